From an optimization exercise on the open Yosys and OpenROAD flow, aimed at a short achievable clock period and few clock cycles; shortcuts taken in it are not production practice.
At most, simulation tests tie the RTL to the original design; equivalence was not proved.
Order is by start time. A run may have started before the one above it ended, and the first run may already hold edits.
The series may have gaps, and a smaller design here may also do less where the tests do not look.
For runs 2 and 3, only the layout was checked, not whether the RTL still works.
Power figures rest on the tool's default switching activity, not on a simulated workload.

`design/flow/design.v`:
```
module mips32 #(parameter WIDTH = 32, REGBITS = 3) (
	input			clk, reset,
	input [WIDTH-1:0] 	memdata,
	output			memread, memwrite,
	output [WIDTH-1:0] 	adr, writedata
);
wire [31:0]	instr;
wire		zero, alusrca, memtoreg, iord, pcen, regwrite, regdst;
wire [1:0]	aluop, pcsource, alusrcb;
wire [3:0]	irwrite;
wire [2:0]	alucont;
controller cont(clk, reset, instr[31:26], zero, memread, memwrite,
			alusrca, memtoreg, iord, pcen, regwrite, regdst,
			pcsource, alusrcb, aluop, irwrite);
alucontrol ac(aluop, instr[5:0], alucont);
datapath #(WIDTH, REGBITS) dp(clk, reset, memdata, alusrca, memtoreg,
			iord, pcen, regwrite, regdst, pcsource, alusrcb,
			irwrite, alucont, zero, instr, adr, writedata);
endmodule
module controller (
	input			clk, reset,
	input [5:0]		op,
	input			zero,
	output reg		memread, memwrite, alusrca, memtoreg, iord,
	output			pcen,
	output reg		regwrite, regdst,
	output reg [1:0]	pcsource, alusrcb, aluop,
	output reg [3:0]	irwrite
);
parameter FETCH1  = 4'b0001;
parameter FETCH2  = 4'b0010;
parameter FETCH3  = 4'b0011;
parameter FETCH4  = 4'b0100;
parameter DECODE  = 4'b0101;
parameter MEMADR  = 4'b0110;
parameter LBRD    = 4'b0111;
parameter LBWR    = 4'b1000;
parameter SBWR    = 4'b1001;
parameter RTYPEEX = 4'b1010;
parameter RTYPEWR = 4'b1011;
parameter BEQEX   = 4'b1100;
parameter JEX     = 4'b1101;
parameter ADDIEX  = 4'b1110;
parameter ADDIWR  = 4'b1111;
parameter LB      = 6'b100000;
parameter SB      = 6'b101000;
parameter LW      = 6'b100011;
parameter SW      = 6'b101011;
parameter RTYPE   = 6'b0;
parameter BEQ     = 6'b000100;
parameter ADDI    = 6'b001000;
parameter J       = 6'b000010;
reg [3:0]	state, nextstate;
reg		pcwrite, pcwritecond;
always @(posedge clk)
	if (reset) state <= FETCH1;
	else state <= nextstate;
always @(*) begin
	case (state)
		FETCH1:	nextstate <= DECODE;
		DECODE:	case (op)
			LB:	nextstate <= MEMADR;
			SB:	nextstate <= MEMADR;
			LW:	nextstate <= MEMADR;
			SW:	nextstate <= MEMADR;
			RTYPE:	nextstate <= RTYPEEX;
			BEQ:	nextstate <= BEQEX;
			ADDI:	nextstate <= ADDIEX;
			J:	nextstate <= JEX;
			default:nextstate <= FETCH1;  
		endcase
		MEMADR: case (op)
			LB:	nextstate <= LBRD;
			SB:	nextstate <= SBWR;
			LW:	nextstate <= LBRD;
			SW:	nextstate <= SBWR;
			default:nextstate <= FETCH1;  
		endcase
		LBRD:	nextstate <= LBWR;
		LBWR:	nextstate <= FETCH1;
		SBWR:	nextstate <= FETCH1;
		RTYPEEX:nextstate <= RTYPEWR;
		RTYPEWR:nextstate <= FETCH1;
		BEQEX:	nextstate <= FETCH1;
		JEX:	nextstate <= FETCH1;
		ADDIEX: nextstate <= ADDIWR;
		ADDIWR:	nextstate <= FETCH1;
		default:nextstate <= FETCH1;  
	endcase
end
always @(*) begin
	irwrite <= 4'b0000;
	pcwrite <= 0; pcwritecond <= 0;
	regwrite <= 0; regdst <= 0;
	memread <= 0; memwrite <= 0;
	alusrca <= 0; alusrcb <= 2'b00; aluop <= 2'b00;
	pcsource <= 2'b00;
	iord <= 0; memtoreg <= 0;
	case (state)
		FETCH1: begin
			memread <= 1;
			irwrite <= 4'b1000;
			alusrcb <= 2'b01;
			pcwrite <= 1;
		end
		FETCH2: begin
			memread <= 1;
			irwrite <= 4'b0100;
			alusrcb <= 2'b01;
			pcwrite <= 1;
		end
		FETCH3: begin
			memread <= 1;
			irwrite <= 4'b0010;
			alusrcb <= 2'b01;
			pcwrite <= 1;
		end
		FETCH4: begin
			memread <= 1;
			irwrite <= 4'b0001;
			alusrcb <= 2'b01;
			pcwrite <= 1;
		end
		DECODE: alusrcb <= 2'b11;
		MEMADR: begin
			alusrca <= 1;
			alusrcb <= 2'b10;
		end
		LBRD: begin
			memread <= 1;
			iord    <= 1;
		end
		LBWR: begin
			regwrite <= 1;
			memtoreg <= 1;
		end
		SBWR: begin
			memwrite <= 1;
			iord     <= 1;
		end
		RTYPEEX: begin
			alusrca <= 1;
			aluop   <= 2'b10;
		end
		RTYPEWR: begin
			regdst   <= 1;
			regwrite <= 1;
		end
		BEQEX: begin
			alusrca     <= 1;
			aluop       <= 2'b01;
			pcwritecond <= 1;
			pcsource    <= 2'b01;
		end
		JEX: begin
			pcwrite  <= 1;
			pcsource <= 2'b10;
		end
		ADDIEX: begin
			alusrca <= 1;
			alusrcb <= 2'b10;
		end
		ADDIWR: begin
			regdst   <= 0;
			regwrite <= 1;
		end
	endcase
end
assign pcen = pcwrite | (pcwritecond & zero);  
endmodule
module alucontrol (
	input [1:0]		aluop,
	input [5:0]		funct,
	output reg [2:0]	alucont
);
always @(*)
	case (aluop)
		2'b00:	alucont <= 3'b010;  
		2'b01:	alucont <= 3'b110;  
		default: case (funct)  
			6'b100000: alucont <= 3'b010;  
			6'b100010: alucont <= 3'b110;  
			6'b100100: alucont <= 3'b000;  
			6'b100101: alucont <= 3'b001;  
			6'b101010: alucont <= 3'b111;  
			default:   alucont <= 3'b101;  
		endcase
	endcase
endmodule
module datapath #(parameter WIDTH = 8, REGBITS = 3) (
	input			clk, reset,
	input [WIDTH-1:0]	memdata,
	input			alusrca, memtoreg, iord, pcen, regwrite, regdst,
	input [1:0]		pcsource, alusrcb,
	input [3:0]		irwrite,
	input [2:0]		alucont,
	output			zero,
	output [31:0]		instr,
	output [WIDTH-1:0]	adr, writedata
);
parameter CONST_ZERO = 32'b0;
parameter CONST_ONE = 32'b1;
parameter CONST_FOUR = 32'b100;
wire [REGBITS-1:0] ra1, ra2, wa;
wire [WIDTH-1:0] pc, nextpc, md, rd1, rd2, wd, a, src1, src2, aluresult,
			aluout, constx4;
assign constx4 = {instr[16-3:0], 2'b00};
assign ra1 = instr[REGBITS+20:21];
assign ra2 = instr[REGBITS+15:16];
mux2 #(REGBITS) regmux(instr[REGBITS+15:16], instr[REGBITS+10:11], regdst, wa);
flopen #(32) ir(clk, irwrite[3], memdata[31:0], instr[31:0]);
flopenr #(WIDTH) pcreg(clk, reset, pcen, nextpc, pc);
flop #(WIDTH) mdr(clk, memdata, md);
flop #(WIDTH) areg(clk, rd1, a);
flop #(WIDTH) wrd(clk, rd2, writedata);
flop #(WIDTH) res(clk, aluresult, aluout);
mux2 #(WIDTH) adrmux(pc, aluout, iord, adr);
mux2 #(WIDTH) src1mux(pc, a, alusrca, src1);
mux4 #(WIDTH) src2mux(writedata, CONST_FOUR, {{16{instr[15]}}, instr[15:0]},
			{{16{constx4[15]}}, constx4[15:0]}, alusrcb, src2);
mux4 #(WIDTH) pcmux(aluresult, aluout, constx4, CONST_ZERO, pcsource, nextpc);
mux2 #(WIDTH) wdmux(aluout, md, memtoreg, wd);
regfile #(WIDTH,REGBITS) rf(clk, regwrite, ra1, ra2, wa, wd, rd1, rd2);
alu #(WIDTH) alunit(src1, src2, alucont, aluresult);
zerodetect #(WIDTH) zd(aluresult, zero);
endmodule
module alu #(parameter WIDTH = 8) (
	input [WIDTH-1:0]	a, b,
	input [2:0]		alucont,
	output reg [WIDTH-1:0]	result
);
wire [WIDTH-1:0]	b2, sum, slt;
assign b2 = alucont[2] ? ~b : b; 
assign sum = a + b2 + alucont[2];
assign slt = sum[WIDTH-1];
always @(*)
	case (alucont[1:0])
		2'b00:	result <= a & b;
		2'b01:	result <= a | b;
		2'b10:	result <= sum;
		2'b11:	result <= slt;
	endcase
endmodule
module regfile #(parameter WIDTH = 8, REGBITS = 3) (
	input			clk,
	input			regwrite,
	input [REGBITS-1:0]	ra1, ra2, wa,
	input [WIDTH-1:0]	wd,
	output [WIDTH-1:0]	rd1, rd2
);
reg [WIDTH-1:0] RAM [(1<<REGBITS)-1:0];
always @(posedge clk)
	if (regwrite) RAM[wa] <= wd;
assign rd1 = ra1 ? RAM[ra1] : 0;
assign rd2 = ra2 ? RAM[ra2] : 0;
endmodule
module zerodetect #(parameter WIDTH = 8) (
	input [WIDTH-1:0]	a,
	output			y
);
assign y = (a == 0);
endmodule
module flop #(parameter WIDTH = 8) (
	input			clk,
	input [WIDTH-1:0]	d,
	output reg [WIDTH-1:0]	q
);
always @(posedge clk)
	q <= d;
endmodule
module flopen #(parameter WIDTH = 8) (
	input			clk, en,
	input [WIDTH-1:0]	d,
	output reg [WIDTH-1:0]	q
);
always @(posedge clk)
	if (en) q <= d;
endmodule
module flopenr #(parameter WIDTH = 8) (
	input			clk, reset, en,
	input [WIDTH-1:0]	d,
	output reg [WIDTH-1:0]	q
);
always @(posedge clk)
	if (reset) q <= 0;
	else if (en) q <= d;
endmodule
module mux2 #(parameter WIDTH = 8) (
	input [WIDTH-1:0]	d0, d1,
	input			s,
	output [WIDTH-1:0]	y
);
assign y = s ? d1 : d0;
endmodule
module mux4 #(parameter WIDTH = 8) (
	input [WIDTH-1:0]	d0, d1, d2, d3,
	input [1:0]		s,
	output reg [WIDTH-1:0] 	y
);
always @(*)
	case (s)
		2'b00:	y <= d0;
		2'b01:	y <= d1;
		2'b10:	y <= d2;
		2'b11:	y <= d3;
	endcase
endmodule
```
`design/flow/run.sh`:
```
#!/bin/bash
# synth_recipe.tcl (not shown) runs the flow's synth.tcl, then flattens the netlist and writes it again
# the make line also repeats each setting of config.mk as NAME=value (left out here)
make -C /OpenROAD-flow-scripts/flow DESIGN_CONFIG=/design/flow/config.mk WORK_HOME=/design/flow/orfs CLKGATE_MAP_FILE= SYNTH_SCRIPT=/design/flow/synth_recipe.tcl finish
```
`design/flow/config.mk`:
```
export PLATFORM = sky130hd
export DESIGN_NAME = mips32
export DESIGN_NICKNAME = mips32
export VERILOG_FILES = /design/flow/design.v
export SDC_FILE = /design/flow/constraint.sdc
export NUM_CORES = 4
export LEC_CHECK = 0
export CAP_MARGIN = 20
export CORE_MARGIN = 2
export CORE_UTILIZATION = 40
export SLEW_MARGIN = 20
```
`design/flow/constraint.sdc`:
```
create_clock -name core_clock -period 7.0 [get_ports {clk}]
set_input_delay 1.4000 -clock core_clock [delete_from_list [all_inputs] [get_ports {clk}]]
set_output_delay 1.4000 -clock core_clock [all_outputs]
set_load 0.01 [all_outputs]
```
==> results of run 1 <==
-- cells by family after synthesis --
| family | synth area share, % |
|---|---|
| compound gates | 15.5 |
| flops | 49.7 |
| xor+xnor | 1.51 |
| simple gates | 11.7 |
| buf+inv | 3.77 |
| fa+ha+maj | 2.51 |
| mux | 15.3 |
-- cell type report --
cell class | instances | area share, %
clock buffers | 61 | 4.67
inverters | 64 | 0.940
clock inverters | 19 | 0.818
repair buffers | 150 | 5.41
multi-input cells | 1324 | 41.1
well taps | 748 | 3.66
flip-flops and latches | 424 | 43.4
-- final timing paths --
| check | start | endpoint | slack [ns] |
|---|---|---|---|
| worst min-delay path | dp.rf.RAM[2][28]$_DFFE_PP_ | dp.areg.q[28]$_SDFF_PN0_ | 0.53 |
| worst max register to register | cont.state[0]$_SDFF_PP1_ | dp.pcreg.q[19]$_SDFFE_PP0P_ | 0.62 |
| worst max-delay path | cont.state[0]$_SDFF_PP1_ | dp.pcreg.q[19]$_SDFFE_PP0P_ | 0.62 |
| worst min register to register | dp.rf.RAM[2][28]$_DFFE_PP_ | dp.areg.q[28]$_SDFF_PN0_ | 0.53 |
-- power by group --
part           switching (W)  internal [W]  leakage (nW)  total, W
logic                0.00345       0.00221          4.95   0.00566
registers           0.000556       0.00331          3.76   0.00387
clock network       0.000977       0.00131         0.680   0.00229
-- worst max-delay path: stages, from the launching register on --
cell and delay [ns]:
dfxtp_2 0.50, buf_4 0.40, and4bb_1 0.58, a22oi_1 0.17, o21ai_0 0.10, o21a_1 0.20
xor2_1 0.23, ha_1 0.29, nor2b_1 0.15, o2111ai_1 0.52, a32oi_1 0.42, a211o_1 0.49
a31o_2 0.25, o32ai_1 0.81, or3_1 0.25, nor4_1 0.05, nand4_1 0.12, buf_4 0.31
mux2i_1 0.24, o211ai_1 0.11
-- stage by stage --
stage,power (W),std cells
4_1_cts,0.0117,2790
2_1_floorplan,0.00727,1961
3_3_place_gp,0.00941,2710
6_report,0.0118,2790
5_1_grt,0.0124,2790
3_5_place_dp,0.00945,2710
-- flip-flops by register name, summed over array words and instances, names as in the netlist --
name        flops
cont.state      4
dp.areg.q      32
dp.ir.q        28
dp.mdr.q       32
dp.pcreg.q     32
dp.res.q       32
dp.rf.RAM     232
dp.wrd.q       32
-- cell usage in the layout, fill, tap and decap left out, types with 42 or more instances in the layout --
cell and n:
dfxtp_1 163, clkdlybuf4s50_1 98, mux2i_1 42, o21ai_0 87
clkbuf_16 43, nand2_1 118, a221oi_1 63, a21oi_1 102
edfxtp_1 260, buf_4 50, nor2_1 117, mux2_2 138
inv_1 64, mux4_2 64
-- routing by layer --
layer	global-route usage (%)	up-vias	part of all wire (%)
li1	-	7684	-
met1	36.2	8662	43
met2	41.1	823	47
met3	2.88	122	7.5
met4	7.87	0	3.0
met5	0	-	0
==> summary.txt, run 1 <==
status=complete, no violations; post-layout net count=2,073; minimum clock period=6.38 ns; core region area=55,100 sq um; Commonest cells post-synth=edfxtp_1 (260), dfxtp_1 (164), mux2_2 (138); port bufs=99; final hold vios=0; Slew HR=24.7%; measured slew at the worst slew-check pin=1.13 ns; RSZ-0062 raised after global routing=false; Synth-to-Final Area Change=14.5%; Area contributors post-synth=edfxtp_1 (35%), dfxtp_1 (15%), mux2_2 (7.0%), mux4_2 (6.5%), a221oi_1 (2.5%); fillers=5,014; largest area contributor in the netlist=edfxtp_1; fin area=25,600 sq um; GP Congestion=0.925; clk slew on worst S/H paths=0.06 ns; # Max-Cap Violations=0; CP Data Required Time=7.40 ns; CTS Buffer Depth=3; Die Area=57,700 sq um; via/cell ratio=6.20; FMAX=157 MHz; row count=86; cell area after synthesis=22,300 sq um; grt ovf=0; Min-Delay Path Depth=2; Yosys Warn Count=8; initial antenna violation count=4; setup TNS=0 ns; CP Launch Type=flop; Vias=17,291; CP Capture Type=flop; hold_buf cts=0; post-CTS setup buffer count=0; initial drt markers=2,292; reg2reg path depth=19; final setup fails=0; VDD IR max=259 uV; drt first pass iters=7; clk root buf=clkbuf_16; share of layout cells above drive strength 1=17.5%; CTS Sinks=424; hold_ws=0.531 ns; Avg Synthesized Cell Area=11.4 sq um; cts repair resizes=0; clk_skew=0.0229 ns; Slew Viols, Final=0; PwrDens=463 nW/um^2; ANT cells=0; post-route ant nets=0; Detailed Route WL=74.7 mm; sequential fraction of the synthesis area=49.7%; Seq cells post-synth=424; Remaining DRCs=0; Reg area=11,100 sq um; total track usage=25.6%; Synth cell types=90; Post-synth EDFFs=260; leak pwr=9.39 nW; Die Ht=240 um; Mapped Cells=1,961; Initial Util=40.5%; CTS tree=yes; H-tree Lvls=2; syn_nets=2,027; Synth top area share=35.0%; CTS buffer count=43; first-pass GRT wire length=109 mm; worst skew pair latency=0.56 ns; multi-input logic area=10,500 sq um; die width=240 um; post-route setup slack=0.623 ns; Main synth FF type=edfxtp_1; final core utilization=46.4%; Worst EP arrival=6.77 ns; routed length per instance=26.8 um; Setup CP Type=reg -> reg; largest net degree at the start of global routing=63; most common cell in the synthesized netlist=edfxtp_1; hpwl dp=52.0 mm; placed cell area=24,100 sq um; Top-Level Pins=100; vias in the first global route=16,445; pre-CTS setup slack=0.826 ns; Async SR Flop Fraction=0%; worst-path maximum fanout=28; crit share post-route=91.1%; HP Class=reg -> reg
Testbench counts, summed over its fixed seeds: cycles 120,692.
==> run 2, diff against run 1 <==
==> design/flow/design.v (replaced) <==
module mips32 #(parameter WIDTH = 32, REGBITS = 3) (
	input			clk, reset,
	input [WIDTH-1:0] 	memdata,
	output			memread, memwrite,
	output [WIDTH-1:0] 	adr, writedata
);
localparam CI = 5;			 
localparam CN = 1 << CI;		 
localparam CT = 10 - CI;		 
reg [9:0]	pc;			 
reg [CN-1:0]	cv;			 
reg [CT-1:0]	ctag [0:CN-1];
reg [31:0]	cdat [0:CN-1];
reg [CN-1:0]	cj;			 
reg		dv;			 
reg [31:0]	dir;
reg [9:0]	dbt;			 
reg [31:0]	da, db;			 
reg		d_alu, d_imm, d_sub, d_and, d_or, d_slt, d_ld, d_st, d_beq, d_j;
reg		d_urt;			 
reg [2:0]	d_wa;			 
reg		mpend, mld, mlw;	 
reg [2:0]	mrt;
reg [31:0]	ma, msd;
reg [31:0]	rf [1:7];
wire [2:0] d_rs = dir[23:21];
wire [2:0] d_rt = dir[18:16];
wire [31:0] simm = {{16{dir[15]}}, dir[15:0]};
wire stall = dv & mlw & ((d_rs == mrt & ~d_j) | (d_rt == mrt & d_urt));
wire ex = dv & ~stall;
wire [31:0] bsrc = d_imm ? simm : db;
wire [31:0] sum = da + (d_sub ? ~bsrc : bsrc) + {31'b0, d_sub};
wire [31:0] res = d_and ? (da & db) : d_or ? (da | db) :
		  d_slt ? {31'b0, sum[31]} : sum;
wire e_we = ex & d_alu & (d_wa != 3'd0);
wire taken = ex & d_beq & (da == db);
wire redir = taken | (ex & d_j);
wire [9:0] rtgt = d_j ? dir[9:0] : dbt;
wire [CI-1:0] fidx = pc[CI-1:0];
wire fhit = cv[fidx] & (ctag[fidx] == pc[9:CI]);
wire [31:0] finst = fhit ? cdat[fidx] : memdata;
wire fgot = fhit | ~mpend;
wire [9:0] pc1 = pc + 10'd1;
wire [CI-1:0] lidx = pc1[CI-1:0];
wire lfold = cv[lidx] & cj[lidx] & (ctag[lidx] == pc1[9:CI]);
wire [9:0] ltgt = cdat[lidx][9:0];
wire [5:0] fop = finst[31:26];
wire [5:0] ffn = finst[5:0];
wire f_r    = fop == 6'b000000;
wire f_addi = fop == 6'b001000;
wire f_ld   = fop == 6'b100011 | fop == 6'b100000;
wire f_st   = fop == 6'b101011 | fop == 6'b101000;
wire f_beq  = fop == 6'b000100;
wire f_j    = fop == 6'b000010;
wire f_fadd = ffn == 6'b100000;
wire f_fsub = ffn == 6'b100010;
wire f_fand = ffn == 6'b100100;
wire f_fslt = ffn == 6'b101010;
wire [2:0] f_rs = finst[23:21];
wire [2:0] f_rt = finst[18:16];
wire advance = ~(dv & stall);
function [31:0] rdreg(input [2:0] r);
	if (e_we && d_wa == r) rdreg = res;
	else if (mlw && mrt == r) rdreg = memdata;
	else if (r == 3'd0) rdreg = 32'd0;
	else rdreg = rf[r];
endfunction
wire [31:0] fa = rdreg(f_rs);
wire [31:0] fb = rdreg(f_rt);
wire [31:0] ha = (mlw && d_rs == mrt) ? memdata : da;
wire [31:0] hb = (mlw && d_rt == mrt) ? memdata : db;
integer i;
always @(posedge clk) begin
	for (i = 1; i < 8; i = i + 1) begin
		if (e_we && d_wa == i) rf[i] <= res;
		else if (mlw && mrt == i) rf[i] <= memdata;
	end
	ma  <= sum;
	msd <= db;
	mrt <= dir[18:16];
	mld <= d_ld;
	if (reset) begin
		mpend <= 1'b0;
		mlw <= 1'b0;
	end else begin
		mpend <= ex & (d_ld | d_st);
		mlw <= ex & d_ld & (d_rt != 3'd0);
	end
	if (reset) cv <= {CN{1'b0}};
	else if (~fhit & ~mpend) begin
		cv[fidx] <= 1'b1;
		ctag[fidx] <= pc[9:CI];
		cdat[fidx] <= memdata;
		cj[fidx] <= f_j;
	end
	if (reset) begin
		pc <= 10'd0;
		dv <= 1'b0;
	end else if (advance) begin
		if (redir) begin
			pc <= rtgt;
			dv <= 1'b0;
		end else if (fgot) begin
			pc <= lfold ? ltgt : pc1;
			dv <= 1'b1;
		end else begin
			dv <= 1'b0;
		end
	end
	if (advance) begin
		dir   <= finst;
		dbt   <= pc1 + finst[9:0];
		da    <= fa;
		db    <= fb;
		d_alu <= f_r | f_addi;
		d_imm <= ~f_r;
		d_sub <= f_r & (f_fsub | f_fslt);
		d_and <= f_r & f_fand;
		d_or  <= f_r & ~(f_fadd | f_fsub | f_fand | f_fslt);
		d_slt <= f_r & f_fslt;
		d_ld  <= f_ld;
		d_st  <= f_st;
		d_beq <= f_beq;
		d_j   <= f_j;
		d_urt <= f_r | f_st | f_beq;
		d_wa  <= (f_r | f_addi) ? (f_r ? finst[13:11] : finst[18:16]) : 3'd0;
	end else begin
		da <= ha;
		db <= hb;
	end
end
assign memread = 1'b1;
assign memwrite = mpend & ~mld;
assign writedata = msd;
assign adr = {ma[31:12], (mpend ? ma[11:2] : pc), ma[1:0]};
endmodule
--- a/design/flow/config.mk
+++ b/design/flow/config.mk
@@ -9,3 +9,4 @@
 export CORE_MARGIN = 2
 export CORE_UTILIZATION = 40
+export SETUP_SLACK_MARGIN = 4.2
 export SLEW_MARGIN = 20
==> run 2 against run 1 <==
Compared with the run above: clock-buffer cell count grew 149; setup slack gained 1.5 ns; highest routed layer is now met5; fmax grew 31%; still clean.
==> summary.txt, run 2 <==
status=complete, no violations; Seq cells post-synth=1,540 (+260%); Synth cell types=99 (+10%); met3 Use GR=8.66% (+5.8 points); VDD IR max=231 uV (-11%); met2 usage=46.2% (+5.0 points); core region area=181,000 sq um (+230%); final setup fails=0 (unchanged); syn_nets=4,844 (+140%); HP Class=reg -> reg; worst path cell trace=buf_4 > buf_12 > buf_16 > buf_12 > mux2i_1 > a22oi_1 > nand3_1 > o311ai_2 > buf_4 > clkinv_2 > nand4_1 > buf_6 > nand2_8 > buf_4 > o311ai_2 > a311oi_4 > buf_4 > nor2_4 > clkbuf_16 > a221o_1; slowest cell on the critical path=dfxtp_4; grt ovf=0 (unchanged); Die Area=185,000 sq um (+220%); CP Capture Type=flop; total track usage=30.8% (+5.3 points); Area contributors post-synth=edfxtp_1 (59%), mux4_2 (13%), dfxtp_1 (3.3%), mux2i_1 (2.3%), mux2_2 (2.2%); CP Launch Type=flop; initial drt markers=10,368 (+350%); clk_skew=0.0892 ns (+0.0663 ns); minimum clock period=4.87 ns (-1.50 ns); fillers=13,387 (+170%); largest area contributor in the netlist=edfxtp_1; fin area=99,400 sq um (+290%); Post-synth EDFFs=1,422 (+450%); Worst EP arrival=5.46 ns (-1.31 ns); Commonest cells post-synth=edfxtp_1 (1,422), mux4_2 (419), nand2_1 (366); post-layout net count=5,763 (+180%); Yosys Warn Count=34 (+26); clk root buf=clkbuf_16; Remaining DRCs=0 (unchanged); PwrDens=260 nW/um^2 (-44%); GRT busiest layer=met2; CP delay by family, top=buffers and inverters; vias in the first global route=50,760 (+210%); Max stage delay on crit path=0.40 ns (-0.41 ns); share of layout cells above drive strength 1=42.5% (+25 points); measured slew at the worst slew-check pin=1.37 ns (+0.241 ns); CTS Buffer Depth=3 (unchanged); post-route ant nets=0 (unchanged); RSZ-0062 raised after global routing=true; placed cell area=77,200 sq um (+220%); setup TNS=0 ns (unchanged); sequential fraction of the synthesis area=62.0% (+12 points); # Max-Cap Violations=0 (unchanged); power consumption=0.0258 W (+120%); Synth top area share=58.8% (+24 points); Reg area=45,100 sq um (+310%); multi-input logic area=29,500 sq um (+180%); CTS Sinks=1,540 (+260%); most frequent cells in the layout=edfxtp_1 (1,422), mux4_2 (419), buf_4 (335); GR Util met1=39.7% (+3.5 points); cell area after synthesis=72,700 sq um (+230%); largest net degree at the start of global routing=59 (-6.3%); die width=430 um (+79%); Slew Viols, Final=0 (unchanged); Detailed Route WL=314 mm (+320%); Async SR Flop Fraction=0% (unchanged); hold_buf cts=0 (unchanged); worst-path maximum fanout=32 (+14%); FF-to-FF setup slack=2.13 ns (+1.50 ns); final core utilization=55.1% (+8.7 points); Vias=55,125 (+220%); Synth-to-Final Area Change=36.8%; hold_ws=0.433 ns (-0.0979 ns); Critical path buffers and inverters=10 (+8); FMAX=205 MHz (+31%); worst skew pair latency=0.87 ns (+0.31 ns); largest register by flop count=cdat; Mapped Cells=4,700 (+140%); port bufs=98 (-1.0%); Main synth FF type=edfxtp_1; Avg Synthesized Cell Area=15.5 sq um (+36%); crit share post-route=69.6% (-21 points); hpwl dp=150 mm (+190%); Die Ht=430 um (+79%); first-pass GRT wire length=401 mm (+270%); CP most frequent cell=buf_4; routed length per instance=38.6 um (+44%); Setup CP Type=reg -> reg; row count=156 (+81%); final hold vios=0 (unchanged); leak pwr=34.7 nW (+270%); clk slew on worst S/H paths=0.07 ns (about the same); commonest non-fill, non-tap cell in the layout=edfxtp_1; via/cell ratio=6.77 (+9.3%); most common cell in the synthesized netlist=edfxtp_1; Slew HR=8.38% (-16 points); max reg flops=896 (+290%); largest registers=cdat: 896 flops, rf: 224 flops, ctag: 160 flops; CTS tree=yes; CP Data Required Time=7.59 ns (+0.19 ns); Top-Level Pins=100 (unchanged); CTS buffer count=165 (+280%); GP Congestion=0.937 (+1.3%); H-tree Lvls=4 (+2); Initial Util=40.3% (-0.26 points); drt first pass iters=13 (+6); initial antenna violation count=14 (+10)
## run 2: metal layers
layer,part of all wire (%),routed length (um),up-vias
met5,0.067,209,-
met4,9.6,30200,10
met3,14,45500,1558
met2,43,134000,5062
li1,-,-,20769
met1,33,104000,27726
## run 2: worst paths after layout
check,from,to,cells after the start
worst max-delay path,flop,da[14]$_DFFE_PP_,20
worst max register to register,flop,da[14]$_DFFE_PP_,20
worst min register to register,dir[16]$_DFFE_PN_,mrt[0]$_DFF_P_,0
worst min-delay path,dir[16]$_DFFE_PN_,mrt[0]$_DFF_P_,0
## run 2: logic make-up (layout without fill, tap and decap cells)
| group | after synthesis | after routing | synth area share, % |
|---|---|---|---|
| other | 1 | 7 | 0.00516 |
| AND/OR/NAND/NOR | 806 | 812 | 4.97 |
| multiplexers | 751 | 753 | 18.3 |
| flip-flops | 1540 | 1540 | 62.0 |
| adder cells (fa/ha/maj) | 110 | 110 | 1.91 |
| buffers and inverters | 488 | 1540 | 3.10 |
| XOR/XNOR | 96 | 96 | 1.18 |
| AO/OA/AOI/OAI | 908 | 910 | 8.50 |
## run 2: power breakdown
part           leakage [nW]  switching [W]  internal [W]
Sequential             14.1       0.000252        0.0104
Combinational          17.9        0.00339       0.00283
Clock                  2.70        0.00394       0.00508
## run 2: timing repair
item                        CTS  global route
pin swaps                   163           168
setup endpoints to repair  1861          1746
buffers inserted            448           179
gates resized for setup    1325           448
gates cloned                118            49
## run 2: metrics by stage
| step | instances | setup WS, ns |
|---|---|---|
| global route | 8134 | 2.16 |
| floorplan | 4700 | 1.90 |
| detailed placement | 7028 | 1.09 |
| global placement | 7027 | 1.14 |
| finish | 8138 | 2.13 |
| CTS | 7904 | 2.39 |
## run 2: layout make-up
type | count | area share, %
clock buffer | 210 | 4.48
clock inverter | 100 | 1.07
multi-input combinational | 2682 | 29.7
tap | 2370 | 2.98
inverter | 139 | 0.617
sequential | 1540 | 45.4
antenna | 6 | 0.0151
timing repair buffer | 1091 | 15.8
==> run 3, diff against run 2 <==
==> design/flow/design.v (replaced) <==
module mips32 #(parameter WIDTH = 32, REGBITS = 3) (
	input			clk, reset,
	input [WIDTH-1:0] 	memdata,
	output			memread, memwrite,
	output [WIDTH-1:0] 	adr, writedata
);
localparam CI = 6;			 
localparam CN = 1 << CI;		 
localparam CT = 10 - CI;		 
localparam PW = 40;			 
localparam NF = 14;
localparam NI = 16 + 3 + 3 + NF;
localparam F_ALU = 13, F_ARITH = 12, F_INV = 11, F_AND = 10, F_OR = 9,
	   F_SLT = 8, F_LD = 7, F_ST = 6, F_BEQ = 5, F_J = 4, F_URT = 3;
function [NI-1:0] predecode(input [31:0] w);
	reg [5:0] op, fn;
	reg r, addi, ld, st, beq, j, fadd, fsub, fand, fslt;
	begin
		op = w[31:26]; fn = w[5:0];
		r    = op == 6'b000000;
		addi = op == 6'b001000;
		ld   = op == 6'b100011 | op == 6'b100000;
		st   = op == 6'b101011 | op == 6'b101000;
		beq  = op == 6'b000100;
		j    = op == 6'b000010;
		fadd = fn == 6'b100000;
		fsub = fn == 6'b100010;
		fand = fn == 6'b100100;
		fslt = fn == 6'b101010;
		predecode = {w[15:0], w[18:16], w[23:21],
			r | addi, (r & (fadd | fsub)) | addi, r & (fsub | fslt),
			r & fand, r & ~(fadd | fsub | fand | fslt), r & fslt,
			ld, st, beq, j, r | st | beq,
			(r ? w[13:11] : addi ? w[18:16] : 3'd0)};
	end
endfunction
function [2:0] i_rs(input [NI-1:0] x); i_rs = x[NF+2:NF]; endfunction
function [2:0] i_rt(input [NI-1:0] x); i_rt = x[NF+5:NF+3]; endfunction
function [2:0] i_wa(input [NI-1:0] x); i_wa = x[2:0]; endfunction
function [31:0] i_sx(input [NI-1:0] x); i_sx = {{16{x[NI-1]}}, x[NI-1:NI-16]}; endfunction
function i_useimm(input [NI-1:0] x);
	i_useimm = ~x[F_URT] | x[F_ST];
endfunction
function [31:0] alu(input [NI-1:0] x, input [31:0] a, b, be);
	reg [31:0] s;
	begin
		s = a + be + {31'b0, x[F_INV]};
		alu = x[F_ARITH] ? s :
		      ({32{x[F_AND]}} & (a & b)) | ({32{x[F_OR]}} & (a | b)) |
		      {31'b0, x[F_SLT] & s[31]};
	end
endfunction
reg [9:0]	pc;			 
reg [9:0]	pf;			 
reg		pfsel;			 
reg [CN-1:0]	cv;			 
reg [CT-1:0]	ctag [0:CN-1];
reg [NI-1:0]	cins [0:CN-1];		 
reg [9:0]	ctgt [0:CN-1];		 
reg [CN-1:0]	cbp;			 
reg		iv, i1v;
reg [NI-1:0]	iins, i1ins;
reg [9:0]	itgt, ifall, ipc, i1tgt, i1fall, i1pc;
reg		ipt, i1pt;		 
reg		dv;
reg [NI-1:0]	dins;
reg [9:0]	dtgt, dfall, dpc;
reg		dpt;
reg [31:0]	da, db, dbe;		 
reg		d1v;
reg [NI-1:0]	d1ins;
reg [9:0]	d1tgt, d1fall, d1pc;
reg		d1pt;
reg [31:0]	d1a, d1b, d1be;
reg		mpend, mld, mlw;	 
reg [2:0]	mrt;
reg [31:0]	ma, msd;
reg [31:0]	rf [1:7];
wire [2:0] d_rs = i_rs(dins), d_rt = i_rt(dins), d_wa = i_wa(dins);
wire [2:0] d1_rs = i_rs(d1ins), d1_rt = i_rt(d1ins), d1_wa = i_wa(d1ins);
wire d_ld = dins[F_LD], d_st = dins[F_ST], d_beq = dins[F_BEQ], d_j = dins[F_J];
wire d1_ld = d1ins[F_LD], d1_st = d1ins[F_ST];
wire use0 = (d_rs == mrt & ~d_j) | (d_rt == mrt & dins[F_URT]);
wire use1 = d1v & ((d1_rs == mrt) | (d1_rt == mrt & d1ins[F_URT]));
wire stall = dv & mlw & (use0 | use1);
wire ex = dv & ~stall;
wire ex1 = ex & d1v;
wire [31:0] res0 = alu(dins, da, db, dbe);
wire [31:0] res1 = alu(d1ins, d1a, d1b, d1be);
wire [31:0] sum0 = da + dbe;
wire [31:0] sum1 = d1a + d1be;
wire eq = da == db;
wire acttk = d_j | (d_beq & eq);
wire redir0 = ex & (acttk != dpt);
wire eq1 = d1a == d1b;
wire acttk1 = d1ins[F_BEQ] & eq1;
wire redir1 = ex1 & ~redir0 & (acttk1 != d1pt);
wire redir = redir0 | redir1;
wire [9:0] rtgt = redir0 ? (acttk ? dtgt : dfall) : (acttk1 ? d1tgt : d1fall);
wire e_we = ex & dins[F_ALU] & (d_wa != 3'd0);
wire e1_we = ex1 & ~redir0 & d1ins[F_ALU] & (d1_wa != 3'd0);
wire m0 = d_ld | d_st;
wire m1 = d1v & ~redir0 & (d1_ld | d1_st);
wire advance = ~stall;
function [31:0] rdreg(input [2:0] r);
	if (e1_we && d1_wa == r) rdreg = res1;
	else if (e_we && d_wa == r) rdreg = res0;
	else if (mlw && mrt == r) rdreg = memdata;
	else if (r == 3'd0) rdreg = 32'd0;
	else rdreg = rf[r];
endfunction
function [31:0] bop(input [NI-1:0] x, input [31:0] v);
	bop = i_useimm(x) ? i_sx(x) : x[F_INV] ? ~v : v;
endfunction
wire [31:0] fa  = rdreg(i_rs(iins));
wire [31:0] fb  = rdreg(i_rt(iins));
wire [31:0] fa1 = rdreg(i_rs(i1ins));
wire [31:0] fb1 = rdreg(i_rt(i1ins));
wire hit_a  = mlw && d_rs == mrt,  hit_b  = mlw && d_rt == mrt;
wire hit_a1 = mlw && d1_rs == mrt, hit_b1 = mlw && d1_rt == mrt;
wire [CI-1:0] fidx = pc[CI-1:0];
wire fhit = cv[fidx] & (ctag[fidx] == pc[9:CI]);
wire fmem = ~mpend & ~pfsel;		 
wire fgot = fhit | fmem;
wire [NI-1:0] c_ins = cins[fidx];
wire [NI-1:0] m_ins = predecode(memdata);
wire [NI-1:0] f_ins = fhit ? c_ins : m_ins;
wire [9:0] pc1 = pc + 10'd1;
wire [9:0] pc2 = pc + 10'd2;
wire [9:0] m_tgt = m_ins[F_J] ? memdata[9:0] : pc1 + memdata[9:0];
wire [9:0] c_tgt = ctgt[fidx];
wire c_pt = c_ins[F_J] | (c_ins[F_BEQ] & cbp[fidx]);
wire f_pt = fhit & c_pt;
wire [CI-1:0] lidx = pc1[CI-1:0];
wire lhit = cv[lidx] & (ctag[lidx] == pc1[9:CI]);
wire [NI-1:0] l_ins = cins[lidx];
wire lfold = lhit & l_ins[F_J];
wire [9:0] ltgt = ctgt[lidx];
wire [9:0] f_fall = lfold ? ltgt : pc1;
wire [CI-1:0] l2idx = pc2[CI-1:0];
wire l2hit = cv[l2idx] & (ctag[l2idx] == pc2[9:CI]);
wire l2fold = l2hit & cins[l2idx][F_J];
wire [9:0] l2tgt = ctgt[l2idx];
wire c_mem = c_ins[F_LD] | c_ins[F_ST];
wire l_mem = l_ins[F_LD] | l_ins[F_ST];
wire [2:0] c_wa = i_wa(c_ins), c_rt = i_rt(c_ins);
wire [2:0] l_rs = i_rs(l_ins), l_rt = i_rt(l_ins), l_wa = i_wa(l_ins);
wire dep = (c_wa != 3'd0 & (c_wa == l_rs | (l_ins[F_URT] & c_wa == l_rt))) |
	   (c_ins[F_LD] & c_rt != 3'd0 &
	    (c_rt == l_rs | (l_ins[F_URT] & c_rt == l_rt) | c_rt == l_wa));
wire c_bnt = c_ins[F_BEQ] & ~cbp[fidx];	 
wire l_pt = l_ins[F_BEQ] & cbp[lidx];
wire pair = fhit & lhit & (c_ins[F_ALU] | c_mem | c_bnt) &
	    (l_ins[F_ALU] | l_mem | l_ins[F_BEQ]) &
	    ~(c_mem & l_mem) & ~(c_ins[F_BEQ] & l_ins[F_BEQ]) & ~dep;
wire [9:0] l_fall = l2fold ? l2tgt : pc2;
reg [9:0] pc_n;
reg nhit;				 
always @(*) begin
	if (reset) begin
		pc_n = 10'd0; nhit = 1'b0;
	end else if (advance & redir) begin
		pc_n = rtgt; nhit = 1'b0;
	end else if (advance & pair) begin
		pc_n = l_pt ? ltgt : l_fall;
		nhit = ~l_pt & ~l2fold & l2hit;
	end else if (advance & fgot) begin
		pc_n = f_pt ? c_tgt : f_fall;
		nhit = ~f_pt & ~lfold & lhit;
	end else begin
		pc_n = pc; nhit = fhit;
	end
end
wire mpend_n = ~reset & ex & (m0 | m1);
wire pfdo = pfsel & ~mpend;		 
wire [9:0] pf_a = pfdo ? pf + 10'd1 : pf;
wire [9:0] pf_d = pf_a - pc;
wire pf_ok = pf_d != 10'd0 && pf_d <= PW;
wire fill = ~reset & (fmem | pfdo);
wire [9:0] fa_adr = pfdo ? pf : pc;
wire [CI-1:0] widx = fa_adr[CI-1:0];
wire [9:0] w_tgt = m_ins[F_J] ? memdata[9:0] : fa_adr + 10'd1 + memdata[9:0];
wire w_bp = memdata[23:21] == memdata[18:16];
integer i;
always @(posedge clk) begin
	for (i = 1; i < 8; i = i + 1) begin
		if (e1_we && d1_wa == i) rf[i] <= res1;
		else if (e_we && d_wa == i) rf[i] <= res0;
		else if (mlw && mrt == i) rf[i] <= memdata;
	end
	ma  <= m0 ? sum0 : sum1;
	msd <= m0 ? db : d1b;
	mrt <= m0 ? d_rt : d1_rt;
	mld <= m0 ? d_ld : d1_ld;
	mpend <= mpend_n;
	mlw <= ~reset & ex & (m0 ? d_ld & (d_rt != 3'd0) : m1 & d1_ld & (d1_rt != 3'd0));
	if (reset) cv <= {CN{1'b0}};
	else if (fill) cv[widx] <= 1'b1;
	if (fill) begin
		ctag[widx] <= fa_adr[9:CI];
		cins[widx] <= m_ins;
		ctgt[widx] <= w_tgt;
	end
	if (ex & d_beq) cbp[dpc[CI-1:0]] <= eq;
	else if (ex1 & d1ins[F_BEQ]) cbp[d1pc[CI-1:0]] <= eq1;
	if (fill & ~(fmem & fhit)) cbp[widx] <= w_bp;
	pc <= pc_n;
	pfsel <= mpend_n ? 1'b0 : nhit & pf_ok;
	pf <= reset ? 10'd0 : pf_ok ? pf_a : pc1;
	if (reset) begin
		iv <= 1'b0;
		i1v <= 1'b0;
	end else if (advance) begin
		iv <= fgot & ~redir;
		i1v <= pair & ~redir;
	end
	if (advance) begin
		iins  <= f_ins;
		itgt  <= fhit ? c_tgt : m_tgt;
		ifall <= f_fall;
		ipc   <= pc;
		ipt   <= f_pt;
		i1ins <= l_ins;
		i1tgt <= ltgt;
		i1fall <= l_fall;
		i1pc  <= pc1;
		i1pt  <= l_pt;
	end
	if (reset) begin
		dv <= 1'b0;
		d1v <= 1'b0;
	end else if (advance) begin
		dv <= iv & ~redir;
		d1v <= i1v & ~redir;
	end
	if (advance) begin
		dins  <= iins;
		dtgt  <= itgt;
		dfall <= ifall;
		dpc   <= ipc;
		dpt   <= ipt;
		da    <= fa;
		db    <= fb;
		dbe   <= bop(iins, fb);
		d1ins <= i1ins;
		d1tgt <= i1tgt;
		d1fall <= i1fall;
		d1pc  <= i1pc;
		d1pt  <= i1pt;
		d1a   <= fa1;
		d1b   <= fb1;
		d1be  <= bop(i1ins, fb1);
	end else begin
		if (hit_a) da <= memdata;
		if (hit_b) begin
			db <= memdata;
			dbe <= bop(dins, memdata);
		end
		if (hit_a1) d1a <= memdata;
		if (hit_b1) begin
			d1b <= memdata;
			d1be <= bop(d1ins, memdata);
		end
	end
end
assign memread = 1'b1;
assign memwrite = mpend & ~mld;
assign writedata = msd;
assign adr = {ma[31:12], (mpend ? ma[11:2] : pfsel ? pf : pc), ma[1:0]};
endmodule
--- a/design/flow/config.mk
+++ b/design/flow/config.mk
@@ -8,5 +8,6 @@
 export CAP_MARGIN = 20
 export CORE_MARGIN = 2
-export CORE_UTILIZATION = 40
-export SETUP_SLACK_MARGIN = 4.2
+export CORE_UTILIZATION = 60
+export PLACE_DENSITY = 0.75
+export SETUP_SLACK_MARGIN = 4.0
 export SLEW_MARGIN = 20
==> run 3 against run 2 <==
Compared with the run above: the flow now stops in clock tree synthesis; synthesized cell count grew to 3.1 times the previous value; area after synthesis rose to 3.0 times the previous value.
==> summary.txt, run 3 <==
Avg Synthesized Cell Area=15.4 sq um (-0.36%); Yosys Warn Count=34 (unchanged); Die Ht=611 um (+42%); GP Congestion=1.02 (+9.0%); Halt Stage=clock tree synthesis; Initial Util=60.4% (+20 points); Seq cells post-synth=4,095 (+170%); placed cell count=18,631 (+170%); row count=222 (+42%); post-CTS setup buffer count=1,170 (+160%); sequential fraction of the synthesis area=54.6% (-7.4 points); Synth cell types=96 (-3.0%); Mapped Cells=14,350 (+210%); CTS Buffer Depth=4 (+1); port bufs=98 (unchanged); H-tree Lvls=5 (+1); cell area after synthesis=221,000 sq um (+200%); Area contributors post-synth=edfxtp_1 (53%), mux4_2 (25%), dfxtp_1 (2.1%), mux2i_1 (2.0%), nand2_1 (1.9%); syn_nets=14,623 (+200%); hold_buf cts=0 (unchanged); Commonest cells post-synth=edfxtp_1 (3,866), mux4_2 (2,436), nand2_1 (1,119); Main synth FF type=edfxtp_1; CTS buffer count=422 (+160%); Top-Level Pins=100 (unchanged); Async SR Flop Fraction=0% (unchanged); status=stopped before the end; Synth top area share=52.5% (-6.2 points); tool error=[ERROR DPL-0033] detailed placement checks failed during check placement.; largest area contributor in the netlist=edfxtp_1; cts repair resizes=3,317 (+150%); clk root buf=clkbuf_16; hpwl dp=548 mm (+270%); CTS Sinks=4,095 (+170%); die width=611 um (+42%); most common cell in the synthesized netlist=edfxtp_1; Post-synth EDFFs=3,866 (+170%)
==> run 3: power groups by stage <==
stage          Combinational, W  Sequential, W  Clock [W]
3_5_place_dp             0.0216         0.0298          0
3_3_place_gp             0.0214         0.0298          0
2_1_floorplan            0.0133         0.0291          0
==> run 3: how the worst max path moves through the flow <==
stage                       start                  to  slack [ns]  cells after the start
2_1_floorplan  pc[0]$_SDFFE_PP0N_  pc[1]$_SDFFE_PP0N_        2.22                     17
3_3_place_gp     d1a[0]$_DFFE_PP_  d1be[31]$_DFFE_PP_        1.13                     16
3_5_place_dp     d1a[0]$_DFFE_PP_   dbe[31]$_DFFE_PP_        1.14                     16
==> run 3: cells by family after synthesis <==
| kind of cell | Yosys count | synth area share [%] |
|---|---|---|
| compound gates | 2492 | 6.99 |
| mux | 3043 | 27.7 |
| xor+xnor | 317 | 1.26 |
| flops | 4095 | 54.6 |
| buf+inv | 1504 | 2.88 |
| other cells | 1 | 0.00170 |
| fa+ha+maj | 239 | 1.37 |
| simple gates | 2659 | 5.26 |
==> run 3: stage by stage <==
stage | worst slack [ns] | hold slack (ns) | power, W | area [sq um]
detailed placement | 1.14 | 0.405 | 0.0513 | 231000
global placement | 1.13 | 0.401 | 0.0512 | 231000
floorplan | 2.22 | 0.400 | 0.0423 | 222000
==> run 4, diff against run 3 <==
--- a/design/flow/design.v
+++ b/design/flow/design.v
@@ -5,11 +5,11 @@
 	output [WIDTH-1:0] 	adr, writedata
 );
-localparam CI = 6;			 
+localparam CI = 5;			 
 localparam CN = 1 << CI;		 
 localparam CT = 10 - CI;		 
-localparam PW = 40;			 
+localparam PW = 14;			 
 localparam NF = 14;
 localparam NI = 16 + 3 + 3 + NF;
-localparam F_ALU = 13, F_ARITH = 12, F_INV = 11, F_AND = 10, F_OR = 9,
+localparam F_ALU = 13, F_ADD = 12, F_SUB = 11, F_AND = 10, F_OR = 9,
 	   F_SLT = 8, F_LD = 7, F_ST = 6, F_BEQ = 5, F_J = 4, F_URT = 3;
 function [NI-1:0] predecode(input [31:0] w);
@@ -29,5 +29,5 @@
 		fslt = fn == 6'b101010;
 		predecode = {w[15:0], w[18:16], w[23:21],
-			r | addi, (r & (fadd | fsub)) | addi, r & (fsub | fslt),
+			r | addi, (r & fadd) | addi, r & fsub,
 			r & fand, r & ~(fadd | fsub | fand | fslt), r & fslt,
 			ld, st, beq, j, r | st | beq,
@@ -43,13 +43,16 @@
 endfunction
 function [31:0] alu(input [NI-1:0] x, input [31:0] a, b, be);
-	reg [31:0] s;
+	reg [31:0] s, d;
 	begin
-		s = a + be + {31'b0, x[F_INV]};
-		alu = x[F_ARITH] ? s :
+		s = a + be;
+		d = a - b;
+		alu = ({32{x[F_ADD]}} & s) | ({32{x[F_SUB]}} & d) |
 		      ({32{x[F_AND]}} & (a & b)) | ({32{x[F_OR]}} & (a | b)) |
-		      {31'b0, x[F_SLT] & s[31]};
+		      {31'b0, x[F_SLT] & d[31]};
 	end
 endfunction
 reg [9:0]	pc;			 
+reg [9:0]	pc1, pc2;		 
+reg [CN-1:0]	oh;			 
 reg [9:0]	pf;			 
 reg		pfsel;			 
@@ -66,4 +69,5 @@
 reg [NI-1:0]	dins;
 reg [9:0]	dtgt, dfall, dpc;
+reg [9:0]	dtgt1, dtgt2, dfall1, dfall2;	 
 reg		dpt;
 reg [31:0]	da, db, dbe;		 
@@ -71,4 +75,5 @@
 reg [NI-1:0]	d1ins;
 reg [9:0]	d1tgt, d1fall, d1pc;
+reg [9:0]	d1tgt1, d1tgt2, d1fall1, d1fall2;
 reg		d1pt;
 reg [31:0]	d1a, d1b, d1be;
@@ -98,4 +103,6 @@
 wire redir = redir0 | redir1;
 wire [9:0] rtgt = redir0 ? (acttk ? dtgt : dfall) : (acttk1 ? d1tgt : d1fall);
+wire [9:0] rtgt1 = redir0 ? (acttk ? dtgt1 : dfall1) : (acttk1 ? d1tgt1 : d1fall1);
+wire [9:0] rtgt2 = redir0 ? (acttk ? dtgt2 : dfall2) : (acttk1 ? d1tgt2 : d1fall2);
 wire e_we = ex & dins[F_ALU] & (d_wa != 3'd0);
 wire e1_we = ex1 & ~redir0 & d1ins[F_ALU] & (d1_wa != 3'd0);
@@ -111,35 +118,57 @@
 endfunction
 function [31:0] bop(input [NI-1:0] x, input [31:0] v);
-	bop = i_useimm(x) ? i_sx(x) : x[F_INV] ? ~v : v;
-endfunction
-wire [31:0] fa  = rdreg(i_rs(iins));
-wire [31:0] fb  = rdreg(i_rt(iins));
-wire [31:0] fa1 = rdreg(i_rs(i1ins));
-wire [31:0] fb1 = rdreg(i_rt(i1ins));
-wire hit_a  = mlw && d_rs == mrt,  hit_b  = mlw && d_rt == mrt;
-wire hit_a1 = mlw && d1_rs == mrt, hit_b1 = mlw && d1_rt == mrt;
-wire [CI-1:0] fidx = pc[CI-1:0];
-wire fhit = cv[fidx] & (ctag[fidx] == pc[9:CI]);
+	bop = i_useimm(x) ? i_sx(x) : v;
+endfunction
+wire [NI-1:0] n_ins  = advance ? iins : dins;
+wire [NI-1:0] n1_ins = advance ? i1ins : d1ins;
+wire [31:0] fa  = rdreg(i_rs(n_ins));
+wire [31:0] fb  = rdreg(i_rt(n_ins));
+wire [31:0] fa1 = rdreg(i_rs(n1_ins));
+wire [31:0] fb1 = rdreg(i_rt(n1_ins));
+wire [CN-1:0] oh1 = {oh[CN-2:0], oh[CN-1]};
+wire [CN-1:0] oh2 = {oh[CN-3:0], oh[CN-1:CN-2]};
+reg [NI-1:0] c_ins, l_ins;
+reg [9:0] c_tgt, ltgt, l2tgt;
+reg [CT-1:0] c_tag, l_tag, l2_tag;
+reg c_v, l_v, l2_v, c_bp, l_bp, l2_j;
+integer k;
+always @(*) begin
+	c_ins = {NI{1'b0}}; l_ins = {NI{1'b0}};
+	c_tgt = 10'd0; ltgt = 10'd0; l2tgt = 10'd0;
+	c_tag = {CT{1'b0}}; l_tag = {CT{1'b0}}; l2_tag = {CT{1'b0}};
+	c_v = 1'b0; l_v = 1'b0; l2_v = 1'b0; c_bp = 1'b0; l_bp = 1'b0; l2_j = 1'b0;
+	for (k = 0; k < CN; k = k + 1) begin
+		c_ins = c_ins | ({NI{oh[k]}} & cins[k]);
+		c_tgt = c_tgt | ({10{oh[k]}} & ctgt[k]);
+		c_tag = c_tag | ({CT{oh[k]}} & ctag[k]);
+		c_v = c_v | (oh[k] & cv[k]);
+		c_bp = c_bp | (oh[k] & cbp[k]);
+		l_ins = l_ins | ({NI{oh1[k]}} & cins[k]);
+		ltgt = ltgt | ({10{oh1[k]}} & ctgt[k]);
+		l_tag = l_tag | ({CT{oh1[k]}} & ctag[k]);
+		l_v = l_v | (oh1[k] & cv[k]);
+		l_bp = l_bp | (oh1[k] & cbp[k]);
+		l2tgt = l2tgt | ({10{oh2[k]}} & ctgt[k]);
+		l2_tag = l2_tag | ({CT{oh2[k]}} & ctag[k]);
+		l2_v = l2_v | (oh2[k] & cv[k]);
+		l2_j = l2_j | (oh2[k] & cins[k][F_J]);
+	end
+end
+function [CN-1:0] dec(input [CI-1:0] x);
+	dec = {{(CN-1){1'b0}}, 1'b1} << x;
+endfunction
+wire fhit = c_v & (c_tag == pc[9:CI]);
 wire fmem = ~mpend & ~pfsel;		 
 wire fgot = fhit | fmem;
-wire [NI-1:0] c_ins = cins[fidx];
 wire [NI-1:0] m_ins = predecode(memdata);
 wire [NI-1:0] f_ins = fhit ? c_ins : m_ins;
-wire [9:0] pc1 = pc + 10'd1;
-wire [9:0] pc2 = pc + 10'd2;
 wire [9:0] m_tgt = m_ins[F_J] ? memdata[9:0] : pc1 + memdata[9:0];
-wire [9:0] c_tgt = ctgt[fidx];
-wire c_pt = c_ins[F_J] | (c_ins[F_BEQ] & cbp[fidx]);
+wire c_pt = c_ins[F_J] | (c_ins[F_BEQ] & c_bp);
 wire f_pt = fhit & c_pt;
-wire [CI-1:0] lidx = pc1[CI-1:0];
-wire lhit = cv[lidx] & (ctag[lidx] == pc1[9:CI]);
-wire [NI-1:0] l_ins = cins[lidx];
+wire lhit = l_v & (l_tag == pc1[9:CI]);
 wire lfold = lhit & l_ins[F_J];
-wire [9:0] ltgt = ctgt[lidx];
 wire [9:0] f_fall = lfold ? ltgt : pc1;
-wire [CI-1:0] l2idx = pc2[CI-1:0];
-wire l2hit = cv[l2idx] & (ctag[l2idx] == pc2[9:CI]);
-wire l2fold = l2hit & cins[l2idx][F_J];
-wire [9:0] l2tgt = ctgt[l2idx];
+wire l2hit = l2_v & (l2_tag == pc2[9:CI]);
+wire l2fold = l2hit & l2_j;
 wire c_mem = c_ins[F_LD] | c_ins[F_ST];
 wire l_mem = l_ins[F_LD] | l_ins[F_ST];
@@ -149,25 +178,45 @@
 	   (c_ins[F_LD] & c_rt != 3'd0 &
 	    (c_rt == l_rs | (l_ins[F_URT] & c_rt == l_rt) | c_rt == l_wa));
-wire c_bnt = c_ins[F_BEQ] & ~cbp[fidx];	 
-wire l_pt = l_ins[F_BEQ] & cbp[lidx];
+wire c_bnt = c_ins[F_BEQ] & ~c_bp;	 
+wire l_pt = l_ins[F_BEQ] & l_bp;
 wire pair = fhit & lhit & (c_ins[F_ALU] | c_mem | c_bnt) &
 	    (l_ins[F_ALU] | l_mem | l_ins[F_BEQ]) &
 	    ~(c_mem & l_mem) & ~(c_ins[F_BEQ] & l_ins[F_BEQ]) & ~dep;
 wire [9:0] l_fall = l2fold ? l2tgt : pc2;
-reg [9:0] pc_n;
+wire [9:0] ltgt1 = ltgt + 10'd1, ltgt2 = ltgt + 10'd2;
+wire [9:0] l2tgt1 = l2tgt + 10'd1, l2tgt2 = l2tgt + 10'd2;
+wire [9:0] c_tgt1 = c_tgt + 10'd1, c_tgt2 = c_tgt + 10'd2;
+wire [9:0] pc3 = pc2 + 10'd1, pc4 = pc2 + 10'd2;
+reg [9:0] pc_n, pc1_n, pc2_n;
+reg [CN-1:0] oh_n;
 reg nhit;				 
 always @(*) begin
 	if (reset) begin
-		pc_n = 10'd0; nhit = 1'b0;
+		pc_n = 10'd0; pc1_n = 10'd1; pc2_n = 10'd2; nhit = 1'b0;
+		oh_n = dec(0);
 	end else if (advance & redir) begin
-		pc_n = rtgt; nhit = 1'b0;
+		pc_n = rtgt; pc1_n = rtgt1; pc2_n = rtgt2; nhit = 1'b0;
+		oh_n = dec(rtgt[CI-1:0]);
 	end else if (advance & pair) begin
-		pc_n = l_pt ? ltgt : l_fall;
+		if (l_pt) begin
+			pc_n = ltgt; pc1_n = ltgt1; pc2_n = ltgt2; oh_n = dec(ltgt[CI-1:0]);
+		end else if (l2fold) begin
+			pc_n = l2tgt; pc1_n = l2tgt1; pc2_n = l2tgt2; oh_n = dec(l2tgt[CI-1:0]);
+		end else begin
+			pc_n = pc2; pc1_n = pc3; pc2_n = pc4; oh_n = oh2;
+		end
 		nhit = ~l_pt & ~l2fold & l2hit;
 	end else if (advance & fgot) begin
-		pc_n = f_pt ? c_tgt : f_fall;
+		if (f_pt) begin
+			pc_n = c_tgt; pc1_n = c_tgt1; pc2_n = c_tgt2; oh_n = dec(c_tgt[CI-1:0]);
+		end else if (lfold) begin
+			pc_n = ltgt; pc1_n = ltgt1; pc2_n = ltgt2; oh_n = dec(ltgt[CI-1:0]);
+		end else begin
+			pc_n = pc1; pc1_n = pc2; pc2_n = pc3; oh_n = oh1;
+		end
 		nhit = ~f_pt & ~lfold & lhit;
 	end else begin
-		pc_n = pc; nhit = fhit;
+		pc_n = pc; pc1_n = pc1; pc2_n = pc2; nhit = fhit;
+		oh_n = oh;
 	end
 end
@@ -179,6 +228,7 @@
 wire fill = ~reset & (fmem | pfdo);
 wire [9:0] fa_adr = pfdo ? pf : pc;
-wire [CI-1:0] widx = fa_adr[CI-1:0];
-wire [9:0] w_tgt = m_ins[F_J] ? memdata[9:0] : fa_adr + 10'd1 + memdata[9:0];
+wire [CN-1:0] woh = pfdo ? dec(pf[CI-1:0]) : oh;
+wire [CN-1:0] boh0 = dec(dpc[CI-1:0]), boh1 = dec(d1pc[CI-1:0]);
+wire [9:0] w_tgt = m_ins[F_J] ? memdata[9:0] : (pfdo ? pf + 10'd1 : pc1) + memdata[9:0];
 wire w_bp = memdata[23:21] == memdata[18:16];
 integer i;
@@ -195,15 +245,20 @@
 	mpend <= mpend_n;
 	mlw <= ~reset & ex & (m0 ? d_ld & (d_rt != 3'd0) : m1 & d1_ld & (d1_rt != 3'd0));
-	if (reset) cv <= {CN{1'b0}};
-	else if (fill) cv[widx] <= 1'b1;
-	if (fill) begin
-		ctag[widx] <= fa_adr[9:CI];
-		cins[widx] <= m_ins;
-		ctgt[widx] <= w_tgt;
-	end
-	if (ex & d_beq) cbp[dpc[CI-1:0]] <= eq;
-	else if (ex1 & d1ins[F_BEQ]) cbp[d1pc[CI-1:0]] <= eq1;
-	if (fill & ~(fmem & fhit)) cbp[widx] <= w_bp;
+	for (i = 0; i < CN; i = i + 1) begin
+		if (reset) cv[i] <= 1'b0;
+		else if (fill & woh[i]) cv[i] <= 1'b1;
+		if (fill & woh[i]) begin
+			ctag[i] <= fa_adr[9:CI];
+			cins[i] <= m_ins;
+			ctgt[i] <= w_tgt;
+		end
+		if (fill & ~(fmem & fhit) & woh[i]) cbp[i] <= w_bp;
+		else if (ex & d_beq & boh0[i]) cbp[i] <= eq;
+		else if (ex1 & d1ins[F_BEQ] & boh1[i]) cbp[i] <= eq1;
+	end
 	pc <= pc_n;
+	oh <= oh_n;
+	pc1 <= pc1_n;
+	pc2 <= pc2_n;
 	pfsel <= mpend_n ? 1'b0 : nhit & pf_ok;
 	pf <= reset ? 10'd0 : pf_ok ? pf_a : pc1;
@@ -238,29 +293,26 @@
 		dtgt  <= itgt;
 		dfall <= ifall;
+		dtgt1 <= itgt + 10'd1;
+		dtgt2 <= itgt + 10'd2;
+		dfall1 <= ifall + 10'd1;
+		dfall2 <= ifall + 10'd2;
 		dpc   <= ipc;
 		dpt   <= ipt;
-		da    <= fa;
-		db    <= fb;
-		dbe   <= bop(iins, fb);
 		d1ins <= i1ins;
 		d1tgt <= i1tgt;
 		d1fall <= i1fall;
+		d1tgt1 <= i1tgt + 10'd1;
+		d1tgt2 <= i1tgt + 10'd2;
+		d1fall1 <= i1fall + 10'd1;
+		d1fall2 <= i1fall + 10'd2;
 		d1pc  <= i1pc;
 		d1pt  <= i1pt;
-		d1a   <= fa1;
-		d1b   <= fb1;
-		d1be  <= bop(i1ins, fb1);
-	end else begin
-		if (hit_a) da <= memdata;
-		if (hit_b) begin
-			db <= memdata;
-			dbe <= bop(dins, memdata);
-		end
-		if (hit_a1) d1a <= memdata;
-		if (hit_b1) begin
-			d1b <= memdata;
-			d1be <= bop(d1ins, memdata);
-		end
-	end
+	end
+	da   <= fa;
+	db   <= fb;
+	dbe  <= bop(n_ins, fb);
+	d1a  <= fa1;
+	d1b  <= fb1;
+	d1be <= bop(n1_ins, fb1);
 end
 assign memread = 1'b1;
--- a/design/flow/config.mk
+++ b/design/flow/config.mk
@@ -7,7 +7,8 @@
 export LEC_CHECK = 0
 export CAP_MARGIN = 20
+export CELL_PAD_IN_SITES_DETAIL_PLACEMENT = 1
+export CELL_PAD_IN_SITES_GLOBAL_PLACEMENT = 2
 export CORE_MARGIN = 2
-export CORE_UTILIZATION = 60
-export PLACE_DENSITY = 0.75
-export SETUP_SLACK_MARGIN = 4.0
+export CORE_UTILIZATION = 40
+export SETUP_SLACK_MARGIN = 2.5
 export SLEW_MARGIN = 20
==> run 4 against run 3 <==
Compared with the run above: now clean on timing, DRC and antenna; synthesized cell count shrank 11%; area after synthesis is 38% lower.
==> summary.txt, run 4 <==
status=complete, no violations; Post-synth EDFFs=2,162 (-44%); row count=214 (-3.6%); worst-path maximum fanout=62; via/cell ratio=7.37; CTS tree=yes; Mapped Cells=12,765 (-11%); Psw=0.0204 W; die width=588 um (-3.7%); leak pwr=54.5 nW; Main synth FF type=edfxtp_1; clk slew on worst S/H paths=0.06 ns; Area contributors post-synth=edfxtp_1 (48%), a22oi_1 (9.2%), dfxtp_1 (6.1%), nand2_1 (3.9%), ha_1 (2.9%); initial drt markers=22,378; largest area contributor in the netlist=edfxtp_1; clk_skew=0.0992 ns; Synth-to-Final Area Change=16.2%; minimum clock period=4.75 ns; # Max-Cap Violations=0; final core utilization=46.7%; met2 usage=64.5%; Synth top area share=47.5% (-5.0 points); PwrDens=333 nW/um^2; Seq cells post-synth=2,581 (-37%); Detailed Route WL=803 mm; Synth cell types=105 (+9.4%); largest net degree at the start of global routing=87; cell area after synthesis=137,000 sq um (-38%); FMAX=211 MHz; GR Util met1=57.8%; VDD IR max=279 uV; Initial Util=40.2% (-20 points); share of layout cells above drive strength 1=14.3%; initial antenna violation count=73; CTS buffer count=305 (-28%); worst skew pair latency=1.01 ns; measured slew at the worst slew-check pin=1.25 ns; H-tree Lvls=5 (unchanged); switching share of power=38.5%; most common cell in the synthesized netlist=edfxtp_1; GRT busiest layer=met2; CP Data Required Time=7.79 ns; Async SR Flop Fraction=0% (unchanged); Commonest cells post-synth=edfxtp_1 (2,162), a22oi_1 (1,680), nand2_1 (1,432); drt first pass iters=9; Remaining DRCs=0; pre-CTS setup slack=0.674 ns (-0.468 ns); grt ovf=0; Seq pwr share=35.9%; total track usage=44.5%; most frequent cells in the layout=edfxtp_1 (2,162), a22oi_1 (1,677), nand2_1 (1,409); FF-to-FF setup slack=2.25 ns; Setup CP Type=reg -> reg; crit share post-route=67.9%; Vias=129,958; CP Launch Type=flop; Internal=0.0325 W; post-layout net count=13,165; setup TNS=0 ns; Yosys Warn Count=37 (+8.8%); post-route setup slack=2.25 ns; vias in the first global route=125,340; Slew HR=16.5%; routed length per instance=45.6 um; port bufs=98 (unchanged); Avg Synthesized Cell Area=10.7 sq um (-31%); first-pass GRT wire length=1070 mm; post-route ant nets=0; syn_nets=13,121 (-10%); clock share of power=31.1%; HP Class=reg -> reg; Die Ht=588 um (-3.7%); Slew Viols, Final=0; largest register by flop count=cins; Comb power frac=33.0%; largest registers=cins: 1152 flops, ctgt: 320 flops, rf: 224 flops; core region area=340,000 sq um; final hold vios=0; CTS Sinks=2,581 (-37%); RSZ-0062 raised after global routing=true; commonest non-fill, non-tap cell in the layout=edfxtp_1; final setup fails=0; met3 Use GR=12.5%; Top-Level Pins=100 (unchanged); Worst EP arrival=5.54 ns; hpwl dp=499 mm (-9.1%); CP Capture Type=flop; max reg flops=1,152; sequential fraction of the synthesis area=53.7% (-0.92 points); clk root buf=clkbuf_16; GP Congestion=1.02 (+0.12%); Die Area=346,000 sq um; CTS Buffer Depth=4 (unchanged)
==> run 4: changes by cell type after synthesis, moves of 104 or more <==
cell and change:
o211ai_1 +104, dfxtp_1 +190, mux2i_1 -257, a221oi_1 +171
nand3_1 +150, a22oi_1 +1605, edfxtp_1 -1704, mux4_2 -2430
a21oi_1 -120, nand4_1 +359, a22o_1 +179, clkbuf_1 -267
nand2_1 +313, nor2_1 -182
==> run 4: through the flow <==
| stage | instances | cell area (sq um) | hold slack, ns | total power (W) |
|---|---|---|---|---|
| finish | 17631 | 159000 | 0.422 | 0.0528 |
| floorplan | 12765 | 137000 | 0.400 | 0.0271 |
| detailed placement | 16855 | 144000 | 0.407 | 0.0351 |
| global placement | 16846 | 144000 | 0.403 | 0.0349 |
| global route | 17609 | 159000 | 0.428 | 0.0540 |
| CTS | 17517 | 157000 | 0.410 | 0.0519 |
==> run 4: layout make-up <==
class	instances	area, sq um
clock buffer	365	8030
tap	4536	5680
clock inverter	192	1990
inverter	315	1220
fill	35688	181000
antenna	36	90.1
timing repair inverter	2	17.5
multi-input combinational	8748	59600
sequential	2581	73500
timing repair buffer	856	8600
==> run 4: logic make-up (layout without fill, tap and decap cells) <==
group           count (synthesis)  in the layout  synth area share [%]
compound gates               4415           4415                  22.6
xor+xnor                      329            330                  2.11
mux                           281            281                  2.27
flops                        2581           2581                  53.7
simple gates                 3393           3399                  11.7
fa+ha+maj                     322            322                  2.99
buf+inv                      1443           1730                  4.74
other cells                     1             37               0.00275
==> run 4: power by group through the flow <==
stage | combinational [W] | clock, W | sequential (W)
floorplan | 0.00835 | 0 | 0.0188
global placement | 0.0156 | 0 | 0.0193
global route | 0.0179 | 0.0170 | 0.0191
finish | 0.0174 | 0.0164 | 0.0190
detailed placement | 0.0158 | 0 | 0.0193
CTS | 0.0164 | 0.0165 | 0.0190
==> run 4: path summary, 6_finish.rpt <==
kind,cells past startpoint,end,startpoint
setup / recovery,14,d1a[10]$_DFF_P_,d1ins[18]$_DFF_P_
hold / removal,0,d1ins[13]$_DFFE_PN_,i1ins[13]$_DFFE_PN_
setup reg to reg,14,d1a[10]$_DFF_P_,d1ins[18]$_DFF_P_
hold reg to reg,0,d1ins[13]$_DFFE_PN_,i1ins[13]$_DFFE_PN_
==> run 4: per-layer routing <==
metal  up-vias  part of all wire, %
met5         -                0.025
met4        18                  8.2
met3      2884                   13
met2     11069                   41
met1     66083                   37
li1      49904                    -
==> run 4: worst max-delay path, cell delays in order (launching register included) <==
cell and delay [ns]:
dfxtp_1 0.53, xnor2_1 0.19, o2111ai_1 0.18, a21boi_2 0.24, o211a_4 0.28, inv_16 0.11, mux2i_4 0.36, buf_4 0.42
xnor2_1 0.16, nor4_4 0.20, buf_12 0.30, a211oi_1 0.19, a211oi_1 0.75, a211oi_1 0.14, a21o_1 0.26
==> run 4: timing repair <==
item / 4_1_cts / 5_1_grt
gates resized for setup: 292 / 233
hold buffers: 0 / 0
setup endpoints to repair: 815 / 684
pin swaps: 27 / 34
cloned: 8 / 7
setup buffers: 97 / 67
Testbench counts for the RTL of run 4, summed over its fixed seeds: cycles 24,695.
==> run 5, diff against run 4 <==
--- a/design/flow/design.v
+++ b/design/flow/design.v
@@ -82,4 +82,10 @@
 reg [31:0]	ma, msd;
 reg [31:0]	rf [1:7];
+reg		jb_v;
+reg [9:0]	jb_j;			 
+reg [NI-1:0]	jb_ins;			 
+reg [9:0]	jb_t, jb_t1, jb_t2, jb_t3;	 
+reg		jf_p;			 
+reg [9:0]	jf_j, jf_t;
 wire [2:0] d_rs = i_rs(dins), d_rt = i_rt(dins), d_wa = i_wa(dins);
 wire [2:0] d1_rs = i_rs(d1ins), d1_rt = i_rt(d1ins), d1_wa = i_wa(d1ins);
@@ -165,5 +171,8 @@
 wire [9:0] m_tgt = m_ins[F_J] ? memdata[9:0] : pc1 + memdata[9:0];
 wire c_pt = c_ins[F_J] | (c_ins[F_BEQ] & c_bp);
-wire f_pt = fhit & c_pt;
+wire m_pt = m_ins[F_J] | (m_ins[F_BEQ] & memdata[23:21] == memdata[18:16]);
+wire f_pt = fhit ? c_pt : m_pt;
+wire [9:0] m_tgt1 = m_ins[F_J] ? memdata[9:0] + 10'd1 : pc2 + memdata[9:0];
+wire [9:0] m_tgt2 = m_ins[F_J] ? memdata[9:0] + 10'd2 : pc2 + memdata[9:0] + 10'd1;
 wire lhit = l_v & (l_tag == pc1[9:CI]);
 wire lfold = lhit & l_ins[F_J];
@@ -184,4 +193,12 @@
 	    ~(c_mem & l_mem) & ~(c_ins[F_BEQ] & l_ins[F_BEQ]) & ~dep;
 wire [9:0] l_fall = l2fold ? l2tgt : pc2;
+wire t_mem = jb_ins[F_LD] | jb_ins[F_ST];
+wire [2:0] t_rs = i_rs(jb_ins), t_rt = i_rt(jb_ins), t_wa = i_wa(jb_ins);
+wire tdep = (c_wa != 3'd0 & (c_wa == t_rs | (jb_ins[F_URT] & c_wa == t_rt))) |
+	    (c_ins[F_LD] & c_rt != 3'd0 &
+	     (c_rt == t_rs | (jb_ins[F_URT] & c_rt == t_rt) | c_rt == t_wa));
+wire jb_ok = jb_v & (jb_j == pc1) & (jb_ins[F_ALU] | t_mem);
+wire tpair = fhit & lfold & jb_ok & (c_ins[F_ALU] | c_mem | c_bnt) &
+	     ~(c_mem & t_mem) & ~tdep;
 wire [9:0] ltgt1 = ltgt + 10'd1, ltgt2 = ltgt + 10'd2;
 wire [9:0] l2tgt1 = l2tgt + 10'd1, l2tgt2 = l2tgt + 10'd2;
@@ -207,7 +224,12 @@
 		end
 		nhit = ~l_pt & ~l2fold & l2hit;
+	end else if (advance & tpair) begin
+		pc_n = jb_t1; pc1_n = jb_t2; pc2_n = jb_t3; nhit = 1'b0;
+		oh_n = dec(jb_t1[CI-1:0]);
 	end else if (advance & fgot) begin
-		if (f_pt) begin
+		if (f_pt & fhit) begin
 			pc_n = c_tgt; pc1_n = c_tgt1; pc2_n = c_tgt2; oh_n = dec(c_tgt[CI-1:0]);
+		end else if (f_pt) begin
+			pc_n = m_tgt; pc1_n = m_tgt1; pc2_n = m_tgt2; oh_n = dec(m_tgt[CI-1:0]);
 		end else if (lfold) begin
 			pc_n = ltgt; pc1_n = ltgt1; pc2_n = ltgt2; oh_n = dec(ltgt[CI-1:0]);
@@ -259,4 +281,17 @@
 	pc <= pc_n;
 	oh <= oh_n;
+	jf_p <= ~reset & advance & ~redir & fgot & ~f_pt & lfold & ~pair & ~tpair;
+	jf_j <= pc1;
+	jf_t <= ltgt;
+	if (reset) jb_v <= 1'b0;
+	else if (jf_p & fhit & (pc == jf_t)) begin
+		jb_v  <= 1'b1;
+		jb_j  <= jf_j;
+		jb_ins <= c_ins;
+		jb_t  <= pc;
+		jb_t1 <= pc1;
+		jb_t2 <= pc2;
+		jb_t3 <= pc2 + 10'd1;
+	end
 	pc1 <= pc1_n;
 	pc2 <= pc2_n;
@@ -268,5 +303,5 @@
 	end else if (advance) begin
 		iv <= fgot & ~redir;
-		i1v <= pair & ~redir;
+		i1v <= (pair | tpair) & ~redir;
 	end
 	if (advance) begin
@@ -276,9 +311,9 @@
 		ipc   <= pc;
 		ipt   <= f_pt;
-		i1ins <= l_ins;
+		i1ins <= tpair ? jb_ins : l_ins;
 		i1tgt <= ltgt;
 		i1fall <= l_fall;
-		i1pc  <= pc1;
-		i1pt  <= l_pt;
+		i1pc  <= tpair ? jb_t : pc1;
+		i1pt  <= l_pt & ~tpair;
 	end
 	if (reset) begin
==> run 5 against run 4 <==
Compared with the run above: still clean on timing, DRC and antenna; hold slack got worse by 0.019 ns; sequential power increased by 5%; first-iteration DRC count increased by 6.3%; register-to-register slack improved by 0.08 ns; sequential cell count increased by 102; setup slack improved by 0.076 ns; clock-buffer cell count increased by 27; clock power increased by 4%; synthesized cell count increased by 4.6%; non-clock buffer count increased by 286; final area increased by 7.2%; via count increased by 5.7%; critical path type is now reg -> out; highest routed layer unchanged.
==> summary.txt, run 5 <==
status=complete, no violations; CP Data Required Time=5.60 ns (-2.19 ns); Vias=137,304 (+5.7%); # Max-Cap Violations=0 (unchanged); HP Class=reg -> reg; Die Ht=602 um (+2.3%); Worst EP arrival=3.27 ns (-2.27 ns); worst skew pair latency=1.01 ns (about the same); measured slew at the worst slew-check pin=1.30 ns (+0.0492 ns); Main synth FF type=edfxtp_1; Seq cells post-synth=2,683 (+4.0%); Synth cell types=110 (+4.8%); clk_skew=0.0923 ns (-0.00690 ns); total track usage=45.0% (+0.56 points); RSZ-0062 raised after global routing=true; row count=219 (+2.3%); PwrDens=331 nW/um^2 (-0.58%); setup TNS=0 ns (unchanged); largest registers=cins: 1152 flops, ctgt: 320 flops, rf: 224 flops; slowest cell on the critical path=dfxtp_1; final hold vios=0 (unchanged); Die Area=362,000 sq um (+4.6%); crit share post-route=66.8% (-1.1 points); Post-synth EDFFs=2,242 (+3.7%); Max stage delay on crit path=0.76 ns (about the same); largest register by flop count=cins; CTS Buffer Depth=4 (unchanged); CTS tree=yes; share of layout cells above drive strength 1=17.1% (+2.8 points); drt first pass iters=27 (+18); Slew Viols, Final=0 (unchanged); VDD IR max=336 uV (+20%); Synth top area share=47.1% (-0.41 points); Remaining DRCs=0 (unchanged); most frequent cells in the layout=edfxtp_1 (2,242), a22oi_1 (1,633), nand2_1 (1,322); Avg Synthesized Cell Area=10.7 sq um (about the same); leak pwr=59.0 nW (+8.2%); Mapped Cells=13,357 (+4.6%); CTS Sinks=2,683 (+4.0%); Setup CP Type=reg -> out; Initial Util=40.2% (about the same); GP Congestion=1.03 (+0.63%); initial antenna violation count=62 (-15%); CTS buffer count=314 (+3.0%); Detailed Route WL=849 mm (+5.7%); worst path cell trace=mux2i_1 > o21ai_2 > clkdlybuf4s50_1; vias in the first global route=133,120 (+6.2%); syn_nets=13,728 (+4.6%); initial drt markers=23,786 (+6.3%); FMAX=214 MHz (+1.6%); sequential fraction of the synthesis area=53.3% (-0.37 points); Commonest cells post-synth=edfxtp_1 (2,242), a22oi_1 (1,686), nand2_1 (1,351); max reg flops=1,152 (unchanged); H-tree Lvls=5 (unchanged); power consumption=0.0563 W (+6.5%); largest net degree at the start of global routing=163 (+87%); Yosys Warn Count=37 (unchanged); largest area contributor in the netlist=edfxtp_1; Slew HR=13.4% (-3.1 points); CP Capture Type=output port; grt ovf=0 (unchanged); core region area=356,000 sq um (+4.7%); via/cell ratio=7.35 (-0.31%); port bufs=98 (unchanged); Top-Level Pins=100 (unchanged); cell area after synthesis=143,000 sq um (+4.6%); die width=602 um (+2.3%); commonest non-fill, non-tap cell in the layout=edfxtp_1; final setup fails=0 (unchanged); CP Launch Type=flop; clk slew on worst S/H paths=0.06 ns (about the same); Async SR Flop Fraction=0% (unchanged); first-pass GRT wire length=1140 mm (+6.1%); post-layout net count=14,015 (+6.5%); Synth-to-Final Area Change=19.0%; minimum clock period=4.67 ns (-0.0756 ns); clk root buf=clkbuf_16; hpwl dp=538 mm (+8.0%); post-route ant nets=0 (unchanged); Area contributors post-synth=edfxtp_1 (47%), a22oi_1 (8.9%), dfxtp_1 (6.2%), nand2_1 (3.5%), ha_1 (2.9%); worst-path maximum fanout=5 (-92%); most common cell in the synthesized netlist=edfxtp_1; hold_buf cts=0 (unchanged); routed length per instance=45.4 um (-0.31%)
==> run 5: changes by cell type after synthesis, sizes merged, moves of 51 or more <==
| cell | delta |
|---|---|
| nand2 | -81 |
| edfxtp | +80 |
| mux2i | +83 |
| o21ai | +51 |
| xnor2 | +62 |
| clkbuf | +108 |
| a211oi | +62 |
==> run 5: where the power goes <==
part | internal [W] | switching [W] | total, W
logic | 0.00605 | 0.0133 | 0.0193
clock network | 0.00971 | 0.00739 | 0.0171
registers | 0.0188 | 0.00108 | 0.0199
==> run 5: worst paths after layout <==
kind,start,to,slack (ns),cells after the start
hold / removal,jf_j[3]$_DFF_P_,jb_j[3]$_DFFE_PP_,0.40,0
setup / recovery,pc[5]$_SDFFE_PP0P_,adr[7],2.33,3
hold reg to reg,jf_j[3]$_DFF_P_,jb_j[3]$_DFFE_PP_,0.40,0
setup reg to reg,oh[29]$_SDFFE_PP0P_,oh[11]$_SDFFE_PP0P_,2.33,13
==> run 5: through the flow <==
step / area [sq um] / setup WS (ns) / hold slack, ns / instances / util (%)
2_1_floorplan: 143000 / 1.78 / 0.363 / 13357 / -
3_3_place_gp: 152000 / 0.0995 / 0.385 / 17716 / 42.7
3_5_place_dp: 152000 / 1.05 / 0.390 / 17720 / 42.7
4_1_cts: 168000 / 2.44 / 0.401 / 18573 / 47.2
5_1_grt: 170000 / 2.31 / 0.407 / 18655 / 47.8
6_report: 170000 / 2.33 / 0.403 / 18686 / 47.8
==> run 5: layout make-up <==
cell class              count  area (sq um)
fillers                 37394        186000
clock inverters           181          1930
clock buffers             392          8490
multi-input cells        9161         64400
well taps                4751          5940
repair buffers           1142         11500
inverters                 342          1360
flip-flops and latches   2683         76300
diodes                     34          85.1
==> run 5: repair_timing <==
action,in CTS,in global routing
cloned,18,8
setup endpoints to repair,827,545
pin swaps,90,90
endpoints found under the hold margin,0,0
resized for setup,521,305
buffers inserted,262,68
==> run 5: logic make-up (layout without fill, tap and decap cells) <==
family                   count (synthesis)  after routing  share of synthesized area (%)
AND/OR/NAND/NOR                       3373           3390                           11.3
multiplexers                           366            366                           2.68
XOR/XNOR                               397            397                           2.45
adder cells (fa/ha/maj)                337            337                           2.99
flip-flops                            2683           2683                           53.3
other                                    1             35                        0.00262
buffers and inverters                 1531           2057                           4.33
AO/OA/AOI/OAI                         4669           4670                           22.9
==> run 5: critical path, delay by kind of cell, from the launching register on <==
family | cells | cell delay, ns
flops | 1 | 0.76
buf+inv | 1 | 0.64
compound gates | 1 | 0.45
mux | 1 | 0.43
==> run 5: routing by layer <==
metal / up-vias / global-route usage (%) / share of wire [%]
met5: - / 0.251 / 0.055
met4: 33 / 28.8 / 7.9
met3: 3077 / 14.8 / 13
met2: 11458 / 65.0 / 41
met1: 69792 / 57.8 / 38
li1: 52944 / - / -
Testbench counts for the RTL of run 5, summed over its fixed seeds: cycles 22,994.

re-timing with driven ports:
No port has a modelled driver above. Below, the same layouts with a new extraction and two added sets of constraints.
Step 1 assumes that a clkbuf_16 drives the clock port and a buf_2 every other input.
Step 2 times the ports against the registers' clock, not the clock port: input delays grow and output delays shrink by t, the midpoint of the rising clock arrivals with the driver on.
Slacks: ideal / step 1 / step 2; pairs: ideal / step 1.
run	t, ns	slack for setup (ns)	hold WS [ns]
run 1	0.607	0.623 / 0.623 / 0.623	0.531 / 0.531 / 0.531
run 2	0.911	2.128 / 2.128 / 2.065	0.433 / 0.433 / 0.433
run 4	1.088	2.250 / 2.250 / 1.428	0.422 / 0.422 / 0.422
run 5	1.087	2.326 / 2.201 / 1.518	0.403 / 0.403 / 0.403
After both steps every run listed still meets setup and hold. For run 4, which loses most, drivers alone change the setup slack by 0.000 ns; drivers and shift together by -0.822 ns.
